From an optimization exercise on the open Yosys and OpenROAD flow, aimed at small area; shortcuts taken in it are not production practice. Only simulation tests tie the RTL to the original design; equivalence was not proved. Runs are listed by start time; runs that overlapped did not see each other's results, and the first one shown may already differ from the original design. Not every run is shown, and edits may drop behaviour that the tests do not exercise. Power is estimated from default activity; no workload was simulated.

==> flow/design.v <==
`timescale 1ns / 1ps
module clk_divider (
    input wire clk,
    input wire rst,
    output wire display_en,
    output wire sym_en,
    output wire scan_en
);
    reg [11:0] q;
    always @(posedge clk) begin
        if (rst)
            q <= 0;
        else
            q <= q + 1;
    end
    assign display_en = (q[1:0] == 2'b01);       
    assign scan_en    = (q[9:0] == 10'h1FF);     
    assign sym_en     = (q[11:0] == 12'h7FF);    
endmodule
`timescale 1ns / 1ps
module vga640x480(
input wire clk,  
input wire rst,  
input wire en,  
output wire hsync,  
output wire vsync,  
output reg [2:0] red,  
output reg [2:0] green,  
output reg [1:0] blue,  
input wire [1:0] symbol
);
parameter hpixels = 800; 
parameter vlines = 521;  
parameter hpulse = 96;  
parameter vpulse = 2;  
parameter hbp = 144;  
parameter hfp = 784;  
parameter vbp = 31;  
parameter vfp = 511;  
reg [9:0] hc;
reg [9:0] vc;
wire [9:0] tmp1;
wire [9:0] tmp2;
always @(posedge clk)
begin
if (rst == 1)
begin
hc <= 0;
vc <= 0;
end
else if (en)
begin
if (hc < hpixels - 1)
hc <= hc + 1;
else
begin
hc <= 0;
if (vc < vlines - 1)
vc <= vc + 1;
else
vc <= 0;
end
end
end
assign hsync = (hc < hpulse) ? 0:1;
assign vsync = (vc < vpulse) ? 0:1;
assign tmp1 = (hc > hbp + 320) ? (hc - (hbp + 320)) : (-hc + (hbp + 320));
assign tmp2 = (vc > vbp + 240) ? (vc - (vbp + 240)) : (-vc + (vbp + 240));
always @(*)
begin
if (vc >= vbp && vc < vfp && hc >= hbp && hc < hfp)
begin
  if (symbol == 0) begin
     red = 3'b000;
     green = 3'b111;
     blue = 2'b00;
  end else if (symbol == 1) begin
     if (hc >= (hbp+240) && hc <= (hbp+400) && vc >= (vbp+160) && vc <= (vbp+320)) begin
          red = 3'b111;
          green = 3'b000;
          blue = 2'b00;
     end else begin
          red = 3'b000;
               green = 3'b111;
               blue = 2'b00;
     end
  end else if (symbol == 2) begin
          red = 3'b111;
          green = 3'b000;
          blue = 2'b00;
  end else begin
     if ((tmp1 + tmp2) <= 120) begin
          red = 3'b000;
               green = 3'b111;
               blue = 2'b00;
     end else begin
               red = 3'b111;
               green = 3'b000;
               blue = 2'b00;
          end
  end
end
else
begin
red = 0;
green = 0;
blue = 0;
end
end
endmodule
`timescale 1ns / 1ps
module main(
    input wire clk,
    input wire rst,
    input wire btnC,
    input wire btnL,
    input wire btnR,
    output reg [6:0] seg,
    output reg [3:0] an_on,
    output wire [2:0] vgaRed,
    output wire [2:0] vgaGreen,
    output wire [1:0] vgaBlue,
    output wire Hsync,
    output wire Vsync
);
    wire display_en;
    wire sym_en;
    wire scan_en;
    reg [4:0] score_p1_tens;
    reg [4:0] score_p1_units;
    reg [4:0] score_p2_tens;
    reg [4:0] score_p2_units;
    reg winner_determined;
    reg [4:0] digit_to_display;
    reg [1:0] symbol;
    reg [1:0] prev_symbol;
    reg [5:0] lfsr;
    wire feedback = lfsr[5] ^ lfsr[0];
    reg [4:0] n_p1_tens;
    reg [4:0] n_p1_units;
    reg [4:0] n_p2_tens;
    reg [4:0] n_p2_units;
    reg n_winner;
    reg [1:0] n_prev_symbol;
    reg [3:0] n_an_on;
    reg [6:0] n_seg;
    clk_divider div (
        .clk(clk),
        .rst(rst),
        .display_en(display_en),
        .sym_en(sym_en),
        .scan_en(scan_en)
    );
    vga640x480 display (
        .clk(clk),
        .rst(rst),
        .en(display_en),
        .hsync(Hsync),
        .vsync(Vsync),
        .red(vgaRed),
        .green(vgaGreen),
        .blue(vgaBlue),
        .symbol(symbol)
    );
    always @(posedge clk) begin
        if (rst) begin
            lfsr <= 6'b000001;
            symbol <= 2'b00;
        end else if (sym_en) begin
            lfsr <= { lfsr[4:0], feedback };
            symbol <= { lfsr[0], feedback };
        end
    end
    always @(*) begin
        n_prev_symbol = prev_symbol;
        n_winner = winner_determined;
        n_p1_tens = score_p1_tens;
        n_p1_units = score_p1_units;
        n_p2_tens = score_p2_tens;
        n_p2_units = score_p2_units;
        if (prev_symbol != symbol) begin
            n_prev_symbol = symbol;
            n_winner = 0;
        end
        if (btnC) begin
            n_p1_tens = 0;
            n_p1_units = 0;
            n_p2_tens = 0;
            n_p2_units = 0;
        end
        if (n_winner == 0) begin
            if (btnR) begin
                n_winner = 1;
                if (symbol == 3) begin
                    if (n_p2_units == 9) begin
                        n_p2_units = 0;
                        if (n_p2_tens == 9) begin
                            n_p2_tens = 0;
                        end else begin
                            n_p2_tens = n_p2_tens + 1;
                        end
                    end else begin
                        n_p2_units = n_p2_units + 1;
                    end
                end else begin
                    if (n_p2_units == 0) begin
                        if (n_p2_tens != 0) begin
                            n_p2_units = 9;
                            n_p2_tens = n_p2_tens - 1;
                        end
                    end else begin
                        n_p2_units = n_p2_units - 1;
                    end
                end
            end
            if (btnL) begin
                n_winner = 1;
                if (symbol == 3) begin        
                    if (n_p1_units == 9) begin
                        n_p1_units = 0;
                        if (n_p1_tens == 9) begin
                            n_p1_tens = 0;
                        end else begin
                            n_p1_tens = n_p1_tens + 1;
                        end
                    end else begin
                        n_p1_units = n_p1_units + 1;
                    end
                 end else begin
                    if (n_p1_units == 0) begin
                        if (n_p1_tens != 0) begin
                            n_p1_units = 9;
                            n_p1_tens = n_p1_tens - 1;
                        end
                    end else begin
                        n_p1_units = n_p1_units - 1;
                    end
                end
            end
        end
    end
    always @(posedge clk) begin
        if (rst) begin
            prev_symbol <= 2'b00;
            winner_determined <= 1'b0;
            score_p1_tens <= 0;
            score_p1_units <= 0;
            score_p2_tens <= 0;
            score_p2_units <= 0;
        end else begin
            prev_symbol <= n_prev_symbol;
            winner_determined <= n_winner;
            score_p1_tens <= n_p1_tens;
            score_p1_units <= n_p1_units;
            score_p2_tens <= n_p2_tens;
            score_p2_units <= n_p2_units;
        end
    end
    always @(*) begin
            if (an_on == 4'b0111) begin
                n_an_on = 4'b1011;
                digit_to_display = score_p1_units;
            end else if (an_on == 4'b1011) begin
                n_an_on = 4'b1101;
                digit_to_display = score_p2_tens;
            end else if (an_on == 4'b1101) begin
                n_an_on = 4'b1110;
                digit_to_display = score_p2_units;
            end else begin
                n_an_on = 4'b0111;
                digit_to_display = score_p1_tens;
            end
            if (digit_to_display == 0) n_seg = 7'b1000000;
            else if (digit_to_display == 1) n_seg = 7'b1111001;
            else if (digit_to_display == 2) n_seg = 7'b0100100;
            else if (digit_to_display == 3) n_seg = 7'b0110000;
            else if (digit_to_display == 4) n_seg = 7'b0011001;
            else if (digit_to_display == 5) n_seg = 7'b0010010;
            else if (digit_to_display == 6) n_seg = 7'b0000010;
            else if (digit_to_display == 7) n_seg = 7'b1111000;
            else if (digit_to_display == 8) n_seg = 7'b0000000;
            else if (digit_to_display == 9) n_seg = 7'b0010000;
            else n_seg = 7'b1111111;
    end
    always @(posedge clk) begin
        if (rst) begin
            an_on <= 4'b1111;
            seg <= 7'b1111111;
        end else if (scan_en) begin
            an_on <= n_an_on;
            seg <= n_seg;
        end
    end
endmodule
==> flow/run.sh <==
#!/bin/bash
# synth_recipe.tcl (not shown) runs the flow's synth.tcl, then flattens the netlist and writes it again
# the make line also repeats each setting of config.mk as NAME=value (left out here)
make -C /OpenROAD-flow-scripts/flow DESIGN_CONFIG=/design/flow/config.mk WORK_HOME=/design/flow/orfs CLKGATE_MAP_FILE= SYNTH_SCRIPT=/design/flow/synth_recipe.tcl finish
==> flow/config.mk <==
export PLATFORM = sky130hd
export DESIGN_NAME = main
export DESIGN_NICKNAME = main
export VERILOG_FILES = /design/flow/design.v
export SDC_FILE = /design/flow/constraint.sdc
export NUM_CORES = 4
export LEC_CHECK = 0
export CAP_MARGIN = 20
export CORE_MARGIN = 2
export CORE_UTILIZATION = 40
export SLEW_MARGIN = 20
==> flow/constraint.sdc <==
create_clock -name core_clock -period 7.0 [get_ports {clk}]
set_input_delay 1.4000 -clock core_clock [delete_from_list [all_inputs] [get_ports {clk}]]
set_output_delay 1.4000 -clock core_clock [all_outputs]
set_load 0.01 [all_outputs]
==> reports/results.txt, run 1 <==
Across the run, the number of max-cap violations was 0. The worst setup path is of the reg -> out kind. The run gives 43 as the cell row count.

Setup repair after global routing left no endpoint under its margin. The number of unique standard cell types used by synthesis was 72; the total global routing track utilization was 20.0%. In this run the most used layer during global routing was met2. Via count of the first global-routing pass: 4935.

The share of post-route cells with drive strength above 1 is 4.48%, and the layout overhead on the synthesized area is 10.5%. The arrival time at the worst endpoint was 5.05 ns; the final count of hold timing violations was 0. The tools report the number of nets in the layout as 772. The run finished with no timing, DRC or antenna violations.

Multiplexer cells account for 3.51% of the synthesized area. The post-synthesis compound-gate area fraction works out to 23.5%. After technology mapping, the gate count stands at 733. The biggest area consumer among synthesized cells is sky130_fd_sc_hd__dfxtp_1. The run gives 0.000277 W as the switching power of the nets. The tools report the nature of the critical path endpoint as an output port. The floorplan step set the die height to 122 um. The count of nets left with antenna violations once routing finished came out at 0. The initial core utilization was 40.6%. Clock-pin slew was measured on the worst setup and hold paths at 0.06 ns.

Global routing consumed, on the met1 layer, 25.7% of the routing resources. STA classifies the critical path startpoint as a flop. After Yosys synthesis, XOR and XNOR cells account for 5.80% of the synthesized area. The smallest clock period supported by the final layout is computed as 6.45 ns. The routed wirelength normalized by instance count was 15.9 um. The logs give 52 for the maximum number of pins on one net before global-route repair and 9 for the number of buffers inserted during clock tree synthesis. Dividing the detail-routed via count by the number of cells gives 5.84.

The tools report the post-place setup slack as 0.882 ns. The violation count after the first detailed-route iteration was 442; the placeable core region was 0.0138 mm2. Clock root buffer master: sky130_fd_sc_hd__clkbuf_16. The count of pins over their slew limit is 0, and the I/O pin count is 26. The switching power as a share of total power was 27.0%.

The tools report the cell-internal power as 0.000750 W. In the routed design, unresolved DRC markers number 0. The total of buffers placed on input and output ports is 23, and the initial antenna violation count is 0. After Yosys synthesis, full adders, half adders and majority gates account for 7.97% of the synthesized area.

Setup slack on the critical path of the routed design comes to 0.554 ns. The normalized max-slew margin is 38.8%, and the highest ir drop seen on vdd is 0.000174 V. The total overflow left after global routing is 0. After synthesis, the largest family of logic cells by area is simple AND/OR/NAND/NOR gates. The highest clock rate came out at 155 MHz. The die covers 0.0149 mm2. On the final layout, the worst clock skew is 0.00750 ns.

The leading cell type in the layout, fill and taps excluded is sky130_fd_sc_hd__nor2_1. The number of enable-type register cells in the synthesized netlist was 0. Detailed routing inserted a total of 5355 vias. The clock tree synthesis step divided the H-tree into 3 levels. In the layout the commonest cells are 82 x sky130_fd_sc_hd__nor2_1, 73 x sky130_fd_sc_hd__dfxtp_1, 60 x sky130_fd_sc_hd__o21ai_0.

The share of synthesized area in the top cell type comes to 26.1%. The simple-gate area share of the yosys netlist is 27.8%, and the leakage power figure is 2.30 nW. Of all nets on the critical path, the largest fanout is 9. In this run, synthesis produced a sequential element count of 73. For the final routed database, the setup TNS stands at 0 ns. For the pin with the worst max-slew slack, the measured transition is 0.918 ns. Sequential cells were found to cover 26.1% of the synthesized design area.

The number of setup buffers added after CTS is 0. The cell area that synthesis handed to floorplanning was 0.00559 mm2. Combinational logic burns 12.5% of the power.

The x dimension of the die is 122 um, and the post-route clock period utilization is 92.1%. For this run, global-route usage on met3 was measured as 4.46%. Counting flops with an async set or reset pin after synthesis yields a share of 0%.

The first global-routing pass estimated 23900 um of wire. The most used flip-flop cell after synthesis is sky130_fd_sc_hd__dfxtp_1. For this design the ratio of total power to cell area is 166 mW/mm2. For this run, the detailed router's first-pass iteration total came to 5. TritonCTS built the clock tree. The number of gates resized after CTS was 0. Hold timing on the final database bottoms out at a slack of 0.467 ns. The tools report the number of warning messages in the yosys log as 3. The clock drives 73 sinks. The number of antenna diodes in the final layout is 0.

The final layout contains routed wiring with a total length of 14600 um. In this run the mean area of a mapped cell was 7.63 um2. Clock latency on the worst-skew pair, taken at its later pin, is 0.35 ns.

The HPWL after detailed placement is 10500 um. Of the total power, the clock network draws 46.0%. Cells fill 44.9% of the core in the end. Routability-driven placement finished with a final weighted congestion of 0.877. The number of buffers added to fix hold violations after cts is 0.

Yosys attributes the largest share of cell area to sky130_fd_sc_hd__dfxtp_1 26%, sky130_fd_sc_hd__ha_1 7.6%, sky130_fd_sc_hd__nor2_1 5.5%. The routing usage on met2 was 33.2%. The required time of the worst setup path was 5.60 ns. The longest clock path from root to sink contains 2 buffers.

The fraction of power consumed by sequential logic is 41.5%. Setup violations remaining at the end of the flow were counted as 0. The classification of the worst-slack hold path was reg -> reg.
-- flip-flops by register name, summed over array words and instances, names as in the netlist --
register           count
lfsr                   6
symbol                 1
score_p1_tens          5
score_p2_units         5
score_p2_tens          5
display.hc            10
winner_determined      1
score_p1_units         5
seg                    7
an_on                  4
prev_symbol            2
display.vc            10
div.q                 12
-- synth_stat cells (11+ instances only) --
| cell | n |
|---|---|
| sky130_fd_sc_hd__ha_1 | 34 |
| sky130_fd_sc_hd__nor2b_1 | 16 |
| sky130_fd_sc_hd__mux2i_1 | 17 |
| sky130_fd_sc_hd__xor2_1 | 14 |
| sky130_fd_sc_hd__a31oi_1 | 11 |
| sky130_fd_sc_hd__o22ai_1 | 11 |
| sky130_fd_sc_hd__and3_1 | 12 |
| sky130_fd_sc_hd__nand2_1 | 44 |
| sky130_fd_sc_hd__a21oi_1 | 51 |
| sky130_fd_sc_hd__nor2_1 | 82 |
| sky130_fd_sc_hd__inv_1 | 30 |
| sky130_fd_sc_hd__o21ai_0 | 60 |
| sky130_fd_sc_hd__xnor2_1 | 23 |
| sky130_fd_sc_hd__nor3_1 | 25 |
| sky130_fd_sc_hd__clkbuf_1 | 23 |
| sky130_fd_sc_hd__dfxtp_1 | 73 |
| sky130_fd_sc_hd__or3_1 | 13 |
| sky130_fd_sc_hd__nand4_1 | 14 |
| sky130_fd_sc_hd__nand3_1 | 29 |
| sky130_fd_sc_hd__nand2b_1 | 16 |
-- cell type report --
| type | instances | area [um2] |
|---|---|---|
| Fill cell | 1427 | 7590 |
| Multi-Input combinational cell | 593 | 3840 |
| Sequential cell | 73 | 1460 |
| Timing Repair Buffer | 24 | 233 |
| Clock buffer | 9 | 225 |
| Tap cell | 180 | 225 |
| Inverter | 31 | 116 |
| Clock inverter | 7 | 77.6 |
-- critical path, stage by stage (launching register included) --
cell	delay, ns
sky130_fd_sc_hd__dfxtp_1	0.39
sky130_fd_sc_hd__inv_1	0.17
sky130_fd_sc_hd__ha_1	0.29
sky130_fd_sc_hd__a41oi_1	0.16
sky130_fd_sc_hd__nand2b_1	0.17
sky130_fd_sc_hd__a21oi_1	0.53
sky130_fd_sc_hd__mux2i_1	0.39
sky130_fd_sc_hd__ha_1	0.30
sky130_fd_sc_hd__a211oi_2	0.42
sky130_fd_sc_hd__o21ba_2	0.24
sky130_fd_sc_hd__o2111ai_1	0.12
sky130_fd_sc_hd__a41oi_1	0.30
sky130_fd_sc_hd__nand2b_1	0.10
sky130_fd_sc_hd__o41ai_1	0.47
sky130_fd_sc_hd__clkdlybuf4s50_1	0.63
-- stage by stage --
step | cell area (um2) | power, W | instances
4_1_cts | 6180 | 0.00104 | 917
2_1_floorplan | 5590 | 0.000534 | 734
5_1_grt | 6180 | 0.00107 | 917
3_5_place_dp | 5880 | 0.000562 | 901
3_3_place_gp | 5880 | 0.000557 | 901
6_report | 6180 | 0.00103 | 917
-- power by group through the flow --
stage / sequential, W / combinational (W) / clock (W)
floorplan: 0.000434 / 0.000100 / 0
global placement: 0.000436 / 0.000122 / 0
detailed placement: 0.000436 / 0.000127 / 0
CTS: 0.000426 / 0.000127 / 0.000486
global route: 0.000427 / 0.000144 / 0.000504
finish: 0.000427 / 0.000128 / 0.000472
-- path summary, 6_finish.rpt --
check,start,depth (start not counted),end,slack (ns)
setup / recovery,display.vc[5]$_SDFFE_PP0P_,14,vgaRed[1],0.55
hold / removal,div.q[0]$_SDFF_PP0_,1,div.q[0]$_SDFF_PP0_,0.47
setup reg to reg,an_on[1]$_SDFFE_PP1N_,6,seg[3]$_SDFFE_PP1N_,4.55
hold reg to reg,div.q[0]$_SDFF_PP0_,1,div.q[0]$_SDFF_PP0_,0.47
-- cell families (layout without fill, tap and decap cells) --
logic type,Yosys count,in the layout
flops,73,73
compound gates,207,207
buf+inv,68,71
simple gates,293,293
xor+xnor,37,37
other cells,1,2
mux,19,19
fa+ha+maj,35,35
-- layer usage --
metal / vias up / share of wire (%)
li1: 2683 / -
met1: 2514 / 46
met2: 141 / 48
met3: 17 / 5.1
met4: 0 / 1.5
met5: - / 0
==> run 2: changes to the inputs <==
==> flow/design.v (replaced) <==
`timescale 1ns / 1ps
module clk_divider (
    input wire clk,
    input wire rst,
    output wire display_en,
    output wire scan_en,
    output wire sym_en
);
    reg [11:0] q;
    always @(posedge clk) begin
        if (rst) q <= 12'd0;
        else     q <= q + 12'd1;
    end
    assign display_en = (q[1:0] == 2'b01);
    wire low = &q[8:0];
    assign scan_en    = low & ~q[9];                  
    assign sym_en     = low & q[9] & q[10] & ~q[11];  
endmodule
`timescale 1ns / 1ps
module vga640x480(
    input wire clk, input wire rst, input wire en, input wire [1:0] symbol,
    output wire hsync, output wire vsync,
    output wire [2:0] red, output wire [2:0] green, output wire [1:0] blue
);
    reg [9:0] hx;
    wire hend = hx[9] & hx[8] & hx[6] & hx[3] & hx[2] & hx[1] & hx[0];  
    wire hwrap = en & hend;
    always @(posedge clk) begin
        if (rst | hwrap) hx <= 10'd48;
        else hx <= hx + {9'd0, en};
    end
    reg [8:0] ws;
    reg vdn;
    wire vtop = ws[8] & ws[6] & ws[5] & ws[4] & ws[2] & ws[1] & ws[0];  
    wire vend = ~ws[8] & ~ws[7];                                       
    wire [9:0] vt;
    assign vt[0] = hwrap;
    genvar i;
    generate for (i = 0; i < 9; i = i + 1) begin : vch
        assign vt[i+1] = vt[i] & (ws[i] ^ vdn);
    end endgenerate
    always @(posedge clk) begin
        if (rst | (hwrap & vdn & vend)) begin
            ws <= 9'd105;
            vdn <= 1'b0;
        end else begin
            ws <= ws ^ vt[8:0];
            if (hwrap & ~vdn & vtop) vdn <= 1'b1;
        end
    end
    assign hsync = (hx >= 10'd144);
    assign vsync = (ws >= 9'd107);
    wire activeh = (hx >= 10'd192) && (hx < 10'd832);
    wire activev = (ws > 9'd136) || (ws == 9'd136 && !vdn);
    wire active = activeh & activev;
    wire recth = (hx >= 10'd432) && (hx <= 10'd592);
    wire rectv = (ws >= 9'd296);
    wire rect = recth & rectv;
    wire [8:0] ax = hx[9] ? hx[8:0] : ~hx[8:0];
    wire [6:0] nb = ~ws[6:0];
    wire [7:0] c;
    assign c[0] = ~hx[9];
    generate for (i = 0; i < 7; i = i + 1) begin : ch
        assign c[i+1] = (ax[i] & nb[i]) | (c[i] & (ax[i] | nb[i]));
    end endgenerate
    wire diam = (ax[8:7] == 2'b00) && ws[8] && !c[7];
    wire r = (symbol == 2'd2) || (symbol == 2'd1 && rect) || (symbol == 2'd3 && !diam);
    assign red = {3{active & r}};
    assign green = {3{active & ~r}};
    assign blue = 2'b00;
endmodule
`timescale 1ns / 1ps
module main(
    input wire clk,
    input wire rst,
    input wire btnC,
    input wire btnL,
    input wire btnR,
    output wire [6:0] seg,
    output wire [3:0] an_on,
    output wire [2:0] vgaRed,
    output wire [2:0] vgaGreen,
    output wire [1:0] vgaBlue,
    output wire Hsync,
    output wire Vsync
);
    wire display_en, scan_en, sym_en;
    clk_divider div (
        .clk(clk), .rst(rst),
        .display_en(display_en), .scan_en(scan_en), .sym_en(sym_en)
    );
    reg [5:0] lfsr;
    wire lz = ~|lfsr;
    wire fb = lfsr[5] ^ lfsr[0];
    wire [1:0] symbol = lfsr[1:0];
    wire sym_change = lz | lfsr[5] | (lfsr[1] ^ lfsr[0]);
    always @(posedge clk) begin
        if (rst) lfsr <= 6'd0;
        else if (sym_en) lfsr <= {lfsr[4:1], lfsr[0] | lz, fb | lz};
    end
    vga640x480 display (
        .clk(clk), .rst(rst), .en(display_en), .symbol(symbol),
        .hsync(Hsync), .vsync(Vsync),
        .red(vgaRed), .green(vgaGreen), .blue(vgaBlue)
    );
    reg winner;
    reg [3:0] p1t, p1u, p2t, p2u;
    wire inc = lfsr[1] & lfsr[0];
    wire act1 = ~winner & btnL;
    wire act2 = ~winner & btnR;
    function [7:0] upd;
        input [3:0] t0;
        input [3:0] u0;
        input clr;
        input act;
        input up;
        reg [3:0] t, u;
        begin
            t = clr ? 4'd0 : t0;
            u = clr ? 4'd0 : u0;
            if (act) begin
                if (up) begin
                    if (u[3] & u[0]) begin
                        u = 4'd0;
                        t = (t[3] & t[0]) ? 4'd0 : t + 4'd1;
                    end else
                        u = u + 4'd1;
                end else begin
                    if (u == 4'd0) begin
                        if (t != 4'd0) begin
                            u = 4'd9;
                            t = t - 4'd1;
                        end
                    end else
                        u = u - 4'd1;
                end
            end
            upd = {t, u};
        end
    endfunction
    wire [7:0] n1 = upd(p1t, p1u, btnC, act1, inc);
    wire [7:0] n2 = upd(p2t, p2u, btnC, act2, inc);
    always @(posedge clk) begin
        if (rst) begin
            winner <= 1'b0;
            p1t <= 4'd0; p1u <= 4'd0;
            p2t <= 4'd0; p2u <= 4'd0;
        end else begin
            winner <= (winner | btnL | btnR) & ~(sym_en & sym_change);
            {p1t, p1u} <= n1;
            {p2t, p2u} <= n2;
        end
    end
    reg [3:0] dg;
    reg [1:0] pos;
    wire blank = dg[3] & dg[2];
    wire [1:0] npos = blank ? 2'd0 : pos + 2'd1;
    reg [3:0] sel;
    always @(*) begin
        case (npos)
            2'd0: sel = p1t;
            2'd1: sel = p1u;
            2'd2: sel = p2t;
            default: sel = p2u;
        endcase
    end
    always @(posedge clk) begin
        if (rst)
            dg <= 4'hF;
        else if (scan_en) begin
            dg <= sel;
            pos <= npos;
        end
    end
    assign an_on = blank ? 4'b1111 : ~(4'b1000 >> pos);
    reg [6:0] sg;
    always @(*) begin
        case (dg)
            4'd0: sg = 7'b1000000;
            4'd1: sg = 7'b1111001;
            4'd2: sg = 7'b0100100;
            4'd3: sg = 7'b0110000;
            4'd4: sg = 7'b0011001;
            4'd5: sg = 7'b0010010;
            4'd6: sg = 7'b0000010;
            4'd7: sg = 7'b1111000;
            4'd8: sg = 7'b0000000;
            4'd9: sg = 7'b0010000;
            default: sg = 7'b1111111;
        endcase
    end
    assign seg = sg;
endmodule
==> reports/results.txt, run 2 <==
Met2 wirelength from detailed routing: 4380 um (-37%). The highest cell delay on the worst timing path came out at 0.63 ns (about the same). Clock root buffer master: sky130_fd_sc_hd__clkbuf_16. Worst hold-check slack: 0.461 ns (-0.00608 ns). The mean number of vias per cell is 5.49 (-6.0%). Register area share after synthesis: 30.5% (+4.4 points). The cell family contributing the most delay on the critical path is compound AO/OA/AOI/OAI gates.

The number of enable-type register cells in the synthesized netlist is 2 (+2). The logs give 0 (unchanged) for the count of pins over their slew limit and 55.6% (+17 points) for the normalized max-slew margin. The x dimension of the die is 110 um (-9.7%), and the shortest period the worst path allows is 4.52 ns (-1.93 ns). The register bit total from synthesis came out at 68 (-6.8%). The post-layout instance count excluding filler cells is 720 (-21%), and the final HPWL from detailed placement is 6930 um (-34%). The tools report the wire length of the first global-routing pass as 16900 um (-29%). The routed wirelength normalized by instance count is 13.9 um (-12%), and the number of warning messages in the yosys log is 3 (unchanged). The share of post-route cells with drive strength above 1 was 6.03% (+1.6 points). Proportion of synthesized area in mux cells: 3.10% (-0.42 points). The flip-flop cell with the highest count after synthesis is sky130_fd_sc_hd__dfxtp_1. The tools report the post-detailed-routing wire length as 10000 um (-31%).

For the total global routing track utilization, the log shows 17.4% (-2.6 points). Yosys attributes the largest share of cell area to sky130_fd_sc_hd__dfxtp_1 29%, sky130_fd_sc_hd__ha_1 8.3%, sky130_fd_sc_hd__nand2_1 5.7%. The run gives 0 (unchanged) as the post-cts resize count. The run gives 0.34 ns (about the same) as the clock network latency to the later pin of the worst-skew pair. The largest registers in the layout are div.q: 12 flops, display.hx: 10 flops, display.ws: 9 flops.

The tools report the leakage power figure as 1.95 nW (-15%). The violation count after the first detailed-route iteration came out at 276 (-38%). The simple-gate area share of the yosys netlist was 24.4% (-3.5 points). The post-CTS repair timing setup buffer count is 0 (unchanged). The arrival time at the worst endpoint was 3.12 ns (-1.93 ns); the met1 wire length was 5100 um (-23%). The maximum number of pins on one net before global-route repair came out at 49 (-5.8%).

The placeable core region was 0.0109 mm2 (-21%). Top register by number of flip-flops: div.q. The area fraction of the dominant cell type after synthesis is 29.2% (+3.0 points), and the cell area power density is 186 mW/mm2 (+12%).

The total of buffers placed on input and output ports is 23 (unchanged), and the clock edge transition at the registers on the reported setup and hold paths is 0.05 ns (about the same). The cell count after placement was 704 (-22%); the total grt overflow was 0 (unchanged). The run gives 38 (-12%) as the cell row count. In this run the top signal layer used is met4. The flow ran to the end and the layout has no timing, DRC or antenna violations.

The number of maximum-capacitance constraint violations came out at 0 (unchanged). The run gives 9 (unchanged) as the number of buffers inserted during clock tree synthesis. The remaining routing DRC violations was 0 (unchanged); the adder and majority cell fraction of the synthesized area was 8.29% (+0.32 points). Setup repair after global routing left no endpoint under its margin. Number of inserted diodes: 0 (unchanged). The maximum fanout along the worst path was 13 (+4).

The main combinational cell family by area after synthesis was simple AND/OR/NAND/NOR gates. The setup path with the least slack is of type reg -> out. The run gives 0 (unchanged) as the number of routed nets with antenna violations. The run gives 2 (unchanged) as the worst-case clock buffer depth.

The number of nets in the layout is 610 (-21%), and the transition time at the pin with the least slew margin is 0.665 ns (-0.253 ns). The worst clock skew on the final layout is 0.00578 ns (-0.00173 ns). The nature of the critical path endpoint is an output port. By count the netlist is led by 69 x sky130_fd_sc_hd__nand2_1, 66 x sky130_fd_sc_hd__dfxtp_1, 59 x sky130_fd_sc_hd__nor2_1. The number of buffers added to fix hold violations after cts was 0 (unchanged); the final count of hold timing violations was 0 (unchanged). The classification of the worst-slack hold path was reg -> reg. Of all cell types, the one taking the most synthesized area is sky130_fd_sc_hd__dfxtp_1. The number of unique standard cell types used by synthesis was 70 (-2.8%). The run gives 0.0122 mm2 (-18%) as the die area. The run gives 3 (unchanged) as the number of H-tree branching levels. TritonCTS built the clock tree. The run gives 5.60 ns (about the same) as the required time of the worst setup path.

The number of sinks on the clock net was 68 (-6.8%); the post-synthesis compound-gate area fraction was 19.9% (-3.6 points). Leading cell type by number of instances after synthesis: sky130_fd_sc_hd__nand2_1. The leading cell type in the layout, fill and taps excluded is sky130_fd_sc_hd__nand2_1.

The library cells used most frequently in the layout, excluding fill and tap cells, are 69 x sky130_fd_sc_hd__nand2_1, 66 x sky130_fd_sc_hd__dfxtp_1, 59 x sky130_fd_sc_hd__nor2_1. The logs give 221 MHz (+43%) for the highest clock rate and 5 (unchanged) for the number of optimization iterations in the first detailed-route pass. The logs give 0 (unchanged) for the final setup violation count and 0.839 (-4.3%) for the final weighted congestion of routability-driven global placement.

Number of flip-flops under the largest register name: 12 (unchanged). The highest ir drop seen on vdd is 0.000115 V (-34%), and the total length of routed met3 wires is 428 um (-42%). For the routed via count, the log shows 3954 (-26%). The post-route clock period utilization works out to 64.6% (-28 points).

The mean instance size in the synthesized netlist came out at 7.79 um2 (+2.2%). The number of buffers and inverters on the critical path came out at 2 (unchanged). The initial core utilization came out at 41.4% (+0.81 points).

The die height works out to 110 um (-9.7%). The setup TNS is 0 ns (unchanged), and the layout overhead on the synthesized area is 12.1%. The synthesized instance count was 581 (-21%); the initial antenna violation count was 0 (unchanged). The tools report the kind of launch point of the worst setup path as a flop. The run gives 0.00453 mm2 (-19%) as the post-synthesis instance area. The critical path goes through inv_1 -> ha_1 -> o211ai_1 -> a21oi_1 -> o21ai_0 -> a2111oi_0 -> nor2b_1 -> clkdlybuf4s50_1.

The run gives 3636 (-26%) as the via count of the first global-routing pass. The fraction of registers with async set/reset works out to 0% (unchanged). For this design, the slowest cell found on the critical path is sky130_fd_sc_hd__dfxtp_1. The I/O pin count was 26 (unchanged); the post-synthesis xor/xnor area fraction was 6.97% (+1.2 points).
run 2: cell types whose count changed after synthesis, sizes merged, moves of 8 or more:
cell | previous run | this run
or3b | 8 | 0
nor2 | 82 | 61
o21ai | 61 | 29
nand4 | 14 | 5
nor3 | 25 | 10
or3 | 13 | 4
nand2 | 44 | 69
mux2i | 17 | 8
nand3 | 29 | 19
run 2: power by group:
group / internal (W) / switching, W
Clock: 0.000321 / 0.000177
Sequential: 0.000394 / 0.00000700
Combinational: 0.0000179 / 0.0000291
Total: 0.000732 / 0.000213
run 2: worst paths after layout:
kind                                                from                   to  slack [ns]  cells past startpoint
worst max register to register          pos[0]$_DFFE_PP_       seg[3]$_DFF_P_        3.91                     10
worst max-delay path            display.hx[9]$_SDFF_PP0_          vgaGreen[2]        2.48                      8
worst min register to register       div.q[0]$_SDFF_PP0_  div.q[0]$_SDFF_PP0_        0.46                      1
worst min-delay path                 div.q[0]$_SDFF_PP0_  div.q[0]$_SDFF_PP0_        0.46                      1
run 2: logic make-up after synthesis:
group,after synthesis
buf+inv,71
mux,13
other cells,1
fa+ha+maj,30
xor+xnor,36
flops,68
simple gates,222
compound gates,140
run 2: worst reg2reg max path, delay by kind of cell, from the launching register on:
family,cells,cell delay [ns]
compound gates,4,0.80
fa+ha+maj,2,0.85
buf+inv,2,0.25
flops,1,0.52
mux,2,0.53
run 2: area by class of cell:
| class | count | area [um2] |
|---|---|---|
| Clock buffer | 10 | 239 |
| Clock inverter | 6 | 87.6 |
| Fill cell | 1093 | 5860 |
| Inverter | 26 | 97.6 |
| Multi-Input combinational cell | 443 | 2840 |
| Sequential cell | 68 | 1380 |
| Tap cell | 140 | 175 |
| Timing Repair Buffer | 27 | 255 |
run 2: per-stage QoR:
| stage | utilization, % | setup slack [ns] | cell area, um2 | total power [W] |
|---|---|---|---|---|
| final | 46.4 | 2.48 | 5080 | 0.000946 |
| after CTS | 46.4 | 2.45 | 5080 | 0.000954 |
| after global placement | 43.4 | 2.88 | 4750 | 0.000455 |
| after floorplan | - | 3.45 | 4530 | 0.000443 |
| after detailed placement | 43.4 | 2.81 | 4750 | 0.000456 |
| after global routing | 46.4 | 2.15 | 5080 | 0.000982 |
run 2: layer usage:
layer / track usage, % / vias to the layer above
met5: 0 / -
met4: 5.45 / 0
met3: 4.53 / 8
met2: 26.1 / 75
met1: 24.3 / 1865
li1: - / 2006
==> run 3: changes to the inputs <==
--- a/flow/design.v
+++ b/flow/design.v
@@ -110,5 +110,15 @@
     wire act2 = ~winner & btnR;
+    function [3:0] tog;
+        input [3:0] d;
+        input up;
+        begin
+            tog[0] = 1'b1;
+            tog[1] = up ? (d[0] & ~d[3]) : (~d[0] & (d[3] | d[2] | d[1]));
+            tog[2] = up ? (d[1] & d[0]) : (~d[1] & ~d[0] & (d[3] | d[2]));
+            tog[3] = up ? ((d[2] & d[1] & d[0]) | (d[3] & d[0])) : (~d[2] & ~d[1] & ~d[0]);
+        end
+    endfunction
     function [7:0] upd;
-        input [3:0] t0;
-        input [3:0] u0;
+        input [3:0] t;
+        input [3:0] u;
         input clr;
@@ -116,24 +126,10 @@
         input up;
-        reg [3:0] t, u;
+        reg zu, zt, enu, ent;
         begin
-            t = clr ? 4'd0 : t0;
-            u = clr ? 4'd0 : u0;
-            if (act) begin
-                if (up) begin
-                    if (u[3] & u[0]) begin
-                        u = 4'd0;
-                        t = (t[3] & t[0]) ? 4'd0 : t + 4'd1;
-                    end else
-                        u = u + 4'd1;
-                end else begin
-                    if (u == 4'd0) begin
-                        if (t != 4'd0) begin
-                            u = 4'd9;
-                            t = t - 4'd1;
-                        end
-                    end else
-                        u = u - 4'd1;
-                end
-            end
-            upd = {t, u};
+            zu = ~|u;
+            zt = ~|t;
+            enu = act & (up | ~zu | ~zt);
+            ent = act & (up ? (u[3] & u[0]) : (zu & ~zt));
+            upd[3:0] = clr ? {3'b000, act & up} : u ^ ({4{enu}} & tog(u, up));
+            upd[7:4] = clr ? 4'b0000 : t ^ ({4{ent}} & tog(t, up));
         end
@@ -175,19 +171,10 @@
     assign an_on = blank ? 4'b1111 : ~(4'b1000 >> pos);
-    reg [6:0] sg;
-    always @(*) begin
-        case (dg)
-            4'd0: sg = 7'b1000000;
-            4'd1: sg = 7'b1111001;
-            4'd2: sg = 7'b0100100;
-            4'd3: sg = 7'b0110000;
-            4'd4: sg = 7'b0011001;
-            4'd5: sg = 7'b0010010;
-            4'd6: sg = 7'b0000010;
-            4'd7: sg = 7'b1111000;
-            4'd8: sg = 7'b0000000;
-            4'd9: sg = 7'b0010000;
-            default: sg = 7'b1111111;
-        endcase
-    end
-    assign seg = sg;
+    wire [3:0] d = dg;
+    assign seg[0] = (~d[3] & ~d[2] & ~d[1] & d[0]) | (d[3] & d[2]) | (d[2] & ~d[1] & ~d[0]);
+    assign seg[1] = (d[3] & d[2]) | (d[2] & ~d[1] & d[0]) | (d[2] & d[1] & ~d[0]);
+    assign seg[2] = (d[3] & d[2]) | (~d[2] & d[1] & ~d[0]);
+    assign seg[3] = (~d[3] & ~d[2] & ~d[1] & d[0]) | (d[2] & ~d[1] & ~d[0]) | (d[2] & d[1] & d[0]);
+    assign seg[4] = (d[2] & ~d[1]) | d[0];
+    assign seg[5] = (~d[3] & ~d[2] & d[0]) | (~d[2] & d[1]) | (d[1] & d[0]);
+    assign seg[6] = (~d[3] & ~d[2] & ~d[1]) | (d[2] & d[1] & d[0]);
 endmodule
==> reports/results.txt, run 3 <==
The run finished with no timing, DRC or antenna violations. For the number of unique standard cell types used by synthesis, the log shows 64 (-8.6%). The tools report the cell row count as 36 (-5.3%). The I/O pin count was 26 (unchanged); the total length of routed met3 wires was 297 um (-31%). The met2 wirelength from detailed routing came out at 3970 um (-9.4%).

The top metal layer carrying routed signals was met4. The tools report the final count of hold timing violations as 0 (unchanged). The violation count after the first detailed-route iteration is 116 (-58%). The initial antenna violation count is 0 (unchanged), and the number of inserted diodes is 0 (unchanged).

For the leakage power figure, the log shows 1.55 nW (-21%). Maximum number of pins on one net before global-route repair: 32 (-35%). The largest registers in the layout are div.q: 12 flops, display.hx: 10 flops, display.ws: 9 flops. The cell sitting at the root of the clock tree is a sky130_fd_sc_hd__clkbuf_8. The biggest area consumer among synthesized cells is sky130_fd_sc_hd__dfxtp_1. Setup repair after global routing left no endpoint under its margin. The run gives 0.895 (+6.6%) as the final weighted congestion of routability-driven global placement.

For the final HPWL from detailed placement, the log shows 6010 um (-13%). The transition time at the pin with the least slew margin was 0.874 ns (+0.209 ns); the met1 wire length was 4230 um (-17%). Setup TNS: 0 ns (unchanged).

The wire length of the first global-routing pass came out at 14600 um (-13%). The fraction of registers with async set/reset is 0% (unchanged), and the area fraction of the dominant cell type after synthesis is 30.1% (+0.90 points). The total of buffers placed on input and output ports was 23 (unchanged); the die area was 0.0106 mm2 (-13%). TritonCTS built the clock tree. The logs give 2 (unchanged) for the worst-case clock buffer depth and 0.00964 mm2 (-12%) for the placeable core region. The count of pins over their slew limit was 0 (unchanged).

The run gives 3137 (-14%) as the via count of the first global-routing pass. Classification of the worst-slack hold path: reg -> reg. The synthesized instance count is 509 (-12%), and the number of warning messages in the yosys log is 3 (unchanged). The critical setup path kind was reg -> out.

The number of flip-flops under the largest register name works out to 12 (unchanged). For the clock network latency to the later pin of the worst-skew pair, the log shows 0.34 ns (about the same). The final design instance area without fill is 0.00434 mm2 (-15%). STA classifies the critical path endpoint as an output port.

The routed wirelength normalized by instance count came out at 13.6 um (-2.4%). The run gives 0.0113 ns (+0.00556 ns) as the worst clock skew on the final layout. The tools report the total grt overflow as 0 (unchanged).

The share of post-route cells with drive strength above 1 is 6.56% (+0.53 points), and the number of nets in the layout is 520 (-15%). The post-cts resize count was 0 (unchanged); the number of optimization iterations in the first detailed-route pass was 5 (unchanged). The minimum setup slack among reg-to-reg paths was 4.45 ns (+0.54 ns). The post-synthesis instance area was 0.00393 mm2 (-13%); the highest ir drop seen on vdd was 0.000113 V (-2.3%).

The post-route clock period utilization is 61.9% (-2.7 points), and the cell area power density is 162 mW/mm2 (-13%). The number of sinks on the clock net came out at 61 (-10%). The clock edge transition at the registers on the reported setup and hold paths came out at 0.07 ns (+0.02 ns).

The cell area after placement is 0.00413 mm2 (-13%). Relative to the synthesized area, the layout overhead comes to 10.4%. The top register by number of flip-flops is div.q. The maximum fanout along the worst path is 15 (+2), and the total global routing track utilization is 17.1% (-0.30 points). The tools report the highest clock rate as 231 MHz (+4.4%).

The tools report the kind of launch point of the worst setup path as a flop. Leaving out fill and tap cells, the most frequent cells in the layout are 60 x sky130_fd_sc_hd__nor2_1, 59 x sky130_fd_sc_hd__dfxtp_1, 44 x sky130_fd_sc_hd__nand2_1. The commonest cells after synthesis are 60 x sky130_fd_sc_hd__nor2_1, 59 x sky130_fd_sc_hd__dfxtp_1, 44 x sky130_fd_sc_hd__nand2_1. The number of maximum-capacitance constraint violations came out at 0 (unchanged). For this run, the leading register cell type out of synthesis is sky130_fd_sc_hd__dfxtp_1.

The routed via count was 3461 (-12%). Shortest period the worst path allows: 4.33 ns (-0.189 ns). By area the synthesized netlist is led by sky130_fd_sc_hd__dfxtp_1 30%, sky130_fd_sc_hd__nor2_1 5.7%, sky130_fd_sc_hd__ha_1 5.4%. The logs give 41.5% (-14 points) for the normalized max-slew margin and 31.6% (+1.1 points) for the register area share after synthesis. The tools report the final setup violation count as 0 (unchanged). The run gives 40.7% (-0.66 points) as the initial core utilization. The tools report the number of H-tree branching levels as 3 (unchanged). The leading cell type in the layout, fill and taps excluded is sky130_fd_sc_hd__nor2_1. The required time of the worst setup path is 5.60 ns (about the same), and the number of buffers inserted during clock tree synthesis is 9 (unchanged). The post-CTS repair timing setup buffer count was 0 (unchanged); the register bit total from synthesis was 61 (-10%).

The x dimension of the die was 103 um (-6.6%); the number of buffers added to fix hold violations after cts was 0 (unchanged). The number of enable-type register cells in the synthesized netlist works out to 2 (unchanged). The post-detailed-routing wire length is 8630 um (-14%).

The leading cell type by number of instances after synthesis is sky130_fd_sc_hd__nor2_1. The logs give 0 (unchanged) for the number of routed nets with antenna violations and 2.93 ns (-0.19 ns) for the arrival time at the worst endpoint. The mean number of vias per cell was 5.44 (-0.91%). The remaining routing DRC violations was 0 (unchanged); the die height was 103 um (-6.6%).

The mean instance size in the synthesized netlist came out at 7.71 um2 (-1.0%).
==> run 3: area by class of cell <==
cell class | instances | area, um2
fillers | 993 | 5300
multi-input cells | 386 | 2420
flip-flops and latches | 61 | 1240
repair buffers | 25 | 245
well taps | 133 | 166
clock buffers | 11 | 141
clock inverters | 5 | 60.1
inverters | 15 | 56.3
==> run 3: final timing paths <==
check,end,cells past startpoint,startpoint
worst max-delay path,vgaGreen[1],6,display.vdn$_SDFFE_PP0P_
worst min-delay path,div.q[0]$_SDFF_PP0_,1,div.q[0]$_SDFF_PP0_
worst max register to register,p1t[3]$_SDFF_PP0_,7,lfsr[0]$_SDFFE_PP0P_
worst min register to register,div.q[0]$_SDFF_PP0_,1,div.q[0]$_SDFF_PP0_
==> run 3: layer usage <==
metal,vias to the layer above,track usage (%)
li1,1762,-
met1,1624,23.5
met2,61,26.3
met3,14,4.07
met4,0,5.67
met5,-,0
==> run 3: cells by family after synthesis <==
logic type,after synthesis,synth area share [%]
adders and majority gates,17,5.42
and+or+nand+nor,196,25.1
buffers and inverters,63,6.85
AOI/OAI and AO/OA,122,19.5
other,1,0.0955
DFF,61,31.6
muxes,12,3.19
xor gates and xnor gates,37,8.25
==> run 3: worst max-delay path: stages, from the launching register on <==
cell and delay, ns:
sky130_fd_sc_hd__dfxtp_1 0.62, sky130_fd_sc_hd__or4b_1 0.51, sky130_fd_sc_hd__a2111oi_0 0.41, sky130_fd_sc_hd__nor2b_1 0.11, sky130_fd_sc_hd__o22ai_1 0.19, sky130_fd_sc_hd__and4b_1 0.25
sky130_fd_sc_hd__clkdlybuf4s50_1 0.49
==> run 3: power by group <==
group | switching, W | total (W) | internal [W]
Sequential | 0.00000501 | 0.000357 | 0.000352
Clock | 0.000145 | 0.000320 | 0.000175
Combinational | 0.0000149 | 0.0000241 | 0.00000920
==> run 3: per-stage QoR <==
stage               setup slack [ns]  total power [W]  util [%]  cells  hold slack (ns)
floorplan                       3.53         0.000381         -    510            0.430
global placement                3.09         0.000388      42.8    620            0.441
detailed placement              3.05         0.000389      42.8    620            0.453
CTS                             2.67         0.000711      44.9    636            0.472
global route                    2.36         0.000730      45.0    636            0.496
finish                          2.67         0.000701      45.0    636            0.465
==> run 4: changes to the inputs <==
--- a/flow/config.mk
+++ b/flow/config.mk
@@ -7,2 +7,3 @@
 export LEC_CHECK = 0
+export ABC_AREA = 1
 export CAP_MARGIN = 20
@@ -10,2 +11,5 @@
 export CORE_UTILIZATION = 40
+export CTS_BUF_LIST = sky130_fd_sc_hd__clkbuf_4
+export CTS_CLUSTER_DIAMETER = 200
+export CTS_CLUSTER_SIZE = 40
 export SLEW_MARGIN = 20
==> reports/results.txt, run 4 <==
The adder and majority cell fraction of the synthesized area was 5.66% (+0.25 points). The depth of the worst register-to-register path came out at 13 (+6). The total global routing track utilization is 16.8% (-0.24 points). The leakage power figure is 1.72 nW (+11%). Number of nets in the layout: 599 (+15%). The number of warning messages in the yosys log is 3 (unchanged). The post-CTS repair timing setup buffer count was 0 (unchanged).

In this design, the largest share of critical-path delay is due to buffers and inverters. In this run the clock root is driven by a sky130_fd_sc_hd__clkbuf_4. The via count of the first global-routing pass is 3028 (-3.5%), and the mean instance size in the synthesized netlist is 6.68 um2 (-13%). In the synthesized netlist, the cells that appear most often are 117 x sky130_fd_sc_hd__nand2_1, 81 x sky130_fd_sc_hd__inv_1, 59 x sky130_fd_sc_hd__dfxtp_1. The number of flip-flops under the largest register name is 12 (unchanged), and the normalized max-slew margin is 33.9% (-7.6 points). The initial core utilization is 41.0% (+0.29 points), and the number of buffers inserted during clock tree synthesis is 9 (unchanged).

The run gives 3.02 ns (+0.351 ns) as the post-layout worst setup margin. The worst hold path belongs to the class reg -> reg. The mean number of vias per cell is 5.01 (-8.0%). In the layout the commonest cells are 117 x sky130_fd_sc_hd__nand2_1, 81 x sky130_fd_sc_hd__inv_1, 59 x sky130_fd_sc_hd__dfxtp_1.

The layout overhead on the synthesized area came out at 9.40%. Nature of the critical path endpoint: an output port. Yosys attributes the largest share of cell area to sky130_fd_sc_hd__dfxtp_1 31%, sky130_fd_sc_hd__nand2_1 12%, sky130_fd_sc_hd__inv_1 8.1%. Number of inserted diodes: 0 (unchanged). The run gives 0 (unchanged) as the final count of hold timing violations. Violation count after the first detailed-route iteration: 151 (+30%).

The routed wirelength normalized by instance count is 11.7 um (-14%). For the worst clock skew on the final layout, the log shows 0.0147 ns (+0.00336 ns). The I/O pin count is 26 (unchanged).

The run gives 44.9% (-0.096 points) as the post-route core utilization. The proportion of synthesized area in mux cells was 0% (-3.2 points); the clock network latency to the later pin of the worst-skew pair was 0.38 ns (+0.04 ns). The number of maximum-capacitance constraint violations is 0 (unchanged), and the number of routed nets with antenna violations is 0 (unchanged). Register area share after synthesis: 33.1% (+1.4 points). The arrival time at the worst endpoint came out at 2.58 ns (-0.35 ns). The logs give 4.13 ns (-0.32 ns) for the minimum setup slack among reg-to-reg paths and 35 (-2.8%) for the cell row count. For the post-place setup slack, the log shows 3.43 ns (+0.380 ns).

The clock edge transition at the registers on the reported setup and hold paths was 0.10 ns (+0.03 ns); the setup TNS was 0 ns (unchanged). The worst-case clock buffer depth was 2 (unchanged); the die area was 0.0102 mm2 (-4.2%). The die height came out at 101 um (-2.1%).

The endpoint with the worst hold slack was div.q[11]$_SDFF_PP0_. The tools report the synthesized instance count as 562 (+10%). The x dimension of the die was 101 um (-2.1%); the post-cts resize count was 0 (unchanged). The cell count of the worst hold path was 1 (unchanged); the number of fill cells was 933 (-6.0%). Main combinational cell family by area after synthesis: simple AND/OR/NAND/NOR gates. The run finished with no timing, DRC or antenna violations. The post-synthesis compound-gate area fraction is 19.3% (-0.18 points). Among the stages of the critical path, the cell type that occurs most often is sky130_fd_sc_hd__nand2_1. sky130_fd_sc_hd__nand2_1 is the most common cell in the netlist. The biggest area contributor in the post-synthesis netlist is sky130_fd_sc_hd__dfxtp_1.

The total of buffers placed on input and output ports was 23 (unchanged). For the final setup violation count, the log shows 0 (unchanged). The post-detailed-routing wire length was 8100 um (-6.2%); the register bit total from synthesis was 61 (unchanged).

The transition time at the pin with the least slew margin was 0.984 ns (+0.110 ns). The cell count after placement was 677 (+9.2%). The critical path goes through inv_2 -> ha_1 -> o21ai_0 -> nor3_1 -> nand2_1 -> nand2_1 -> nand2_1 -> nor2_1 -> clkdlybuf4s50_1. The post-synthesis xor/xnor area fraction was 3.03% (-5.2 points). The tools report the number of buffers added to fix hold violations after cts as 0 (unchanged). Maximum number of pins on one net before global-route repair: 24 (-25%). In the final layout, the registers with the most flip-flops are div.q: 12 flops, display.hx: 10 flops, display.ws: 9 flops. The initial antenna violation count was 0 (unchanged).

Wire length of the first global-routing pass: 14000 um (-4.5%). The cell area power density works out to 140 mW/mm2 (-13%). The shortest period the worst path allows came out at 3.98 ns (-0.351 ns). More flip-flops sit in one register than any other, and that register is div.q.

Final weighted congestion of routability-driven global placement: 0.855 (-4.4%). The worst hold path begins at div.q[11]$_SDFF_PP0_. The area fraction of the dominant cell type after synthesis was 31.5% (+1.4 points); the maximum fanout along the worst path was 11 (-4).

The post-layout instance count excluding filler cells is 691 (+8.6%). The total grt overflow came out at 0 (unchanged). The number of optimization iterations in the first detailed-route pass is 5 (unchanged), and the final HPWL from detailed placement is 6180 um (+2.7%).

The number of enable-type register cells in the synthesized netlist works out to 2 (unchanged). The number of unique standard cell types used by synthesis is 39 (-39%), and the highest ir drop seen on vdd is 0.000111 V (-1.1%). The final total power is 0.000574 W (-18%). The leading cell type in the layout, fill and taps excluded is sky130_fd_sc_hd__nand2_1.

The worst setup path is launched from a flop. For the count of pins over their slew limit, the log shows 0 (unchanged). Post-route clock period utilization: 56.8% (-5.0 points).

TritonCTS built the clock tree. The post-synthesis instance area came out at 0.00375 mm2 (-4.4%). The highest clock rate is 251 MHz (+8.8%).

The startpoint identified for the worst register-to-register timing path is div.q[0]$_SDFF_PP0_. The fraction of registers with async set/reset is 0% (unchanged), and the number of buffers and inverters on the critical path is 2 (+1). The number of H-tree branching levels came out at 3 (unchanged).

The worst register-to-register path ends at winner$_SDFF_PP0_. Placeable core region: 0.00915 mm2 (-5.0%). Setup repair after global routing left no endpoint under its margin. The highest cell delay on the worst timing path works out to 0.57 ns (-0.05 ns). The standard cell with the maximum stage delay on the critical path was sky130_fd_sc_hd__dfxtp_1.

The critical path in this run is classified as reg -> out. The share of post-route cells with drive strength above 1 is 4.66% (-1.9 points), and the required time of the worst setup path is 5.60 ns (about the same). Remaining routing DRC violations: 0 (unchanged). The simple-gate area share of the yosys netlist came out at 27.4% (+2.3 points). The routed via count was 3461 (unchanged); the number of sinks on the clock net was 61 (unchanged). The most used flip-flop cell after synthesis is sky130_fd_sc_hd__dfxtp_1.
==> run 4: cell families (layout without fill, tap and decap cells) <==
logic type,Yosys count,count (layout)
and+or+nand+nor,237,237
xor gates and xnor gates,13,13
DFF,61,61
AOI/OAI and AO/OA,130,130
adders and majority gates,17,17
buffers and inverters,103,120
other,1,2
==> run 4: power by group <==
group	total (W)	internal (W)	switching, W
sequential	0.000354	0.000351	0.00000307
combinational	0.0000226	0.00000868	0.0000139
clock	0.000197	0.0000757	0.000122
total	0.000574	0.000436	0.000139
==> run 4: per-stage QoR <==
| step | hold slack (ns) | cell area (um2) |
|---|---|---|
| global placement | 0.442 | 4010 |
| CTS | 0.476 | 4110 |
| floorplan | 0.424 | 3760 |
| finish | 0.475 | 4110 |
| global route | 0.495 | 4110 |
| detailed placement | 0.446 | 4010 |
==> run 4: cell type report <==
class	instances	area (um2)	area share, %
clock buffer	11	82.6	2.01
clock inverter	3	15.0	0.366
inverter	83	312	7.58
multi-input combinational	399	2090	50.8
sequential	61	1240	30.2
tap	111	139	3.38
timing repair buffer	23	230	5.60
==> run 4: per-layer routing <==
layer / track usage, % / vias up / part of all wire, %
met1: 24.4 / 1534 / 52
met5: 0 / - / 0
met2: 25.5 / 59 / 43
met3: 2.57 / 7 / 3.7
li1: - / 1861 / -
met4: 5.37 / 0 / 1.1
==> run 4: worst max path at each step <==
stage | from | end | slack (ns) | cells past startpoint
after floorplan | display.hx[9]$_SDFF_PP0_ | vgaGreen[1] | 3.96 | 10
after global placement | display.hx[9]$_SDFF_PP0_ | vgaGreen[0] | 3.47 | 9
after detailed placement | display.hx[9]$_SDFF_PP0_ | vgaGreen[2] | 3.43 | 9
after CTS | display.hx[9]$_SDFF_PP0_ | vgaGreen[2] | 3.00 | 9
after global routing | display.hx[9]$_SDFF_PP0_ | vgaRed[0] | 2.71 | 8
final | display.hx[9]$_SDFF_PP0_ | vgaGreen[2] | 3.02 | 9
==> run 5: changes to the inputs <==
--- a/flow/design.v
+++ b/flow/design.v
@@ -6,13 +6,22 @@
     output wire scan_en,
-    output wire sym_en
+    output wire sym_en,
+    output wire [2:0] qh        
 );
-    reg [11:0] q;
+    reg [1:0] j;
+    reg [9:0] u;
+    wire j3 = j[1] & ~j[0];
     always @(posedge clk) begin
-        if (rst) q <= 12'd0;
-        else     q <= q + 12'd1;
+        if (rst) begin
+            j <= 2'b00;
+            u <= 10'd0;
+        end else begin
+            j <= {j[0], ~j[1]};
+            u <= u + {9'd0, j3};
+        end
     end
-    assign display_en = (q[1:0] == 2'b01);
-    wire low = &q[8:0];
-    assign scan_en    = low & ~q[9];                  
-    assign sym_en     = low & q[9] & q[10] & ~q[11];  
+    assign display_en = ~j[1] & j[0];                      
+    wire low = j3 & (&u[6:0]);                             
+    assign scan_en    = low & ~u[7];                       
+    assign sym_en     = low & u[7] & u[8] & ~u[9];         
+    assign qh = u[9:7];
 endmodule
@@ -87,5 +96,6 @@
     wire display_en, scan_en, sym_en;
+    wire [2:0] qh;
     clk_divider div (
         .clk(clk), .rst(rst),
-        .display_en(display_en), .scan_en(scan_en), .sym_en(sym_en)
+        .display_en(display_en), .scan_en(scan_en), .sym_en(sym_en), .qh(qh)
     );
@@ -150,8 +160,6 @@
     reg [3:0] dg;
-    reg [1:0] pos;
     wire blank = dg[3] & dg[2];
-    wire [1:0] npos = blank ? 2'd0 : pos + 2'd1;
     reg [3:0] sel;
     always @(*) begin
-        case (npos)
+        case (qh[2:1])
             2'd0: sel = p1t;
@@ -165,8 +173,9 @@
             dg <= 4'hF;
-        else if (scan_en) begin
+        else if (scan_en)
             dg <= sel;
-            pos <= npos;
-        end
     end
-    assign an_on = blank ? 4'b1111 : ~(4'b1000 >> pos);
+    assign an_on[3] = blank | ~(qh == 3'd1 | qh == 3'd2);
+    assign an_on[2] = blank | ~(qh == 3'd3 | qh == 3'd4);
+    assign an_on[1] = blank | ~(qh == 3'd5 | qh == 3'd6);
+    assign an_on[0] = blank | ~(qh == 3'd7 | qh == 3'd0);
     wire [3:0] d = dg;
==> reports/results.txt, run 5 <==
The number of warning messages in the yosys log is 3 (unchanged), and the register area share after synthesis is 32.1% (-0.91 points). Normalized max-slew margin: 48.2% (+14 points). The remaining routing DRC violations is 0 (unchanged), and the post-synthesis instance area is 0.00367 mm2 (-2.1%). The number of buffers added to fix hold violations after cts is 0 (unchanged), and the cell area after placement is 0.00392 mm2 (-2.2%). Sorting the synthesized cells by area gives the leading types as sky130_fd_sc_hd__dfxtp_1 32%, sky130_fd_sc_hd__nand2_1 9.7%, sky130_fd_sc_hd__inv_1 8.4%. The mean number of vias per cell is 5.12 (+2.3%), and the clock network latency to the later pin of the worst-skew pair is 0.40 ns (+0.02 ns).

The initial antenna violation count came out at 0 (unchanged). For the required time of the worst setup path, the log shows 5.60 ns (about the same). The leading cell type by number of instances after synthesis is sky130_fd_sc_hd__nand2_1.

The post-CTS repair timing setup buffer count is 0 (unchanged), and the shortest period the worst path allows is 4.40 ns (+0.425 ns). The maximum fanout along the worst path came out at 14 (+3). The number of H-tree branching levels is 3 (unchanged). The post-detailed-routing wire length was 8280 um (+2.2%); the cell row count was 34 (-2.9%). The highest ir drop seen on vdd is 0.0000800 V (-28%). The biggest area consumer among synthesized cells is sky130_fd_sc_hd__dfxtp_1.

For the die area, the log shows 0.00997 mm2 (-2.0%). The critical path in this run is classified as reg -> out. The root buffer cell chosen for the clock tree is sky130_fd_sc_hd__clkbuf_4. The layout overhead on the synthesized area works out to 9.94%.

The leakage power figure is 1.68 nW (-2.0%), and the arrival time at the worst endpoint is 3.00 ns (+0.42 ns). Met1 wire length: 4460 um (+5.2%). The wire length of the first global-routing pass is 14800 um (+5.6%). The x dimension of the die works out to 99.9 um (-1.0%). Nature of the critical path endpoint: an output port. The synthesized instance count was 545 (-3.0%); the post-route clock period utilization was 62.9% (+6.1 points).

The tools report the total global routing track utilization as 18.1% (+1.3 points). The endpoint identified for the worst register-to-register timing path is p2t[3]$_SDFF_PP0_. The run gives 3438 (-0.66%) as the routed via count. The most critical setup path has its endpoint at vgaGreen[1].

The number of fill cells is 929 (-0.43%). Top metal layer carrying routed signals: met4. Total grt overflow: 0 (unchanged).

The run gives 6 (+1) as the number of optimization iterations in the first detailed-route pass. The count of pins over their slew limit came out at 0 (unchanged). Transition time at the pin with the least slew margin: 0.777 ns (-0.207 ns). The flow ran to the end and the layout has no timing, DRC or antenna violations. The worst setup path is launched from a flop. The library cells used most frequently in the layout, excluding fill and tap cells, are 95 x sky130_fd_sc_hd__nand2_1, 82 x sky130_fd_sc_hd__inv_1, 59 x sky130_fd_sc_hd__dfxtp_1. The run gives 0 ns (unchanged) as the setup TNS. In this run the critical register-to-register path is launched from lfsr[0]$_SDFFE_PP0P_. The run gives 21 (-13%) as the maximum number of pins on one net before global-route repair.

The total length of routed met3 wires was 328 um (+8.6%); the depth of the worst register-to-register path was 7 (-6). The run gives 0.909 (+6.3%) as the final weighted congestion of routability-driven global placement. In the final layout, the registers with the most flip-flops are display.hx: 10 flops, div.u: 10 flops, display.ws: 9 flops.

The post-cts resize count is 0 (unchanged). Setup repair after global routing left no endpoint under its margin. The routed wirelength normalized by instance count works out to 12.3 um (+5.2%). Leaving out fill and tap cells, the most frequent cell in the layout is sky130_fd_sc_hd__nand2_1. The number of maximum-capacitance constraint violations is 0 (unchanged). The area fraction of the dominant cell type after synthesis is 32.1% (+0.69 points).

The number of sinks on the clock net came out at 59 (-3.3%). The logs give 0 (unchanged) for the number of routed nets with antenna violations and 9 (unchanged) for the number of buffers inserted during clock tree synthesis. The share of post-route cells with drive strength above 1 is 4.26% (-0.39 points). The critical path starts at display.hx[9]$_SDFF_PP0_. The mean instance size in the synthesized netlist came out at 6.74 um2 (+0.92%). The run gives 4.53 ns (+0.40 ns) as the minimum setup slack among reg-to-reg paths.

The tools report the highest clock rate as 227 MHz (-9.7%). The number of unique standard cell types used by synthesis was 49 (+26%). TritonCTS built the clock tree.

The initial core utilization came out at 41.7% (+0.71 points). The classification of the worst-slack hold path was reg -> reg. The final count of hold timing violations is 0 (unchanged). The I/O pin count was 26 (unchanged). The number of enable-type register cells in the synthesized netlist is 0 (-2), and the final setup violation count is 0 (unchanged). Worst-case clock buffer depth: 2 (unchanged). The die height was 99.9 um (-1.0%); the placeable core region was 0.00881 mm2 (-3.8%). For this run, the leading register cell type out of synthesis is sky130_fd_sc_hd__dfxtp_1.

The violation count after the first detailed-route iteration was 280 (+85%); the met2 wirelength from detailed routing was 3390 um (-2.4%). The final HPWL from detailed placement was 6160 um (-0.20%); the via count of the first global-routing pass was 3248 (+7.3%). The number of inserted diodes is 0 (unchanged). Ranked by instance count, the synthesized netlist is headed by 95 x sky130_fd_sc_hd__nand2_1, 82 x sky130_fd_sc_hd__inv_1, 59 x sky130_fd_sc_hd__dfxtp_1. The total of buffers placed on input and output ports is 23 (unchanged). The final design instance area without fill is 0.00404 mm2 (-1.6%).

The worst clock skew on the final layout was 0.00784 ns (-0.00686 ns); the clock edge transition at the registers on the reported setup and hold paths was 0.10 ns (about the same). The register bit total from synthesis is 59 (-3.3%), and the fraction of registers with async set/reset is 0% (unchanged). The cell area power density was 147 mW/mm2 (+5.3%); the number of nets in the layout was 576 (-3.8%).
==> run 5: cell types whose count changed after synthesis, moves of 5 or more <==
| cell | delta |
|---|---|
| sky130_fd_sc_hd__nand4_1 | -5 |
| sky130_fd_sc_hd__nand3_1 | +7 |
| sky130_fd_sc_hd__o21ai_0 | +6 |
| sky130_fd_sc_hd__ha_1 | -5 |
| sky130_fd_sc_hd__o21bai_1 | -10 |
| sky130_fd_sc_hd__nand2_1 | -22 |
==> run 5: stage by stage <==
step | std cells | hold slack, ns | total power [W] | utilization (%) | setup slack (ns)
detailed placement | 656 | 0.434 | 0.000373 | 44.5 | 3.06
global placement | 656 | 0.420 | 0.000372 | 44.5 | 3.15
floorplan | 546 | 0.414 | 0.000365 | - | 3.89
CTS | 671 | 0.454 | 0.000605 | 45.9 | 2.58
finish | 671 | 0.452 | 0.000595 | 45.9 | 2.60
global route | 671 | 0.466 | 0.000623 | 45.9 | 2.32
==> run 5: routing by layer <==
metal	vias up	global-route usage, %
met1	1527	26.0
met3	8	3.62
met2	71	27.7
met4	0	5.48
met5	-	0
li1	1832	-
==> run 5: report_power, final <==
group	total, W	internal, W	leakage [nW]	switching, W
registers	0.000341	0.000338	0.477	0.00000286
logic	0.0000237	0.00000825	1.14	0.0000155
clock network	0.000230	0.000107	0.0664	0.000123
total	0.000595	0.000453	1.68	0.000142
==> run 5: worst min path at each step <==
| stage | from | slack [ns] | endpoint | cells after the start |
|---|---|---|---|---|
| 2_1_floorplan | div.j[1]$_SDFF_PP0_ | 0.41 | div.j[0]$_SDFF_PP0_ | 1 |
| 3_3_place_gp | div.j[1]$_SDFF_PP0_ | 0.42 | div.j[0]$_SDFF_PP0_ | 1 |
| 3_5_place_dp | div.j[1]$_SDFF_PP0_ | 0.43 | div.j[0]$_SDFF_PP0_ | 1 |
| 4_1_cts | div.j[1]$_SDFF_PP0_ | 0.45 | div.j[0]$_SDFF_PP0_ | 1 |
| 5_1_grt | div.j[1]$_SDFF_PP0_ | 0.47 | div.j[0]$_SDFF_PP0_ | 1 |
| 6_report | div.j[1]$_SDFF_PP0_ | 0.45 | div.j[0]$_SDFF_PP0_ | 1 |
==> run 5: logic make-up (layout without fill, tap and decap cells) <==
| kind of cell | after synthesis | in the layout | share of synthesized area, % |
|---|---|---|---|
| AND/OR/NAND/NOR | 222 | 222 | 27.7 |
| AO/OA/AOI/OAI | 136 | 136 | 21.5 |
| buffers and inverters | 104 | 121 | 11.8 |
| flip-flops | 59 | 59 | 32.1 |
| adder cells (fa/ha/maj) | 12 | 12 | 4.09 |
| XOR/XNOR | 11 | 11 | 2.62 |
| other | 1 | 2 | 0.102 |
==> run 5: cell type report <==
cell class | count | area, um2 | share of cell area (%)
inverters | 83 | 312 | 7.71
clock buffers | 10 | 75.1 | 1.86
repair buffers | 23 | 230 | 5.70
clock inverters | 5 | 45.0 | 1.11
well taps | 108 | 135 | 3.34
flip-flops and latches | 59 | 1180 | 29.2
multi-input cells | 383 | 2060 | 51.0
==> run 5: critical path: stages, from the launching register on <==
cell and delay [ns]:
sky130_fd_sc_hd__dfxtp_1 0.64, sky130_fd_sc_hd__inv_1 0.20, sky130_fd_sc_hd__ha_1 0.31, sky130_fd_sc_hd__o21ai_0 0.07
sky130_fd_sc_hd__a2111oi_0 0.38, sky130_fd_sc_hd__nand2_1 0.11, sky130_fd_sc_hd__nand2_1 0.08, sky130_fd_sc_hd__nand2_1 0.06
sky130_fd_sc_hd__nor2_1 0.18, sky130_fd_sc_hd__clkdlybuf4s50_1 0.58
==> run 6: changes to the inputs <==
==> flow/flow/run.sh (new file) <==
#!/bin/bash
# Own layout flow: the standard synthesis, then its combinational logic
# re-mapped by ABC with a stronger area script (registers untouched: same
# instances, names and cells), then the standard ORFS flow from floorplan on.
# Each tool's output goes to a log file of its own in the work folder.
set -euo pipefail
W=$(pwd)
F=$W/flow
YOSYS=$(command -v yosys || echo "$FLOW_HOME/../tools/install/yosys/bin/yosys")
R=$W/orfs/results/$FLOW_PLATFORM/main/base
LIB=$FLOW_HOME/platforms/$FLOW_PLATFORM/lib/sky130_fd_sc_hd__tt_025C_1v80.lib

# 1. standard synthesis
bash standard.sh synth > $W/1_synth_standard.log 2>&1
cp $R/1_2_yosys.v $W/standard_synth.v

# 2. re-map the combinational logic
SEQ=$(grep -o 'sky130_fd_sc_hd__[a-z0-9_]*' $W/standard_synth.v | sort -u | grep -E '__(dfxtp|dfrtp|dfstp|dfbbp|dfrbp|dfsbp|dfxbp|edfxtp|edfxbp|sdf|dlx|dlr|sedf|dfrtn)' | tr '\n' ' ')
printf 'set_driving_cell sky130_fd_sc_hd__buf_1\nset_load 5\n' > $W/abc.constr
sed -e "s#@LIB@#$LIB#g" -e "s#@IN@#$W/standard_synth.v#" -e "s#@OUT@#$W/resyn.v#g" \
    -e "s#@SCRIPT@#$F/area.abc#" -e "s#@CONSTR@#$W/abc.constr#" -e "s#@SEQ@#$SEQ#g" \
    $F/resyn.ys > $W/resyn.ys
$YOSYS -s $W/resyn.ys > $W/2_resyn_yosys.log 2>&1
# every register of the standard synthesis must be there, unchanged
grep -E '^\s*sky130_fd_sc_hd__\S+ \S+' $W/standard_synth.v | grep -E "$(echo $SEQ | tr ' ' '|')" | sort > $W/regs_standard.txt
grep -E '^\s*sky130_fd_sc_hd__\S+ \S+' $W/resyn.v | grep -E "$(echo $SEQ | tr ' ' '|')" | sort > $W/regs_resyn.txt
cmp $W/regs_standard.txt $W/regs_resyn.txt

# 3. the standard flow from floorplan on, on the re-mapped netlist
cp $W/resyn.v $R/1_2_yosys.v
rm -f $R/1_synth.odb $R/1_synth.sdc
bash standard.sh finish > $W/3_layout_standard.log 2>&1
==> flow/flow/area.abc (new file) <==
strash
&get -n
&deepsyn -T 60
&put
strash
&get -n
&dch -f
&nf -R 1000
&put
topo
==> flow/flow/resyn.ys (new file) <==
# Re-map the combinational logic of the standard synthesis netlist with a
# stronger ABC area script. The registers stay as they are: same instances,
# same names, same cells.
read_liberty -ignore_miss_func @LIB@
read_verilog @IN@
hierarchy -top main
setattr -mod -set keep_hierarchy 1 @SEQ@
flatten
blackbox @SEQ@
hierarchy -top main
techmap
opt -fast -purge
abc -liberty @LIB@ -dont_use *probe* -dont_use *lpflow* -constr @CONSTR@ -D 7000 -script @SCRIPT@
read_liberty -lib -overwrite @LIB@
opt_clean -purge
hilomap -singleton -hicell sky130_fd_sc_hd__conb_1 HI -locell sky130_fd_sc_hd__conb_1 LO
splitnets
opt_clean -purge
insbuf -buf sky130_fd_sc_hd__buf_4 A X
check -assert -mapped
tee -o @OUT@.stat stat -liberty @LIB@
write_verilog -noattr -nohex -nodec @OUT@
==> flow/standard.sh (new file) <==
#!/bin/bash
# synth_recipe.tcl (not shown) runs the flow's synth.tcl, then flattens the netlist and writes it again
# the make line also repeats each setting of config.mk as NAME=value (left out here)
make -C /OpenROAD-flow-scripts/flow DESIGN_CONFIG=/design/flow/config.mk WORK_HOME=/design/flow/orfs CLKGATE_MAP_FILE= SYNTH_SCRIPT=/design/flow/synth_recipe.tcl "${@:-finish}"
removed: flow/run.sh
==> reports/results.txt, run 6 <==
The post-CTS repair timing setup buffer count was 0 (unchanged). For the final weighted congestion of routability-driven global placement, the log shows 0.770 (-15%). The routed wirelength normalized by instance count is 12.5 um (+0.94%).

The highest clock rate is 230 MHz (+1.3%), and the final setup violation count is 0 (unchanged). For the initial core utilization, the log shows 41.5% (-0.22 points). The post-layout instance count excluding filler cells was 507 (-24%); the number of buffers inserted during clock tree synthesis was 9 (unchanged). The count of pins over their slew limit is 0 (unchanged). The slowest stage of the critical path is the sky130_fd_sc_hd__dfxtp_1 cell.

The number of routed nets with antenna violations was 0 (unchanged); the clock edge transition at the registers on the reported setup and hold paths was 0.09 ns (about the same). The number of buffers added to fix hold violations after cts was 0 (unchanged). The worst clock skew on the final layout is 0.0161 ns (+0.00830 ns). In this design, the critical path's most frequently occurring cell is sky130_fd_sc_hd__o21ai_0.

The cell area power density is 167 mW/mm2 (+14%), and the die height is 91.0 um (-8.9%). The flow ran to the end and the layout has no timing, DRC or antenna violations. The kind of cell with the highest combined delay along the critical path is compound AO/OA/AOI/OAI gates. Remaining routing DRC violations: 0 (unchanged).

In the layout the commonest cells are 59 x sky130_fd_sc_hd__dfxtp_1, 39 x sky130_fd_sc_hd__nand2_1, 38 x sky130_fd_sc_hd__nor2_1. The logs give 3 (unchanged) for the number of H-tree branching levels and 60.4% (+12 points) for the normalized max-slew margin. For the cell row count, the log shows 31 (-8.8%). For the final design instance area without fill, the log shows 0.00337 mm2 (-17%). The layout overhead on the synthesized area was 11.3%. Mean instance size in the synthesized netlist: 7.86 um2 (+17%). The logs give 0 (unchanged) for the total grt overflow and 4 (-2) for the number of optimization iterations in the first detailed-route pass.

The post-detailed-routing wire length was 6320 um (-24%); the via count of the first global-routing pass was 2445 (-25%). In this run the worst hold path is classified as reg -> reg. The x dimension of the die came out at 91.0 um (-8.9%). The post-cts resize count is 0 (unchanged), and the number of maximum-capacitance constraint violations is 0 (unchanged). For the clock network latency to the later pin of the worst-skew pair, the log shows 0.40 ns (about the same).

The tools report the post-layout worst setup margin as 2.65 ns (+0.0568 ns). Final HPWL from detailed placement: 4610 um (-25%). The post-route clock period utilization is 62.1% (-0.81 points). TritonCTS built the clock tree. The highest cell delay on the worst timing path is 0.60 ns (-0.04 ns).

The cell count after placement was 491 (-25%); the number of nets in the layout was 408 (-29%). The number of sinks on the clock net was 59 (unchanged). The worst setup path is launched from a flop. The tools report the maximum number of pins on one net before global-route repair as 29 (+38%).

The tools report the routed via count as 2660 (-23%). In the final layout, the registers with the most flip-flops are display.hx: 10 flops, div.u: 10 flops, display.ws: 9 flops. The critical path is of the reg -> out type.

For the initial antenna violation count, the log shows 0 (unchanged). The cell area after placement came out at 0.00326 mm2 (-17%). The required time of the worst setup path is 5.60 ns (about the same). The total global routing track utilization was 16.1% (-2.1 points). For the number of warning messages in the yosys log, the log shows 3 (unchanged). For the placeable core region, the log shows 0.00729 mm2 (-17%). The number of buffers and inverters on the critical path works out to 1 (-1). The mean number of vias per cell was 5.25 (+2.4%). The tools report the die area as 0.00828 mm2 (-17%). The nature of the critical path endpoint is an output port.

The number of fill cells was 770 (-17%); the shortest period the worst path allows was 4.35 ns (-0.0568 ns). The tools report the violation count after the first detailed-route iteration as 67 (-76%). Walking the worst path, the cells encountered are xor2_1 -> o22ai_1 -> o21ai_0 -> o21ai_0 -> a21oi_1 -> a221oi_1 -> o21ai_0 -> o21ai_0 -> nor2_1 -> clkdlybuf4s50_1. The post-place setup slack is 3.10 ns (+0.0460 ns), and the share of post-route cells with drive strength above 1 is 4.17% (-0.096 points).

The I/O pin count came out at 26 (unchanged). Setup repair after global routing left no endpoint under its margin. The logs give 0.00303 mm2 (-18%) for the post-synthesis instance area and 0 (unchanged) for the number of inserted diodes. The tools report the leakage power figure as 1.28 nW (-24%). The worst-case clock buffer depth was 2 (unchanged). For the arrival time at the worst endpoint, the log shows 2.95 ns (-0.05 ns). The logs give 0 (unchanged) for the final count of hold timing violations and 0.000105 V (+31%) for the highest ir drop seen on vdd. Total of buffers placed on input and output ports: 23 (unchanged). The library cell used most frequently in the layout, excluding fill and tap cells, is sky130_fd_sc_hd__dfxtp_1.

The synthesized instance count came out at 385 (-29%). The clock root buffer master was sky130_fd_sc_hd__clkbuf_4. The transition time at the pin with the least slew margin was 0.591 ns (-0.186 ns); the wire length of the first global-routing pass was 10800 um (-27%). The setup TNS was 0 ns (unchanged); the maximum fanout along the worst path was 11 (-3).
run 6: final timing paths:
| kind | cells past startpoint | slack [ns] | to | startpoint |
|---|---|---|---|---|
| worst max-delay path | 10 | 2.65 | vgaGreen[2] | display.hx[9]$_SDFF_PP0_ |
| worst min-delay path | 1 | 0.45 | div.j[0]$_SDFF_PP0_ | div.j[1]$_SDFF_PP0_ |
| worst max register to register | 11 | 3.98 | display.ws[8]$_SDFF_PP0_ | display.hx[0]$_SDFF_PP0_ |
| worst min register to register | 1 | 0.45 | div.j[0]$_SDFF_PP0_ | div.j[1]$_SDFF_PP0_ |
run 6: cell type report:
type | instances | area (um2) | share of cell area (%)
Clock inverter | 3 | 15.0 | 0.446
Sequential cell | 59 | 1180 | 35.1
Multi-Input combinational cell | 300 | 1680 | 49.9
Inverter | 9 | 33.8 | 1.00
Timing Repair Buffer | 24 | 238 | 7.06
Tap cell | 99 | 124 | 3.68
Clock buffer | 13 | 97.6 | 2.90
run 6: through the flow:
step           hold slack [ns]  total power [W]  util (%)
4_1_cts                  0.461         0.000573      46.2
3_3_place_gp             0.426         0.000366      44.7
5_1_grt                  0.491         0.000593      46.2
6_report                 0.452         0.000564      46.2
2_1_floorplan            0.410         0.000358         -
3_5_place_dp             0.439         0.000366      44.7
run 6: where the power goes:
group | leakage, nW | switching [W] | total, W | internal (W)
Clock | 0.0715 | 0.000118 | 0.000206 | 0.0000876
Combinational | 0.732 | 0.0000109 | 0.0000180 | 0.00000711
Sequential | 0.477 | 0.00000243 | 0.000340 | 0.000338
run 6: metal layers:
layer	vias to the layer above	part of all wire, %	track usage (%)
met2	56	48	27.2
li1	1403	-	-
met1	1192	45	18.8
met5	-	0	0
met4	0	1.7	5.05
met3	9	5.2	6.06
==> run 7: changes to the inputs <==
--- a/flow/flow/run.sh
+++ b/flow/flow/run.sh
@@ -3,3 +3,4 @@
 # re-mapped by ABC with a stronger area script (registers untouched: same
-# instances, names and cells), then the standard ORFS flow from floorplan on.
+# instances, names and cells), then the standard ORFS flow from floorplan on,
+# with the smallest buffer on the ports and a smaller clock tree.
 # Each tool's output goes to a log file of its own in the work folder.
@@ -31,2 +32,5 @@
 rm -f $R/1_synth.odb $R/1_synth.sdc
-bash standard.sh finish > $W/3_layout_standard.log 2>&1
+bash standard.sh \
+    "BUFFER_PORTS_ARGS=-buffer_cell sky130_fd_sc_hd__buf_1" \
+    "CTS_ARGS=-sink_clustering_enable -repair_clock_nets -buf_list sky130_fd_sc_hd__clkbuf_8 -sink_clustering_size 60 -sink_clustering_max_diameter 500 -dont_use_dummy_load" \
+    finish > $W/3_layout_standard.log 2>&1
==> reports/results.txt, run 7 <==
The depth of the worst register-to-register path is 11 (unchanged). Normalized max-slew margin: 59.5% (-0.89 points). The die height is 91.0 um (unchanged). The worst clock skew on the final layout was 0.0140 ns (-0.00215 ns); the placeable core region was 0.00729 mm2 (unchanged). The leading cell type in the layout, fill and taps excluded was sky130_fd_sc_hd__dfxtp_1.

For the total global routing track utilization, the log shows 16.3% (+0.23 points). Number of maximum-capacitance constraint violations: 0 (unchanged). In the layout the commonest cells are 59 x sky130_fd_sc_hd__dfxtp_1, 39 x sky130_fd_sc_hd__nand2_1, 38 x sky130_fd_sc_hd__nor2_1.

Mean number of vias per cell: 5.33 (+1.5%). The switching power of the nets came out at 0.000129 W (-2.0%). The maximum number of pins on one net before global-route repair is 29 (unchanged).

The number of warning messages in the yosys log is 3 (unchanged). Worst setup path endpoint: vgaGreen[0]. The shortest period the worst path allows is 3.79 ns (-0.562 ns), and the post-route clock period utilization is 54.1% (-8.0 points).

The I/O pin count was 26 (unchanged). By startpoint and endpoint, the worst setup path is classified as reg -> out. Cell with the most instances on the worst path: sky130_fd_sc_hd__o21ai_0. The clock edge transition at the registers on the reported setup and hold paths came out at 0.05 ns (-0.04 ns).

Clock root buffer master: sky130_fd_sc_hd__clkbuf_8. The run gives 4530 um (-1.8%) as the final HPWL from detailed placement. The worst setup path startpoint was display.hx[9]$_SDFF_PP0_. The number of H-tree branching levels is 3 (unchanged). The number of buffers and inverters on the critical path works out to 1 (unchanged). The largest registers in the layout are display.hx: 10 flops, div.u: 10 flops, display.ws: 9 flops. Setup TNS: 0 ns (unchanged). The tools report the worst-case clock buffer depth as 2 (unchanged).

The worst reg2reg path startpoint was display.hx[0]$_SDFF_PP0_. The required time of the worst setup path came out at 5.60 ns (about the same). The cell family contributing the most delay on the critical path is compound AO/OA/AOI/OAI gates. TritonCTS built the clock tree. The total of buffers placed on input and output ports was 23 (unchanged); the final total power was 0.000587 W (+4.1%). The worst hold path begins at div.j[1]$_SDFF_PP0_. For the highest clock rate, the log shows 264 MHz (+15%). The tools report the nature of the critical path endpoint as an output port. The combinational share of power is 2.9% (-0.3 points). Clock network latency to the later pin of the worst-skew pair: 0.34 ns (-0.06 ns).

The share of post-route cells with drive strength above 1 is 2.49% (-1.7 points). The tools report the cell-internal power as 0.000458 W (+5.9%). The run gives 0.451 ns (-0.000446 ns) as the worst hold-check slack.

The minimum setup slack among reg-to-reg paths was 4.00 ns (+0.02 ns); the post-CTS repair timing setup buffer count was 0 (unchanged). The tools report the highest ir drop seen on vdd as 0.000120 V (+15%). For the clock share of power, the log shows 39.1% (+2.6 points). The logs give 0 (unchanged) for the final count of hold timing violations and 58.0% (-2.3 points) for the fraction of power consumed by sequential logic.

The number of inserted diodes was 0 (unchanged). The worst register-to-register path ends at display.ws[8]$_SDFF_PP0_. The x dimension of the die came out at 91.0 um (unchanged). The tools report the initial core utilization as 41.5% (unchanged). The highest cell delay on the worst timing path was 0.57 ns (-0.03 ns); the cell row count was 31 (unchanged). Setup repair after global routing left no endpoint under its margin.

The tools report the final weighted congestion of routability-driven global placement as 0.780 (+1.2%). The worst setup path is launched from a flop. Via count of the first global-routing pass: 2410 (-1.4%). The final setup violation count came out at 0 (unchanged).

The standard cell with the maximum stage delay on the critical path is sky130_fd_sc_hd__dfxtp_1. The number of optimization iterations in the first detailed-route pass was 4 (unchanged). The initial antenna violation count is 0 (unchanged). The run gives 1.21 nW (-5.6%) as the leakage power figure.

Post-cts resize count: 0 (unchanged). For the post-synthesis instance area, the log shows 0.00303 mm2 (unchanged). The number of sinks on the clock net is 59 (unchanged). Switching power as a share of total power: 22.0% (-1.4 points). The synthesized instance count was 385 (unchanged). Layout overhead on the synthesized area: 6.94%. The critical path depth in cells was 10 (unchanged).

The mean instance size in the synthesized netlist was 7.86 um2 (unchanged). The cell area power density came out at 181 mW/mm2 (+8.3%). The maximum fanout along the worst path was 11 (unchanged); the count of pins over their slew limit was 0 (unchanged).

The transition time at the pin with the least slew margin was 0.605 ns (+0.0133 ns); the wire length of the first global-routing pass was 10800 um (+0.12%). For the post-detailed-routing wire length, the log shows 6360 um (+0.63%). Routed wirelength normalized by instance count: 12.7 um (+2.0%). The arrival time at the worst endpoint was 2.39 ns (-0.56 ns). The run finished with no timing, DRC or antenna violations. The violation count after the first detailed-route iteration came out at 102 (+52%).

For the number of routed nets with antenna violations, the log shows 0 (unchanged). Routed via count: 2663 (+0.11%). Total grt overflow: 0 (unchanged). The signal on the critical path passes through xor2_1 -> o22ai_1 -> o21ai_0 -> o21ai_0 -> a21oi_1 -> a221oi_1 -> o21ai_0 -> o21ai_0 -> nor2_1 -> buf_1. The remaining routing DRC violations is 0 (unchanged), and the number of buffers added to fix hold violations after cts is 0 (unchanged). The post-route core utilization is 44.4% (-1.8 points), and the number of buffers inserted during clock tree synthesis is 9 (unchanged). The number of nets in the layout is 408 (unchanged). The path class of the tightest hold or removal check is reg -> reg.

The die area was 0.00828 mm2 (unchanged).
[run 7: how the worst min path moves through the flow]
| stage | to | slack, ns | cells past startpoint |
|---|---|---|---|
| final | div.j[0]$_SDFF_PP0_ | 0.45 | 1 |
| after global routing | div.j[1]$_SDFF_PP0_ | 0.49 | 2 |
| after CTS | div.j[0]$_SDFF_PP0_ | 0.45 | 1 |
| after detailed placement | div.j[0]$_SDFF_PP0_ | 0.44 | 1 |
| after global placement | div.j[0]$_SDFF_PP0_ | 0.43 | 1 |
| after floorplan | div.j[0]$_SDFF_PP0_ | 0.41 | 1 |
[run 7: power groups by stage]
stage / registers, W / logic [W] / clock network, W
after floorplan: 0.000347 / 0.0000109 / 0
after global placement: 0.000348 / 0.0000165 / 0
after detailed placement: 0.000348 / 0.0000168 / 0
after CTS: 0.000341 / 0.0000169 / 0.000239
after global routing: 0.000341 / 0.0000192 / 0.000249
final: 0.000341 / 0.0000168 / 0.000229
[run 7: per-stage QoR]
stage                     worst slack, ns  instances  cell area [um2]
after floorplan                      3.80        386             3030
after global placement               3.59        491             3110
after detailed placement             3.54        491             3110
after CTS                            3.16        500             3240
after global routing                 2.89        500             3240
final                                3.21        500             3240
[run 7: final cells by class]
type	count	area, um2
Sequential cell	59	1180
Timing Repair Buffer	24	93.8
Clock buffer	9	124
Inverter	9	33.8
Tap cell	99	124
Multi-Input combinational cell	300	1680
Fill cell	783	4060
[run 7: routing by layer]
metal  global-route usage (%)  routed length (um)
met1                     20.2                3040
met2                     26.2                2890
met3                     5.48                 314
met4                     6.06                 111
met5                        0                   0
==> run 8: changes to the inputs <==
--- a/flow/flow/run.sh
+++ b/flow/flow/run.sh
@@ -34,3 +34,3 @@
     "BUFFER_PORTS_ARGS=-buffer_cell sky130_fd_sc_hd__buf_1" \
-    "CTS_ARGS=-sink_clustering_enable -repair_clock_nets -buf_list sky130_fd_sc_hd__clkbuf_8 -sink_clustering_size 60 -sink_clustering_max_diameter 500 -dont_use_dummy_load" \
+    "CTS_ARGS=-sink_clustering_enable -repair_clock_nets -buf_list sky130_fd_sc_hd__clkbuf_4 -sink_clustering_size 60 -sink_clustering_max_diameter 500 -dont_use_dummy_load" \
     finish > $W/3_layout_standard.log 2>&1
==> reports/results.txt, run 8 <==
The layout overhead on the synthesized area was 5.08%. The tools report the die area as 0.00828 mm2 (unchanged). The final HPWL from detailed placement was 4530 um (unchanged). For the placeable core region, the log shows 0.00729 mm2 (unchanged).

The worst setup path is captured at an output port. The number of routed nets with antenna violations is 0 (unchanged). The mean instance size in the synthesized netlist was 7.86 um2 (unchanged); the highest ir drop seen on vdd was 0.000104 V (-14%). The total grt overflow was 0 (unchanged). Cell row count: 31 (unchanged). The number of buffers inserted during clock tree synthesis is 9 (unchanged), and the highest clock rate is 260 MHz (-1.7%). TritonCTS built the clock tree. The total of buffers placed on input and output ports came out at 23 (unchanged).

Fraction of met1 tracks used by global routing: 20.3% (+0.10 points). The final setup violation count came out at 0 (unchanged). The top cell types in the final layout, fill and taps aside, are 59 x sky130_fd_sc_hd__dfxtp_1, 39 x sky130_fd_sc_hd__nand2_1, 38 x sky130_fd_sc_hd__nor2_1. The tools report the post-detailed-routing wire length as 6360 um (about the same). Classification of the worst-slack hold path: reg -> reg. The logs give 78 (-24%) for the violation count after the first detailed-route iteration and 0 (unchanged) for the number of maximum-capacitance constraint violations.

The final weighted congestion of routability-driven global placement was 0.780 (unchanged). The signal on the critical path passes through xor2_1 -> o22ai_1 -> o21ai_0 -> o21ai_0 -> a21oi_1 -> a221oi_1 -> o21ai_0 -> o21ai_0 -> nor2_1 -> buf_1. The number of warning messages in the yosys log was 3 (unchanged); the worst-case clock buffer depth was 2 (unchanged). The remaining routing DRC violations came out at 0 (unchanged).

In the final layout, the registers with the most flip-flops are display.hx: 10 flops, div.u: 10 flops, display.ws: 9 flops. The clock edge transition at the registers on the reported setup and hold paths is 0.08 ns (+0.03 ns). The tools report the initial core utilization as 41.5% (unchanged). The routed via count was 2666 (+0.11%); the x dimension of the die was 91.0 um (unchanged).

The routing layer with the top usage in global route is met2. The die height is 91.0 um (unchanged), and the number of optimization iterations in the first detailed-route pass is 4 (unchanged). The number of inserted diodes is 0 (unchanged). The highest cell delay on the worst timing path came out at 0.58 ns (about the same). The transition time at the pin with the least slew margin is 0.603 ns (-0.00212 ns), and the clock network latency to the later pin of the worst-skew pair is 0.40 ns (+0.06 ns).

The maximum fanout along the worst path is 11 (unchanged). STA classifies the critical path startpoint as a flop. The run gives 0.00303 mm2 (unchanged) as the post-synthesis instance area. The routing usage on met2 is 26.4% (+0.19 points).

The run finished with no timing, DRC or antenna violations. Initial antenna violation count: 0 (unchanged). The number of buffers added to fix hold violations after cts was 0 (unchanged). Leading cell type in the layout, fill and taps excluded: sky130_fd_sc_hd__dfxtp_1. The tools report the post-layout worst setup margin as 3.15 ns (-0.0658 ns). The wire length of the first global-routing pass was 10900 um (+0.32%).

For the I/O pin count, the log shows 26 (unchanged). For this design, the slowest cell found on the critical path is sky130_fd_sc_hd__dfxtp_1. The critical path is of the reg -> out type.

The number of sinks on the clock net was 59 (unchanged). The tools report the post-route core utilization as 43.6% (-0.77 points). The post-route clock period utilization came out at 55.0% (+0.94 points). The tools report the leakage power figure as 1.19 nW (-1.9%).

The final count of hold timing violations was 0 (unchanged). The cell area power density is 165 mW/mm2 (-9.0%). The share of post-route cells with drive strength above 1 works out to 2.49% (unchanged). The count of pins over their slew limit was 0 (unchanged); the post-CTS repair timing setup buffer count was 0 (unchanged). The setup TNS was 0 ns (unchanged); the arrival time at the worst endpoint was 2.45 ns (+0.06 ns). The run gives 3.54 ns (unchanged) as the post-place setup slack. Total global routing track utilization: 16.2% (-0.088 points). Setup repair after global routing left no endpoint under its margin.

Normalized max-slew margin: 59.7% (+0.14 points). The shortest period the worst path allows came out at 3.85 ns (+0.0658 ns). The run gives 2410 (unchanged) as the via count of the first global-routing pass.

The post-cts resize count was 0 (unchanged); the global routing usage on met3 was 5.23% (-0.25 points). The cell with the most instances on the worst path was sky130_fd_sc_hd__o21ai_0. The logs give 385 (unchanged) for the synthesized instance count and 0.0228 ns (+0.00884 ns) for the worst clock skew on the final layout. The worst hold-check slack is 0.456 ns (+0.00442 ns), and the mean number of vias per cell is 5.33 (+0.11%).

The tools report the required time of the worst setup path as 5.60 ns (about the same). The number of nets in the layout came out at 408 (unchanged). The number of H-tree branching levels came out at 3 (unchanged). For the maximum number of pins on one net before global-route repair, the log shows 29 (unchanged). The routed wirelength normalized by instance count is 12.7 um (about the same), and the number of fill cells is 791 (+1.0%). In this run the clock root is driven by a sky130_fd_sc_hd__clkbuf_4.
-- run 8: worst paths after layout --
kind	end	cells past startpoint	from	slack (ns)
hold reg to reg	div.j[0]$_SDFF_PP0_	1	div.j[1]$_SDFF_PP0_	0.46
hold / removal	div.j[0]$_SDFF_PP0_	1	div.j[1]$_SDFF_PP0_	0.46
setup / recovery	vgaGreen[0]	10	display.hx[9]$_SDFF_PP0_	3.15
setup reg to reg	display.ws[8]$_SDFF_PP0_	11	display.hx[0]$_SDFF_PP0_	3.98
-- run 8: critical path: cells and delay by family (launching register included) --
kind,cells,cell delay [ns]
AOI/OAI and AO/OA,7,0.91
xor gates and xnor gates,1,0.23
buffers and inverters,1,0.17
DFF,1,0.58
and+or+nand+nor,1,0.16
-- run 8: report_power, final --
group / total, W / internal (W) / switching (W)
registers: 0.000340 / 0.000338 / 0.00000236
logic: 0.0000168 / 0.00000567 / 0.0000112
clock network: 0.000168 / 0.0000596 / 0.000109
total: 0.000525 / 0.000403 / 0.000122
-- run 8: per-layer routing --
layer,part of all wire [%],vias up
met5,0,-
met4,1.7,0
met3,3.7,9
met2,46,48
met1,48,1212
li1,-,1397
-- run 8: final cells by class --
cell class	instances	area, um2	area share, %
Multi-Input combinational cell	300	1680	52.8
Inverter	9	33.8	1.06
Tap cell	99	124	3.89
Timing Repair Buffer	24	93.8	2.95
Sequential cell	59	1180	37.1
Clock buffer	9	67.6	2.12
-- run 8: stage by stage --
stage                     instances  instance area (um2)  power, W
after floorplan                 386                 3030  0.000358
after global placement          491                 3110  0.000364
after detailed placement        491                 3110  0.000365
after CTS                       500                 3180  0.000532
after global routing            500                 3180  0.000546
final                           500                 3180  0.000525
==> run 9: changes to the inputs <==
--- a/flow/flow/run.sh
+++ b/flow/flow/run.sh
@@ -34,3 +34,3 @@
     "BUFFER_PORTS_ARGS=-buffer_cell sky130_fd_sc_hd__buf_1" \
-    "CTS_ARGS=-sink_clustering_enable -repair_clock_nets -buf_list sky130_fd_sc_hd__clkbuf_4 -sink_clustering_size 60 -sink_clustering_max_diameter 500 -dont_use_dummy_load" \
+    "CTS_ARGS=-sink_clustering_enable -repair_clock_nets -buf_list {sky130_fd_sc_hd__clkbuf_2 sky130_fd_sc_hd__clkbuf_4 sky130_fd_sc_hd__clkbuf_8} -sink_clustering_size 20 -sink_clustering_max_diameter 100 -dont_use_dummy_load" \
     finish > $W/3_layout_standard.log 2>&1
==> reports/results.txt, run 9 <==
The mean instance size in the synthesized netlist works out to 7.86 um2 (unchanged). The final HPWL from detailed placement was 4530 um (unchanged). The tree is rooted in a sky130_fd_sc_hd__clkbuf_8. The highest ir drop seen on vdd came out at 0.000120 V (+16%).

For the placeable core region, the log shows 0.00729 mm2 (unchanged). Worst reg2reg path startpoint: display.hx[0]$_SDFF_PP0_. The post-route clock period utilization was 54.1% (-0.94 points); the highest cell delay on the worst timing path was 0.57 ns (about the same). The mean number of vias per cell was 5.33 (-0.11%); the initial core utilization was 41.5% (unchanged). For the count of pins over their slew limit, the log shows 0 (unchanged). The worst-case clock buffer depth was 2 (unchanged); the x dimension of the die was 91.0 um (unchanged).

The final total power is 0.000587 W (+12%). The critical path is of the reg -> out type. The layout overhead on the synthesized area is 6.94%. The normalized max-slew margin came out at 59.5% (-0.14 points). For the worst clock skew on the final layout, the log shows 0.0140 ns (-0.00884 ns). Walking the worst path, the cells encountered are xor2_1 -> o22ai_1 -> o21ai_0 -> o21ai_0 -> a21oi_1 -> a221oi_1 -> o21ai_0 -> o21ai_0 -> nor2_1 -> buf_1. The tools report the post-layout instance count excluding filler cells as 500 (unchanged). The tools report the number of warning messages in the yosys log as 3 (unchanged). Leaving out fill and tap cells, the most frequent cells in the layout are 59 x sky130_fd_sc_hd__dfxtp_1, 39 x sky130_fd_sc_hd__nand2_1, 38 x sky130_fd_sc_hd__nor2_1.

The setup TNS was 0 ns (unchanged). Post-CTS repair timing setup buffer count: 0 (unchanged). Leading cell type in the layout, fill and taps excluded: sky130_fd_sc_hd__dfxtp_1. The required time of the worst setup path is 5.60 ns (about the same).

For the remaining routing DRC violations, the log shows 0 (unchanged). STA classifies the critical path startpoint as a flop. Among the stages of the critical path, the cell type that occurs most often is sky130_fd_sc_hd__o21ai_0. The total of buffers placed on input and output ports works out to 23 (unchanged). The clock network latency to the later pin of the worst-skew pair is 0.34 ns (-0.06 ns), and the share of post-route cells with drive strength above 1 is 2.49% (unchanged). TritonCTS built the clock tree. The highest clock rate was 264 MHz (+1.7%). For the minimum setup slack among reg-to-reg paths, the log shows 4.00 ns (+0.02 ns).

The run finished with no timing, DRC or antenna violations. For this design, the slowest cell found on the critical path is sky130_fd_sc_hd__dfxtp_1. The number of buffers and inverters on the critical path works out to 1 (unchanged). The cell area power density is 181 mW/mm2 (+9.8%), and the clock edge transition at the registers on the reported setup and hold paths is 0.05 ns (-0.03 ns). The routed wirelength normalized by instance count works out to 12.7 um (about the same).

The cell row count is 31 (unchanged). Setup repair after global routing left no endpoint under its margin. Wire length of the first global-routing pass: 10800 um (-0.32%). In this run the most critical hold path is launched from div.j[1]$_SDFF_PP0_. The post-detailed-routing wire length is 6360 um (about the same). For the arrival time at the worst endpoint, the log shows 2.39 ns (-0.06 ns).

The largest registers in the layout are display.hx: 10 flops, div.u: 10 flops, display.ws: 9 flops. The maximum fanout along the worst path works out to 11 (unchanged). The cell count of the worst hold path is 1 (unchanged), and the number of inserted diodes is 0 (unchanged). The number of optimization iterations in the first detailed-route pass came out at 4 (unchanged). The endpoint identified for the worst register-to-register timing path is display.ws[8]$_SDFF_PP0_. The run gives 2663 (-0.11%) as the routed via count. The total grt overflow was 0 (unchanged); the violation count after the first detailed-route iteration was 102 (+31%). The nature of the critical path endpoint was an output port.

The die area is 0.00828 mm2 (unchanged), and the worst hold-check slack is 0.451 ns (-0.00442 ns). Among cell families on the critical path, the largest total delay comes from compound AO/OA/AOI/OAI gates. The number of buffers inserted during clock tree synthesis came out at 9 (unchanged).

Depth of the worst register-to-register path: 11 (unchanged). The logs give 29 (unchanged) for the maximum number of pins on one net before global-route repair and 16.3% (+0.088 points) for the total global routing track utilization. The shortest period the worst path allows was 3.79 ns (-0.0658 ns); the transition time at the pin with the least slew margin was 0.605 ns (+0.00212 ns). The tools report the final weighted congestion of routability-driven global placement as 0.780 (unchanged). The number of nets in the layout came out at 408 (unchanged). The leakage power figure is 1.21 nW (+2.0%). For the number of routed nets with antenna violations, the log shows 0 (unchanged). The via count of the first global-routing pass is 2410 (unchanged), and the number of H-tree branching levels is 3 (unchanged).

In this run the worst hold path is classified as reg -> reg. The synthesized instance count was 385 (unchanged). The logs give 0 (unchanged) for the final setup violation count and 0.00303 mm2 (unchanged) for the post-synthesis instance area.

The tools report the cell count after placement as 491 (unchanged). Number of buffers added to fix hold violations after cts: 0 (unchanged). The number of sinks on the clock net is 59 (unchanged). The run gives 0 (unchanged) as the post-cts resize count. The number of maximum-capacitance constraint violations was 0 (unchanged); the initial antenna violation count was 0 (unchanged).

The I/O pin count was 26 (unchanged); the post-route core utilization was 44.4% (+0.77 points). The die height works out to 91.0 um (unchanged). The final count of hold timing violations came out at 0 (unchanged). The worst hold path terminates at div.j[0]$_SDFF_PP0_.
-- run 9: cell type report --
class / instances / area, um2
flip-flops and latches: 59 / 1180
multi-input cells: 300 / 1680
clock buffers: 9 / 124
fillers: 783 / 4060
repair buffers: 24 / 93.8
well taps: 99 / 124
inverters: 9 / 33.8
-- run 9: metrics by stage --
stage               setup slack, ns  instance area [um2]
global route                   2.89                 3240
CTS                            3.16                 3240
floorplan                      3.80                 3030
global placement               3.59                 3110
detailed placement             3.54                 3110
finish                         3.21                 3240
-- run 9: worst max-delay path by stage --
stage	from	cells after the start	to
6_report	display.hx[9]$_SDFF_PP0_	10	vgaGreen[0]
3_5_place_dp	display.hx[9]$_SDFF_PP0_	10	vgaGreen[0]
4_1_cts	display.hx[9]$_SDFF_PP0_	10	vgaGreen[0]
5_1_grt	display.hx[9]$_SDFF_PP0_	10	vgaGreen[1]
2_1_floorplan	display.hx[9]$_SDFF_PP0_	10	vgaRed[0]
3_3_place_gp	display.hx[9]$_SDFF_PP0_	10	vgaGreen[0]
-- run 9: power by group --
group | switching (W) | internal [W]
registers | 0.00000235 | 0.000338
clock network | 0.000115 | 0.000114
logic | 0.0000112 | 0.00000567
total | 0.000129 | 0.000458
-- run 9: worst register-to-register path, cell delays in order (launching register included) --
cell and delay, ns:
sky130_fd_sc_hd__dfxtp_1 0.39, sky130_fd_sc_hd__and3_1 0.25, sky130_fd_sc_hd__and3_1 0.21, sky130_fd_sc_hd__and2_0 0.27
sky130_fd_sc_hd__and4_1 0.39, sky130_fd_sc_hd__nand2_1 0.12, sky130_fd_sc_hd__a21oi_1 0.23, sky130_fd_sc_hd__o21a_1 0.25
sky130_fd_sc_hd__o211a_1 0.25, sky130_fd_sc_hd__a21boi_0 0.30, sky130_fd_sc_hd__o21a_1 0.17, sky130_fd_sc_hd__nor3_1 0.04
-- run 9: layer usage --
layer	part of all wire, %	global-route usage (%)
met5	0	0
met4	1.7	6.06
met3	4.9	5.48
met2	45	26.2
met1	48	20.2
==> run 10: changes to the inputs <==
--- a/flow/flow/run.sh
+++ b/flow/flow/run.sh
@@ -12,2 +12,3 @@
 LIB=$FLOW_HOME/platforms/$FLOW_PLATFORM/lib/sky130_fd_sc_hd__tt_025C_1v80.lib
+SEEDS=${RESYN_SEEDS:-"1 2 3 4 5 6 7 8"}
 
@@ -17,9 +18,22 @@
 
-# 2. re-map the combinational logic
+# 2. re-map the combinational logic, with several seeds of ABC's &deepsyn,
+#    four at a time, and keep the smallest result
 SEQ=$(grep -o 'sky130_fd_sc_hd__[a-z0-9_]*' $W/standard_synth.v | sort -u | grep -E '__(dfxtp|dfrtp|dfstp|dfbbp|dfrbp|dfsbp|dfxbp|edfxtp|edfxbp|sdf|dlx|dlr|sedf|dfrtn)' | tr '\n' ' ')
 printf 'set_driving_cell sky130_fd_sc_hd__buf_1\nset_load 5\n' > $W/abc.constr
-sed -e "s#@LIB@#$LIB#g" -e "s#@IN@#$W/standard_synth.v#" -e "s#@OUT@#$W/resyn.v#g" \
-    -e "s#@SCRIPT@#$F/area.abc#" -e "s#@CONSTR@#$W/abc.constr#" -e "s#@SEQ@#$SEQ#g" \
-    $F/resyn.ys > $W/resyn.ys
-$YOSYS -s $W/resyn.ys > $W/2_resyn_yosys.log 2>&1
+for s in $SEEDS; do
+  sed -e "s#@SEED@#$s#" $F/area.abc > $W/area_$s.abc
+  sed -e "s#@LIB@#$LIB#g" -e "s#@IN@#$W/standard_synth.v#" -e "s#@OUT@#$W/resyn_$s.v#g" \
+      -e "s#@SCRIPT@#$W/area_$s.abc#" -e "s#@CONSTR@#$W/abc.constr#" -e "s#@SEQ@#$SEQ#g" \
+      $F/resyn.ys > $W/resyn_$s.ys
+done
+printf '%s\n' $SEEDS | xargs -P 4 -I{} sh -c "$YOSYS -s $W/resyn_{}.ys > $W/2_resyn_yosys_{}.log 2>&1 || true"
+best=""; best_area=""
+for s in $SEEDS; do
+  [[ -f $W/resyn_$s.v.stat ]] || continue
+  a=$(awk '/Chip area for module/ {print $NF}' $W/resyn_$s.v.stat)
+  echo "seed $s area $a" >> $W/2_resyn_areas.log
+  if [[ -z "$best" ]] || awk "BEGIN{exit !($a < $best_area)}"; then best=$s; best_area=$a; fi
+done
+echo "best seed $best area $best_area" >> $W/2_resyn_areas.log
+cp $W/resyn_$best.v $W/resyn.v
 # every register of the standard synthesis must be there, unchanged
@@ -34,3 +48,3 @@
     "BUFFER_PORTS_ARGS=-buffer_cell sky130_fd_sc_hd__buf_1" \
-    "CTS_ARGS=-sink_clustering_enable -repair_clock_nets -buf_list {sky130_fd_sc_hd__clkbuf_2 sky130_fd_sc_hd__clkbuf_4 sky130_fd_sc_hd__clkbuf_8} -sink_clustering_size 20 -sink_clustering_max_diameter 100 -dont_use_dummy_load" \
+    "CTS_ARGS=-sink_clustering_enable -repair_clock_nets -buf_list sky130_fd_sc_hd__clkbuf_4 -sink_clustering_size 60 -sink_clustering_max_diameter 500 -dont_use_dummy_load" \
     finish > $W/3_layout_standard.log 2>&1
==> flow/flow/area.abc (replaced) <==
strash
&get -n
&deepsyn -T 60 -S @SEED@
&put
strash
&get -n
&dch -f
&nf -R 1000
&put
topo
==> reports/results.txt, run 10 <==
The die height was 90.4 um (-0.63%). The flow ran to the end and the layout has no timing, DRC or antenna violations. The highest ir drop seen on vdd is 0.000110 V (-8.5%), and the initial core utilization is 41.2% (-0.33 points). The tools report the final setup violation count as 0 (unchanged). The final count of hold timing violations came out at 0 (unchanged). The number of inserted diodes came out at 0 (unchanged). In this design, the critical path's most frequently occurring cell is sky130_fd_sc_hd__a21oi_1. Traced cell by cell, the critical path runs through nor2_1 -> a21oi_1 -> o22ai_1 -> a21oi_1 -> o21ai_0 -> a21oi_1 -> a221oi_1 -> o21ai_0 -> o211ai_1 -> o2bb2ai_1 -> nor2b_1 -> buf_1.

The post-route core utilization is 43.3% (-1.1 points), and the remaining routing DRC violations is 0 (unchanged). The highest cell delay on the worst timing path is 0.41 ns (-0.16 ns). Setup repair after global routing left no endpoint under its margin. The cell area power density came out at 168 mW/mm2 (-7.6%). The mean number of vias per cell was 5.36 (+0.65%); the highest clock rate was 251 MHz (-4.9%). The logs give 58.1% (-1.5 points) for the normalized max-slew margin and 0.0394 ns (+0.0254 ns) for the worst clock skew on the final layout.

The shortest period the worst path allows is 3.98 ns (+0.194 ns). Final HPWL from detailed placement: 4510 um (-0.34%). The number of buffers inserted during clock tree synthesis was 9 (unchanged); the routed wirelength normalized by instance count was 12.9 um (+1.8%). The x dimension of the die came out at 90.4 um (-0.63%). The logs give 1.12 nW (-7.1%) for the leakage power figure and 78 (-24%) for the violation count after the first detailed-route iteration. The number of routed nets with antenna violations is 0 (unchanged), and the number of warning messages in the yosys log is 3 (unchanged).

The minimum setup slack among reg-to-reg paths was 3.47 ns (-0.53 ns); the number of buffers added to fix hold violations after cts was 0 (unchanged). The required time of the worst setup path is 5.60 ns (about the same), and the total of buffers placed on input and output ports is 23 (unchanged). By startpoint and endpoint, the worst setup path is classified as reg -> out. The total global routing track utilization came out at 16.1% (-0.22 points). TritonCTS built the clock tree.

The tools report the number of H-tree branching levels as 3 (unchanged). The run gives 2349 (-2.5%) as the via count of the first global-routing pass. The total grt overflow is 0 (unchanged), and the mean instance size in the synthesized netlist is 8.25 um2 (+4.9%). For the count of pins over their slew limit, the log shows 0 (unchanged). Die area: 0.00817 mm2 (-1.3%). In the layout the commonest cells are 59 x sky130_fd_sc_hd__dfxtp_1, 38 x sky130_fd_sc_hd__a21oi_1, 37 x sky130_fd_sc_hd__nand2_1. The final total power is 0.000526 W (-10%), and the clock edge transition at the registers on the reported setup and hold paths is 0.09 ns (+0.04 ns). The placeable core region is 0.00725 mm2 (-0.53%). Grouping stages by cell kind, the critical path spends the most delay in compound AO/OA/AOI/OAI gates.

The run gives 0 (unchanged) as the initial antenna violation count. The maximum fanout along the worst path was 7 (-4); the post-cts resize count was 0 (unchanged). The setup TNS is 0 ns (unchanged). The kind of launch point of the worst setup path is a flop. The worst setup path is captured at an output port.

The tools report the arrival time at the worst endpoint as 2.58 ns (+0.19 ns). For this design, the slowest cell found on the critical path is sky130_fd_sc_hd__dfxtp_1. The synthesized instance count is 362 (-6.0%), and the number of maximum-capacitance constraint violations is 0 (unchanged). The logs give 59 (unchanged) for the number of sinks on the clock net and 0.00299 mm2 (-1.3%) for the post-synthesis instance area. The root buffer cell chosen for the clock tree is sky130_fd_sc_hd__clkbuf_4.

The share of post-route cells with drive strength above 1 is 3.70% (+1.2 points). The clock network latency to the later pin of the worst-skew pair is 0.40 ns (+0.06 ns). The post-route clock period utilization works out to 56.8% (+2.8 points). The leading cell type in the layout, fill and taps excluded is sky130_fd_sc_hd__dfxtp_1.

The final weighted congestion of routability-driven global placement is 0.825 (+5.8%). The layout overhead on the synthesized area works out to 5.15%. Wire length of the first global-routing pass: 10700 um (-1.0%). The largest registers in the layout are display.hx: 10 flops, div.u: 10 flops, display.ws: 9 flops. The routed via count was 2557 (-4.0%); the number of optimization iterations in the first detailed-route pass was 4 (unchanged). The post-detailed-routing wire length was 6170 um (-2.9%); the cell row count was 31 (unchanged). The number of buffers and inverters on the critical path was 1 (unchanged).

The post-CTS repair timing setup buffer count came out at 0 (unchanged). The maximum number of pins on one net before global-route repair came out at 21 (-28%). The worst hold path belongs to the class reg -> reg. The worst-case clock buffer depth was 2 (unchanged). Number of fill cells: 770 (-1.7%).

Transition time at the pin with the least slew margin: 0.629 ns (+0.0240 ns). The tools report the I/O pin count as 26 (unchanged). The number of nets in the layout was 385 (-5.6%).
## run 10: final timing paths
check / depth (start not counted) / from / endpoint
setup / recovery: 12 / display.ws[0]$_SDFF_PP1_ / vgaRed[1]
hold / removal: 1 / div.j[1]$_SDFF_PP0_ / div.j[0]$_SDFF_PP0_
setup reg to reg: 12 / display.hx[0]$_SDFF_PP0_ / display.ws[8]$_SDFF_PP0_
hold reg to reg: 1 / div.j[1]$_SDFF_PP0_ / div.j[0]$_SDFF_PP0_
## run 10: stage by stage
| step | cells | area [um2] | hold slack (ns) | setup WS [ns] |
|---|---|---|---|---|
| after CTS | 477 | 3140 | 0.474 | 2.97 |
| final | 477 | 3140 | 0.468 | 3.02 |
| after global routing | 477 | 3140 | 0.490 | 2.74 |
| after global placement | 468 | 3070 | 0.451 | 3.45 |
| after floorplan | 363 | 2990 | 0.422 | 3.80 |
| after detailed placement | 468 | 3070 | 0.459 | 3.42 |
## run 10: worst reg2reg max path, cell delays in order (launching register included)
cell	delay [ns]
sky130_fd_sc_hd__dfxtp_1	0.39
sky130_fd_sc_hd__clkinv_1	0.10
sky130_fd_sc_hd__nor3_1	0.41
sky130_fd_sc_hd__and3_1	0.25
sky130_fd_sc_hd__and2_0	0.26
sky130_fd_sc_hd__nand2_1	0.11
sky130_fd_sc_hd__nor2_1	0.40
sky130_fd_sc_hd__nand2_1	0.19
sky130_fd_sc_hd__a21oi_1	0.28
sky130_fd_sc_hd__o211ai_1	0.21
sky130_fd_sc_hd__a211o_1	0.31
sky130_fd_sc_hd__or4b_1	0.47
sky130_fd_sc_hd__o31ai_1	0.07
## run 10: final cells by class
class                      count  area (um2)  area share (%)
inverter                       9        33.8            1.08
multi-input combinational    277        1640            52.2
clock buffer                   9        67.6            2.15
timing repair buffer          24        93.8            2.99
tap                           99         124            3.94
sequential                    59        1180            37.6
## run 10: per-layer routing
| layer | share of wire, % | vias up | global-route usage, % |
|---|---|---|---|
| met4 | 1.7 | 0 | 5.90 |
| li1 | - | 1343 | - |
| met2 | 45 | 47 | 25.9 |
| met3 | 4.3 | 8 | 5.59 |
| met1 | 49 | 1159 | 19.8 |
| met5 | 0 | - | 0 |
## run 10: where the power goes
| part | switching (W) | leakage [nW] | internal, W |
|---|---|---|---|
| registers | 0.00000328 | 0.477 | 0.000339 |
| clock network | 0.000105 | 0.0414 | 0.0000596 |
| logic | 0.0000133 | 0.605 | 0.00000668 |
==> run 11: changes to the inputs <==
--- a/flow/design.v
+++ b/flow/design.v
@@ -7,3 +7,3 @@
     output wire sym_en,
-    output wire [2:0] qh        
+    output wire [1:0] ph        
 );
@@ -15,3 +15,3 @@
             j <= 2'b00;
-            u <= 10'd0;
+            u <= 10'h380;
         end else begin
@@ -23,5 +23,5 @@
     wire low = j3 & (&u[6:0]);                             
-    assign scan_en    = low & ~u[7];                       
-    assign sym_en     = low & u[7] & u[8] & ~u[9];         
-    assign qh = u[9:7];
+    assign scan_en    = low & u[7];                        
+    assign sym_en     = low & ~u[7] & u[8] & ~u[9];        
+    assign ph = u[9:8];
 endmodule
@@ -96,6 +96,6 @@
     wire display_en, scan_en, sym_en;
-    wire [2:0] qh;
+    wire [1:0] ph;
     clk_divider div (
         .clk(clk), .rst(rst),
-        .display_en(display_en), .scan_en(scan_en), .sym_en(sym_en), .qh(qh)
+        .display_en(display_en), .scan_en(scan_en), .sym_en(sym_en), .ph(ph)
     );
@@ -163,6 +163,6 @@
     always @(*) begin
-        case (qh[2:1])
-            2'd0: sel = p1t;
-            2'd1: sel = p1u;
-            2'd2: sel = p2t;
+        case (ph)
+            2'd3: sel = p1t;
+            2'd0: sel = p1u;
+            2'd1: sel = p2t;
             default: sel = p2u;
@@ -176,6 +176,6 @@
     end
-    assign an_on[3] = blank | ~(qh == 3'd1 | qh == 3'd2);
-    assign an_on[2] = blank | ~(qh == 3'd3 | qh == 3'd4);
-    assign an_on[1] = blank | ~(qh == 3'd5 | qh == 3'd6);
-    assign an_on[0] = blank | ~(qh == 3'd7 | qh == 3'd0);
+    assign an_on[3] = blank | (ph != 2'd0);
+    assign an_on[2] = blank | (ph != 2'd1);
+    assign an_on[1] = blank | (ph != 2'd2);
+    assign an_on[0] = blank | (ph != 2'd3);
     wire [3:0] d = dg;
--- a/flow/flow/run.sh
+++ b/flow/flow/run.sh
@@ -12,3 +12,3 @@
 LIB=$FLOW_HOME/platforms/$FLOW_PLATFORM/lib/sky130_fd_sc_hd__tt_025C_1v80.lib
-SEEDS=${RESYN_SEEDS:-"1 2 3 4 5 6 7 8"}
+SEEDS=${RESYN_SEEDS:-"1 2 3 4 5 6 7 8 9 10 11 12 13 14 15 16"}
 
==> reports/results.txt, run 11 <==
Post-synthesis instance area: 0.00300 mm2 (+0.42%). The depth of the worst register-to-register path came out at 11 (-1). The maximum fanout along the worst path came out at 12 (+5).

The mean instance size in the synthesized netlist was 7.98 um2 (-3.3%). The logs give 0 (unchanged) for the total grt overflow and 9 (unchanged) for the number of buffers inserted during clock tree synthesis. The count of pins over their slew limit was 0 (unchanged); the post-route clock period utilization was 55.6% (-1.3 points). In the layout the commonest cells are 59 x sky130_fd_sc_hd__dfxtp_1, 44 x sky130_fd_sc_hd__a21oi_1, 42 x sky130_fd_sc_hd__nor2_1.

The layout overhead on the synthesized area works out to 5.13% (about the same). The tools report the number of warning messages in the yosys log as 3 (unchanged). The cell area power density works out to 164 mW/mm2 (-2.1%).

Leading cell type in the layout, fill and taps excluded: sky130_fd_sc_hd__dfxtp_1. The x dimension of the die came out at 90.6 um (+0.20%). Clock root buffer master: sky130_fd_sc_hd__clkbuf_4. The run gives 376 (+3.9%) as the synthesized instance count. The tools report the final setup violation count as 0 (unchanged). The die area was 0.00821 mm2 (+0.40%). The shortest period the worst path allows was 3.89 ns (-0.0892 ns). In this run the worst hold path is classified as reg -> reg. I/O pin count: 26 (unchanged).

The share of post-route cells with drive strength above 1 is 2.55% (-1.2 points), and the final HPWL from detailed placement is 4360 um (-3.4%). The post-layout instance count excluding filler cells is 491 (+2.9%). The number of routed nets with antenna violations is 0 (unchanged), and the post-cts resize count is 0 (unchanged). Standard cell with the maximum stage delay on the critical path: sky130_fd_sc_hd__dfxtp_1. The routed wirelength normalized by instance count is 12.3 um (-5.2%). The largest registers in the layout are display.hx: 10 flops, div.u: 10 flops, display.ws: 9 flops. The number of nets in the layout is 399 (+3.6%), and the worst hold-check slack is 0.445 ns (-0.0232 ns).

The nature of the critical path endpoint is an output port. The critical path depth in cells is 11 (-1). Walking the worst path, the cells encountered are xor2_1 -> o21ai_0 -> o21ai_0 -> o21ai_0 -> a21oi_1 -> a221oi_1 -> nor2_1 -> o21ai_0 -> a21oi_1 -> and2_0 -> buf_1.

The violation count after the first detailed-route iteration was 110 (+41%). Transition time at the pin with the least slew margin: 0.577 ns (-0.0520 ns). The arrival time at the worst endpoint is 2.49 ns (-0.09 ns), and the number of buffers added to fix hold violations after cts is 0 (unchanged).

STA classifies the critical path startpoint as a flop. The tools report the normalized max-slew margin as 61.4% (+3.3 points). The run gives 28 (+33%) as the maximum number of pins on one net before global-route repair. Setup repair after global routing left no endpoint under its margin. The logs give 0 (unchanged) for the post-CTS repair timing setup buffer count and 0 (unchanged) for the remaining routing DRC violations.

The logs give 0 (unchanged) for the final count of hold timing violations and 31 (unchanged) for the cell row count. The total of buffers placed on input and output ports came out at 23 (unchanged). The logs give 0.0000916 V (-17%) for the highest ir drop seen on vdd and 5.60 ns (about the same) for the required time of the worst setup path. Number of inserted diodes: 0 (unchanged). The cell family contributing the most delay on the critical path is compound AO/OA/AOI/OAI gates. The cell count of the worst hold path works out to 1 (unchanged).

The number of buffers and inverters on the critical path was 1 (unchanged); the via count of the first global-routing pass was 2371 (+0.94%). The clock edge transition at the registers on the reported setup and hold paths works out to 0.09 ns (about the same). The mean number of vias per cell is 5.34 (-0.38%), and the setup TNS is 0 ns (unchanged).

The flow ran to the end and the layout has no timing, DRC or antenna violations. The wire length of the first global-routing pass was 10600 um (-0.84%). The cell with the most instances on the worst path was sky130_fd_sc_hd__o21ai_0.

The run gives 0.0363 ns (-0.00310 ns) as the worst clock skew on the final layout. Total global routing track utilization: 15.8% (-0.31 points). The initial antenna violation count came out at 0 (unchanged). The critical path is of the reg -> out type. The leakage power figure is 1.12 nW (-0.62%), and the routed via count is 2622 (+2.5%). The number of maximum-capacitance constraint violations was 0 (unchanged); the die height was 90.6 um (+0.20%). The highest clock rate was 257 MHz (+2.3%); the initial core utilization was 41.3% (+0.17 points). The tools report the number of optimization iterations in the first detailed-route pass as 4 (unchanged).

The worst-case clock buffer depth was 2 (unchanged). The number of sinks on the clock net is 59 (unchanged), and the clock network latency to the later pin of the worst-skew pair is 0.40 ns (about the same). The run gives 3 (unchanged) as the number of H-tree branching levels. The logs give 482 (+3.0%) for the cell count after placement and 0.00725 mm2 (unchanged) for the placeable core region. The run gives 0.833 (+0.91%) as the final weighted congestion of routability-driven global placement. TritonCTS built the clock tree. The post-detailed-routing wire length was 6020 um (-2.4%); the highest cell delay on the worst timing path was 0.59 ns (+0.18 ns).
[run 11: path summary, 6_finish.rpt]
| kind | from | end | slack, ns |
|---|---|---|---|
| worst max-delay path | display.hx[9]$_SDFF_PP0_ | vgaGreen[2] | 3.11 |
| worst min-delay path | div.j[1]$_SDFF_PP0_ | div.j[0]$_SDFF_PP0_ | 0.44 |
| worst max register to register | display.hx[0]$_SDFF_PP0_ | display.ws[8]$_SDFF_PP0_ | 3.81 |
| worst min register to register | div.j[1]$_SDFF_PP0_ | div.j[0]$_SDFF_PP0_ | 0.44 |
[run 11: final cells by class]
type                            instances  area (um2)
Clock buffer                            9        67.6
Fill cell                             764        4100
Inverter                                7        26.3
Multi-Input combinational cell        293        1660
Sequential cell                        59        1180
Tap cell                               99         124
Timing Repair Buffer                   24        93.8
[run 11: layer usage]
| layer | global-route usage [%] | wire (um) | up-vias | share of wire, % |
|---|---|---|---|---|
| met5 | 0 | 0 | - | 0 |
| met4 | 5.26 | 82 | 0 | 1.4 |
| met3 | 5.34 | 184 | 6 | 3.1 |
| met2 | 25.3 | 2780 | 37 | 46 |
| met1 | 19.8 | 2970 | 1184 | 49 |
| li1 | - | - | 1395 | - |
[run 11: where the power goes]
part / switching [W] / internal (W) / total (W)
registers: 0.00000221 / 0.000338 / 0.000340
clock network: 0.000101 / 0.0000596 / 0.000160
logic: 0.0000113 / 0.00000543 / 0.0000168
[run 11: through the flow]
stage,utilization [%],power [W],worst slack [ns],area (um2)
floorplan,-,0.000358,3.77,3000
global placement,42.5,0.000365,3.58,3090
detailed placement,42.5,0.000365,3.51,3090
CTS,43.5,0.000529,3.08,3150
global route,43.5,0.000547,2.77,3150
finish,43.5,0.000517,3.11,3150
==> run 12: changes to the inputs <==
--- a/flow/design.v
+++ b/flow/design.v
@@ -7,3 +7,3 @@
     output wire sym_en,
-    output wire [1:0] ph        
+    output wire [2:0] qh        
 );
@@ -15,3 +15,3 @@
             j <= 2'b00;
-            u <= 10'h380;
+            u <= 10'd0;
         end else begin
@@ -23,5 +23,5 @@
     wire low = j3 & (&u[6:0]);                             
-    assign scan_en    = low & u[7];                        
-    assign sym_en     = low & ~u[7] & u[8] & ~u[9];        
-    assign ph = u[9:8];
+    assign scan_en    = low & ~u[7];                       
+    assign sym_en     = low & u[7] & u[8] & ~u[9];         
+    assign qh = u[9:7];
 endmodule
@@ -96,6 +96,6 @@
     wire display_en, scan_en, sym_en;
-    wire [1:0] ph;
+    wire [2:0] qh;
     clk_divider div (
         .clk(clk), .rst(rst),
-        .display_en(display_en), .scan_en(scan_en), .sym_en(sym_en), .ph(ph)
+        .display_en(display_en), .scan_en(scan_en), .sym_en(sym_en), .qh(qh)
     );
@@ -163,6 +163,6 @@
     always @(*) begin
-        case (ph)
-            2'd3: sel = p1t;
-            2'd0: sel = p1u;
-            2'd1: sel = p2t;
+        case (qh[2:1])
+            2'd0: sel = p1t;
+            2'd1: sel = p1u;
+            2'd2: sel = p2t;
             default: sel = p2u;
@@ -176,6 +176,6 @@
     end
-    assign an_on[3] = blank | (ph != 2'd0);
-    assign an_on[2] = blank | (ph != 2'd1);
-    assign an_on[1] = blank | (ph != 2'd2);
-    assign an_on[0] = blank | (ph != 2'd3);
+    assign an_on[3] = blank | ~(qh == 3'd1 | qh == 3'd2);
+    assign an_on[2] = blank | ~(qh == 3'd3 | qh == 3'd4);
+    assign an_on[1] = blank | ~(qh == 3'd5 | qh == 3'd6);
+    assign an_on[0] = blank | ~(qh == 3'd7 | qh == 3'd0);
     wire [3:0] d = dg;
--- a/flow/flow/run.sh
+++ b/flow/flow/run.sh
@@ -12,3 +12,3 @@
 LIB=$FLOW_HOME/platforms/$FLOW_PLATFORM/lib/sky130_fd_sc_hd__tt_025C_1v80.lib
-SEEDS=${RESYN_SEEDS:-"1 2 3 4 5 6 7 8 9 10 11 12 13 14 15 16"}
+SEEDS=${RESYN_SEEDS:-"1 2 3 4 5 6 7 8 9 10 11 12 13 14 15 16 17 18 19 20 21 22 23 24 25 26 27 28 29 30 31 32"}
 
--- a/flow/config.mk
+++ b/flow/config.mk
@@ -8,3 +8,3 @@
 export ABC_AREA = 1
-export CAP_MARGIN = 20
+export CAP_MARGIN = 0
 export CORE_MARGIN = 2
@@ -14,2 +14,2 @@
 export CTS_CLUSTER_SIZE = 40
-export SLEW_MARGIN = 20
+export SLEW_MARGIN = 0
==> reports/results.txt, run 12 <==
The flow ran to the end and the layout has no timing, DRC or antenna violations. The leakage power figure came out at 1.15 nW (+3.0%). Total global routing track utilization: 15.5% (-0.28 points). The wire length of the first global-routing pass was 10300 um (-3.3%); the clock share of power was 31.8% (+0.8 points). The post-route clock period utilization came out at 54.9% (-0.69 points). Arrival time at the worst endpoint: 2.44 ns (-0.05 ns). The library cell used most frequently in the layout, excluding fill and tap cells, is sky130_fd_sc_hd__dfxtp_1. STA classifies the critical path endpoint as an output port.

The run gives 381 (+1.3%) as the synthesized instance count. The number of sinks on the clock net came out at 59 (unchanged). The fraction of power consumed by sequential logic was 65.2% (-0.6 points); the routed via count was 2640 (+0.69%).

The cell area power density works out to 166 mW/mm2 (+1.4%). The die area is 0.00816 mm2 (-0.52%). Cell-internal power: 0.000402 W (about the same).

The total grt overflow is 0 (unchanged). The tools report the violation count after the first detailed-route iteration as 86 (-22%). The number of maximum-capacitance constraint violations was 0 (unchanged). The logs give 0 (unchanged) for the number of routed nets with antenna violations and 0.844 (+1.4%) for the final weighted congestion of routability-driven global placement. Switching power of the nets: 0.000119 W (+4.1%). The total of buffers placed on input and output ports is 23 (unchanged), and the worst hold-check slack is 0.447 ns (+0.00223 ns). The tools report the setup TNS as 0 ns (unchanged). The clock edge transition at the registers on the reported setup and hold paths was 0.09 ns (about the same). Worst-case clock buffer depth: 2 (unchanged). The min-delay analysis places its worst path in the category reg -> reg. Setup repair after global routing left no endpoint under its margin. The tools report the via count of the first global-routing pass as 2317 (-2.3%).

For the post-synthesis instance area, the log shows 0.00298 mm2 (-0.54%). Post-cts resize count: 0 (unchanged). The I/O pin count was 26 (unchanged). Clock root buffer master: sky130_fd_sc_hd__clkbuf_4.

The library cells used most frequently in the layout, excluding fill and tap cells, are 59 x sky130_fd_sc_hd__dfxtp_1, 46 x sky130_fd_sc_hd__nor2_1, 40 x sky130_fd_sc_hd__nand2_1. The number of optimization iterations in the first detailed-route pass was 4 (unchanged); the routed wirelength normalized by instance count was 12.3 um (+0.18%). The layout overhead on the synthesized area works out to 5.16% (about the same). The tools report the cell row count as 31 (unchanged).

The area of combinational cells with multiple inputs was 0.00164 mm2 (-1.4%); the remaining routing DRC violations was 0 (unchanged). The tools report the placeable core region as 0.00725 mm2 (unchanged). The shortest period the worst path allows was 3.84 ns (-0.0485 ns).

The run gives 0 (unchanged) as the number of inserted diodes. The mean instance size in the synthesized netlist was 7.83 um2 (-1.8%); the post-place setup slack was 3.60 ns (+0.0865 ns). The tools report the final HPWL from detailed placement as 4460 um (+2.3%).

The initial antenna violation count was 0 (unchanged). The number of warning messages in the yosys log was 3 (unchanged). For the required time of the worst setup path, the log shows 5.60 ns (about the same). The tools report the clock network latency to the later pin of the worst-skew pair as 0.40 ns (about the same). The x dimension of the die works out to 90.4 um (-0.26%). The die height was 90.4 um (-0.26%). The final count of hold timing violations was 0 (unchanged); the transition time at the pin with the least slew margin was 0.740 ns (+0.163 ns). The tools report the number of nets in the layout as 404 (+1.3%). The count of pins over their slew limit was 0 (unchanged); the combinational share of power was 3.0% (-0.2 points).

The run gives 50.5% (-11 points) as the normalized max-slew margin. For the post-detailed-routing wire length, the log shows 6090 um (+1.2%). Critical setup path kind: reg -> out. The cell area after placement was 0.00307 mm2 (-0.53%); the maximum number of pins on one net before global-route repair was 29 (+3.6%).

The number of buffers added to fix hold violations after cts was 0 (unchanged). The number of fill cells is 770 (+0.79%). The mean number of vias per cell works out to 5.32 (-0.33%).

The maximum fanout along the worst path works out to 8 (-4). For the number of H-tree branching levels, the log shows 3 (unchanged). The switching power as a share of total power is 22.8% (+0.71 points), and the post-layout worst setup margin is 3.16 ns (+0.0485 ns). In the final layout, the registers with the most flip-flops are display.hx: 10 flops, div.u: 10 flops, display.ws: 9 flops. The final setup violation count is 0 (unchanged).

The highest ir drop seen on vdd was 0.0000841 V (-8.2%). The run gives 0.00118 mm2 (unchanged) as the sequential cell area. The tools report the initial core utilization as 41.1% (-0.22 points). TritonCTS built the clock tree. The highest clock rate was 260 MHz (+1.3%); the post-CTS repair timing setup buffer count was 0 (unchanged). For the final design instance area without fill, the log shows 0.00314 mm2 (-0.52%). The number of buffers inserted during clock tree synthesis was 9 (unchanged); the worst clock skew on the final layout was 0.0233 ns (-0.0130 ns). The kind of launch point of the worst setup path was a flop. The share of post-route cells with drive strength above 1 came out at 2.52% (-0.032 points).
## run 12: cell type report
| class | instances | area share (%) |
|---|---|---|
| clock buffers | 9 | 2.15 |
| flip-flops and latches | 59 | 37.7 |
| well taps | 99 | 3.95 |
| inverters | 9 | 1.08 |
| multi-input cells | 296 | 52.2 |
| repair buffers | 24 | 2.99 |
## run 12: worst paths after layout
check | start | depth (start not counted) | endpoint | slack, ns
setup / recovery | display.ws[0]$_SDFF_PP1_ | 11 | vgaGreen[2] | 3.16
hold / removal | div.j[1]$_SDFF_PP0_ | 1 | div.j[0]$_SDFF_PP0_ | 0.45
setup reg to reg | display.hx[0]$_SDFF_PP0_ | 12 | display.ws[8]$_SDFF_PP0_ | 3.75
hold reg to reg | div.j[1]$_SDFF_PP0_ | 1 | div.j[0]$_SDFF_PP0_ | 0.45
## run 12: power groups by stage
stage           logic [W]  registers, W  clock network, W
6_report        0.0000154      0.000340          0.000166
5_1_grt         0.0000176      0.000341          0.000188
4_1_cts         0.0000156      0.000340          0.000172
3_5_place_dp    0.0000155      0.000348                 0
3_3_place_gp    0.0000154      0.000348                 0
2_1_floorplan  0.00000985      0.000347                 0
## run 12: critical path, cell delays in order (launching register included)
cell	delay, ns
sky130_fd_sc_hd__dfxtp_1	0.54
sky130_fd_sc_hd__nor2_1	0.10
sky130_fd_sc_hd__a21oi_1	0.13
sky130_fd_sc_hd__o221ai_1	0.13
sky130_fd_sc_hd__a21oi_1	0.19
sky130_fd_sc_hd__o21ai_0	0.11
sky130_fd_sc_hd__a21oi_1	0.16
sky130_fd_sc_hd__a221oi_1	0.06
sky130_fd_sc_hd__o21ai_0	0.16
sky130_fd_sc_hd__o21ai_0	0.13
sky130_fd_sc_hd__nor2_1	0.17
sky130_fd_sc_hd__buf_1	0.18
## run 12: per-layer routing
layer	up-vias	track usage [%]	wire length [um]
li1	1401	-	-
met1	1186	18.0	2850
met2	49	26.3	2890
met3	4	6.68	292
met4	0	3.85	61
met5	-	0	0
## run 12: metrics by stage
step | util (%) | instances | total power (W)
after CTS | 43.2 | 496 | 0.000528
after global routing | 43.2 | 496 | 0.000546
after floorplan | - | 382 | 0.000357
after global placement | 42.3 | 487 | 0.000363
after detailed placement | 42.3 | 487 | 0.000363
final | 43.2 | 496 | 0.000521

afterwards: timing with drivers on the ports:
The flow's constraints put no driver on any port. The routed layouts listed below were extracted and timed again, unchanged, in two steps. Step 1 (the two cells are an assumption about what drives the block):
set clk [get_ports {clk}]
set_driving_cell -lib_cell sky130_fd_sc_hd__clkbuf_16 $clk
set_driving_cell -lib_cell sky130_fd_sc_hd__buf_2 [delete_from_list [all_inputs] $clk]
Step 2 adds t to the input delays and takes it off the output delays; t is the mean of the earliest and latest rising clock arrival at the registers after step 1. Input paths then give back, and output paths get back, about the clock's delay inside the block. Slacks: ideal / step 1 / step 2; pairs: ideal / step 1.
| run | shift t [ns] | setup slack, ns | worst hold slack (ns) | worst data-port slew with drivers (ns) | cell pins on the clock port's net |
|---|---|---|---|---|---|
| run 1 | 0.386 | 0.554 / 0.514 / 0.899 | 0.467 / 0.467 / 0.467 | 0.03 | 1 |
| run 2 | 0.376 | 2.480 / 2.439 / 2.815 | 0.461 / 0.461 / 0.461 | 0.03 | 1 |
| run 3 | 0.366 | 2.669 / 2.639 / 3.005 | 0.465 / 0.465 / 0.465 | 0.03 | 1 |
| run 4 | 0.404 | 3.021 / 2.992 / 3.396 | 0.475 / 0.475 / 0.475 | 0.03 | 1 |
| run 5 | 0.424 | 2.595 / 2.567 / 2.991 | 0.452 / 0.452 / 0.452 | 0.03 | 1 |
| run 6 | 0.421 | 2.652 / 2.623 / 3.044 | 0.452 / 0.452 / 0.452 | 0.03 | 1 |
| run 7 | 0.366 | 3.215 / 3.183 / 3.549 | 0.451 / 0.451 / 0.451 | 0.03 | 1 |
| run 8 | 0.417 | 3.149 / 3.121 / 3.538 | 0.456 / 0.456 / 0.456 | 0.03 | 1 |
| run 9 | 0.366 | 3.215 / 3.183 / 3.549 | 0.451 / 0.451 / 0.451 | 0.03 | 1 |
| run 10 | 0.406 | 3.021 / 2.994 / 3.400 | 0.468 / 0.468 / 0.468 | 0.03 | 1 |
| run 11 | 0.408 | 3.110 / 3.082 / 3.490 | 0.445 / 0.445 / 0.445 | 0.03 | 1 |
| run 12 | 0.418 | 3.159 / 3.130 / 3.548 | 0.447 / 0.447 / 0.447 | 0.03 | 1 |
After both steps every run listed still meets setup and hold.
